This design comes from an exercise in tuning for a short achievable clock period and few clock cycles on the open sky130 flow, not from production work.
Function was checked by simulation only, so behaviour that the tests miss may differ from the original.
Order is by start time. A run may have started before the one above it ended, and the first run may already hold edits.
Not every run is shown, and edits may drop behaviour that the tests do not exercise.
Power figures rest on the tool's default switching activity, not on a simulated workload.

==> flow/design.v <==
module rvcore_verilog(
   input          clk,
   output [31:0] mem_addr,   
   output [31:0] mem_wdata,  
   output  [3:0] mem_wmask,  
   input  [31:0] mem_rdata,  
   output        mem_rstrb,  
   input         mem_rbusy,  
   input         mem_wbusy,  
   input         reset,       
    input               sobel_busy,
    output  reg         sobel_enable,
    output  reg [31:0]  sobel_in_addr, sobel_out_addr
);
   parameter RESET_ADDR       = 32'h00000000;
   parameter ADDR_WIDTH       = 24;
   wire [4:0] rdId = instr[11:7];
   (* onehot *)
   wire [7:0] funct3Is = 8'b00000001 << instr[14:12];
   wire [31:0] Uimm={    instr[31],   instr[30:12], {12{1'b0}}};
   wire [31:0] Iimm={{21{instr[31]}}, instr[30:20]};
   /*verilator lint_off UNUSED*/  
   wire [31:0] Simm={{21{instr[31]}}, instr[30:25],instr[11:7]};
   wire [31:0] Bimm={{20{instr[31]}}, instr[7],instr[30:25],instr[11:8],1'b0};
   wire [31:0] Jimm={{12{instr[31]}}, instr[19:12],instr[20],instr[30:21],1'b0};
   /*verilator lint_on UNUSED*/
   wire isLoad    =  (instr[6:2] == 5'b00000);  
   wire isALUimm  =  (instr[6:2] == 5'b00100);  
   wire isAUIPC   =  (instr[6:2] == 5'b00101);  
   wire isStore   =  (instr[6:2] == 5'b01000);  
   wire isALUreg  =  (instr[6:2] == 5'b01100);  
   wire isLUI     =  (instr[6:2] == 5'b01101);  
   wire isBranch  =  (instr[6:2] == 5'b11000);  
   wire isJALR    =  (instr[6:2] == 5'b11001);  
   wire isJAL     =  (instr[6:2] == 5'b11011);  
   wire isSYSTEM  =  (instr[6:2] == 5'b11100);  
   wire is_sobel   =  (instr[6:2] == 5'b00010);  
   wire isALU = isALUimm | isALUreg;
   reg [31:0] rs1;
   reg [31:0] rs2;
   reg [31:0] registerFile [31:1];  
   always @(posedge clk) begin
     if (writeBack)
       if (rdId != 0)
         registerFile[rdId] <= writeBackData;
   end
   wire [31:0] aluIn1 = rs1;
   wire [31:0] aluIn2 = isALUreg | isBranch ? rs2 : Iimm;
   wire aluWr;                
   wire [31:0] aluPlus = aluIn1 + aluIn2;
   wire [32:0] aluMinus = {1'b1, ~aluIn2} + {1'b0,aluIn1} + 33'b1;
   wire        LT  = (aluIn1[31] ^ aluIn2[31]) ? aluIn1[31] : aluMinus[32];
   wire        LTU = aluMinus[32];
   wire        EQ  = (aluMinus[31:0] == 0);
   wire [31:0] shifter_in = funct3Is[1] ?
     {aluIn1[ 0], aluIn1[ 1], aluIn1[ 2], aluIn1[ 3], aluIn1[ 4], aluIn1[ 5], 
      aluIn1[ 6], aluIn1[ 7], aluIn1[ 8], aluIn1[ 9], aluIn1[10], aluIn1[11], 
      aluIn1[12], aluIn1[13], aluIn1[14], aluIn1[15], aluIn1[16], aluIn1[17], 
      aluIn1[18], aluIn1[19], aluIn1[20], aluIn1[21], aluIn1[22], aluIn1[23],
      aluIn1[24], aluIn1[25], aluIn1[26], aluIn1[27], aluIn1[28], aluIn1[29], 
      aluIn1[30], aluIn1[31]} : aluIn1;
   /*verilator lint_off WIDTH*/
   wire [31:0] shifter = 
               $signed({instr[30] & aluIn1[31], shifter_in}) >>> aluIn2[4:0];
   /*verilator lint_on WIDTH*/
   wire [31:0] leftshift = {
     shifter[ 0], shifter[ 1], shifter[ 2], shifter[ 3], shifter[ 4], 
     shifter[ 5], shifter[ 6], shifter[ 7], shifter[ 8], shifter[ 9], 
     shifter[10], shifter[11], shifter[12], shifter[13], shifter[14], 
     shifter[15], shifter[16], shifter[17], shifter[18], shifter[19], 
     shifter[20], shifter[21], shifter[22], shifter[23], shifter[24], 
     shifter[25], shifter[26], shifter[27], shifter[28], shifter[29], 
     shifter[30], shifter[31]};
   wire funcM     = instr[25];
   wire isDivide  = isALUreg & funcM & instr[14];  
   wire aluBusy   = |quotient_msk;  
   wire isMULH   = funct3Is[1];
   wire isMULHSU = funct3Is[2];
   wire sign1 = aluIn1[31] &  isMULH;
   wire sign2 = aluIn2[31] & (isMULH | isMULHSU);
   wire signed [32:0] signed1 = {sign1, aluIn1};
   wire signed [32:0] signed2 = {sign2, aluIn2};
   wire signed [63:0] multiply = signed1 * signed2;
   wire [31:0] aluOut_base =
     (funct3Is[0]  ? instr[30] & instr[5] ? aluMinus[31:0] : aluPlus : 32'b0) |
     (funct3Is[1]  ? leftshift                                       : 32'b0) |
     (funct3Is[2]  ? {31'b0, LT}                                     : 32'b0) |
     (funct3Is[3]  ? {31'b0, LTU}                                    : 32'b0) |
     (funct3Is[4]  ? aluIn1 ^ aluIn2                                 : 32'b0) |
     (funct3Is[5]  ? shifter                                         : 32'b0) |
     (funct3Is[6]  ? aluIn1 | aluIn2                                 : 32'b0) |
     (funct3Is[7]  ? aluIn1 & aluIn2                                 : 32'b0) ;
   wire [31:0] aluOut_muldiv =
     (  funct3Is[0]   ?  multiply[31: 0] : 32'b0) |  
     ( |funct3Is[3:1] ?  multiply[63:32] : 32'b0) |  
     (  instr[14]     ?  div_sign ? -divResult : divResult : 32'b0) ; 
   wire [31:0] aluOut = isALUreg & funcM ? aluOut_muldiv : aluOut_base;
   reg [31:0] dividend;
   reg [62:0] divisor;
   reg [31:0] quotient;
   reg [31:0] quotient_msk;
   wire divstep_do = divisor <= {31'b0, dividend};
   wire [31:0] dividendN     = divstep_do ? dividend - divisor[31:0] : dividend;
   wire [31:0] quotientN     = divstep_do ? quotient | quotient_msk  : quotient;
   wire div_sign = ~instr[12] & (instr[13] ? aluIn1[31] : 
                    (aluIn1[31] != aluIn2[31]) & |aluIn2);
   always @(posedge clk) begin
      if (isDivide & aluWr) begin
	 dividend <=   ~instr[12] & aluIn1[31] ? -aluIn1 : aluIn1;
	 divisor  <= {(~instr[12] & aluIn2[31] ? -aluIn2 : aluIn2), 31'b0};
	 quotient <= 0;
	 quotient_msk <= 1 << 31;
      end else begin
	 dividend     <= dividendN;
	 divisor      <= divisor >> 1;
	 quotient     <= quotientN;
	 quotient_msk <= quotient_msk >> 1;
      end
   end
   reg  [31:0] divResult;
   always @(posedge clk) divResult <= instr[13] ? dividendN : quotientN;
    always @(posedge clk)begin
        sobel_enable <= 1'b0;
        if(reset & state[WAIT_ALU_OR_MEM_bit] & is_sobel & !aluBusy &
           !mem_rbusy & !mem_wbusy & !sobel_busy)begin
            sobel_enable <= 1'b1;
            sobel_in_addr <= rs1;
            sobel_out_addr <= rs2; 
        end
    end
   wire predicate =
        funct3Is[0] &  EQ  |  
        funct3Is[1] & !EQ  |  
        funct3Is[4] &  LT  |  
        funct3Is[5] & !LT  |  
        funct3Is[6] &  LTU |  
        funct3Is[7] & !LTU ;  
   reg  [ADDR_WIDTH-1:0] PC;  
   reg  [31:2] instr;         
   wire [ADDR_WIDTH-1:0] PCplus4 = PC + 4;
   wire [ADDR_WIDTH-1:0] PCplusImm = PC + ( instr[3] ? Jimm[ADDR_WIDTH-1:0] :
                                            instr[4] ? Uimm[ADDR_WIDTH-1:0] :
                                                       Bimm[ADDR_WIDTH-1:0] );
   wire [ADDR_WIDTH-1:0] loadstore_addr = rs1[ADDR_WIDTH-1:0] +
                   (instr[5] ? Simm[ADDR_WIDTH-1:0] : Iimm[ADDR_WIDTH-1:0]);
   /*verilator lint_off WIDTH*/
   assign mem_addr = state[WAIT_INSTR_bit] | state[FETCH_INSTR_bit] ?
                     PC : loadstore_addr;
   wire [31:0] writeBackData  =
      (isLUI               ? Uimm      : 32'b0) |   
      (isALU               ? aluOut    : 32'b0) |   
      (isAUIPC             ? PCplusImm : 32'b0) |   
      (isJALR   | isJAL    ? PCplus4   : 32'b0) |   
      (isLoad              ? LOAD_data : 32'b0) ;   
   /*verilator lint_on WIDTH*/
   wire mem_byteAccess     = instr[13:12] == 2'b00;  
   wire mem_halfwordAccess = instr[13:12] == 2'b01;  
   wire LOAD_sign =
        !instr[14] & (mem_byteAccess ? LOAD_byte[7] : LOAD_halfword[15]);
   wire [31:0] LOAD_data =
         mem_byteAccess ? {{24{LOAD_sign}},     LOAD_byte} :
     mem_halfwordAccess ? {{16{LOAD_sign}}, LOAD_halfword} :
                          mem_rdata ;
   wire [15:0] LOAD_halfword =
               loadstore_addr[1] ? mem_rdata[31:16] : mem_rdata[15:0];
   wire  [7:0] LOAD_byte =
               loadstore_addr[0] ? LOAD_halfword[15:8] : LOAD_halfword[7:0];
   assign mem_wdata[ 7: 0] = rs2[7:0];
   assign mem_wdata[15: 8] = loadstore_addr[0] ? rs2[7:0]  : rs2[15: 8];
   assign mem_wdata[23:16] = loadstore_addr[1] ? rs2[7:0]  : rs2[23:16];
   assign mem_wdata[31:24] = loadstore_addr[0] ? rs2[7:0]  :
                             loadstore_addr[1] ? rs2[15:8] : rs2[31:24];
   wire [3:0] STORE_wmask =
              mem_byteAccess      ?
                    (loadstore_addr[1] ?
                          (loadstore_addr[0] ? 4'b1000 : 4'b0100) :
                          (loadstore_addr[0] ? 4'b0010 : 4'b0001)
                    ) :
              mem_halfwordAccess ?
                    (loadstore_addr[1] ? 4'b1100 : 4'b0011) :
              4'b1111;
   localparam FETCH_INSTR_bit     = 0;
   localparam WAIT_INSTR_bit      = 1;
   localparam EXECUTE_bit         = 2;
   localparam WAIT_ALU_OR_MEM_bit = 3;
   localparam NB_STATES           = 4;
   localparam FETCH_INSTR     = 1 << FETCH_INSTR_bit;
   localparam WAIT_INSTR      = 1 << WAIT_INSTR_bit;
   localparam EXECUTE         = 1 << EXECUTE_bit;
   localparam WAIT_ALU_OR_MEM = 1 << WAIT_ALU_OR_MEM_bit;
   (* onehot *)
   reg [NB_STATES-1:0] state;
   wire writeBack = ~(isBranch | isStore ) &
                    (state[EXECUTE_bit] | state[WAIT_ALU_OR_MEM_bit]);
   assign mem_rstrb = state[EXECUTE_bit] & isLoad | state[FETCH_INSTR_bit];
   assign mem_wmask = {4{state[EXECUTE_bit] & isStore}} & STORE_wmask;
   assign aluWr = state[EXECUTE_bit] & isALU;
   wire jumpToPCplusImm = isJAL | (isBranch & predicate);
   wire needToWait = isLoad | isStore | isDivide | is_sobel;    
   wire [ADDR_WIDTH-1:0] PC_new = 
			 isJALR           ? {aluPlus[ADDR_WIDTH-1:1],1'b0} :
                         jumpToPCplusImm  ? PCplusImm :
                         PCplus4;
   always @(posedge clk) begin
      if(!reset) begin
         state      <= WAIT_ALU_OR_MEM;  
         PC         <= RESET_ADDR[ADDR_WIDTH-1:0];
         instr      <= 30'b0;  
      end else
      case(1'b1)
        state[WAIT_INSTR_bit]: begin
           if(!mem_rbusy) begin  
              rs1 <= mem_rdata[19:15] == 5'd0 ? 32'b0 :
                                                registerFile[mem_rdata[19:15]];
              rs2 <= mem_rdata[24:20] == 5'd0 ? 32'b0 :
                                                registerFile[mem_rdata[24:20]];
              instr <= mem_rdata[31:2];  
              state <= EXECUTE;          
           end
        end
        state[EXECUTE_bit]: begin
           PC <= PC_new;
           state <= needToWait ? WAIT_ALU_OR_MEM : FETCH_INSTR;
        end
        state[WAIT_ALU_OR_MEM_bit]: begin
           if(!aluBusy & !mem_rbusy & !mem_wbusy & !(is_sobel & sobel_busy))
             state <= FETCH_INSTR;  
        end
        default: begin  
          state <= WAIT_INSTR;
        end
      endcase
   end
endmodule
==> flow/run.sh <==
#!/bin/bash
# synth_recipe.tcl (not shown) runs the flow's synth.tcl, then flattens the netlist and writes it again
# the make line also repeats each setting of config.mk as NAME=value (left out here)
make -C /OpenROAD-flow-scripts/flow DESIGN_CONFIG=/design/flow/config.mk WORK_HOME=/design/flow/orfs CLKGATE_MAP_FILE= SYNTH_SCRIPT=/design/flow/synth_recipe.tcl finish
==> flow/config.mk <==
export PLATFORM = sky130hd
export DESIGN_NAME = rvcore_verilog
export DESIGN_NICKNAME = rvcore_verilog
export VERILOG_FILES = /design/flow/design.v
export SDC_FILE = /design/flow/constraint.sdc
export NUM_CORES = 4
export LEC_CHECK = 0
export CAP_MARGIN = 20
export CORE_MARGIN = 2
export CORE_UTILIZATION = 30
export SLEW_MARGIN = 20
==> flow/constraint.sdc <==
create_clock -name core_clock -period 15.0 [get_ports {clk}]
set_input_delay 3.0000 -clock core_clock [delete_from_list [all_inputs] [get_ports {clk}]]
set_output_delay 3.0000 -clock core_clock [all_outputs]
set_load 0.01 [all_outputs]
==> results.toml, run 1 <==
[outcome]
status = "no timing/DRC/antenna violations"

[critical_path]
crit_path_max_fanout = 32
crit_slowest_cell = "o21ai_0"
crit_path_end_kind = "flip-flop"
worst_ep_arrival_time_ns = 13.74
required_ns = 15.46
path_class = "flip-flop to flip-flop"
startpoint_type = "flip-flop"
max_stage_delay_ns = 0.85
reg2reg_depth = 36
cp_common_cell = "fa_1"

[cells_and_area]
drive_above_1_share_pct = 12.5
layout_common_cells = "1,319 x inv_1, 1,163 x nand2_1, 1,129 x fa_1, 1,120 x edfxtp_1, 741 x nor2_1"
layout_commonest_cell = "inv_1"
fin_nets = 11900
area_delta_synth_final_pct = 12.0

[routing]
ant_nets = 0
drc = 0
totalWireLength_mm = 463
post_drt_wl_per_cell_um = 30.1
drt_iter0_drc = 10800
dr.pass1.iters = 6
vias = 86500
via_per_inst = 5.61

[worst_hold_path]
hp-class = "flip-flop to flip-flop"
holdPathStages = 2

[synthesis]
netlist-cell-type-count = 100
syn_area_per_cell_um2 = 10.9
syn_inst = 10300
synth_edf_count = 1120
ys_seq_elements = 1369
netlist_area_um2 = 113000
yosysWarnings = 1
synth_ff_type = "edfxtp_1"
seq_area_frac_synth_pct = 34.3
async_flop_share_pct = 0

[pwr]
p_switching_mw = 4.34
seqPwrFrac_pct = 36.7
powerDensity_nw_per_um2 = 96.0
p_leak_nw = 48.4
clkPwrFrac_pct = 31.7
internal_power_mw = 7.77
power_frac_comb_pct = 31.6
p_total_mw = 12.1
swShare_pct = 35.8
max-vdd-ir-drop_uv = 93.2

[timing]
fin_crit_ns = 13.28
worst_slew_pin_slew_ns = 1.32
finalSetupViolCount = 0
max_freq_mhz = 75.3
hold_ws_ns = 0.421
grt_setup_unrepaired = "false"
drv_slew = 0
skew_ns = 0.132
period_share_pct = 88.6
slew_headroom_pct = 11.9
final-hold-violation-count = 0
tns_ns = 0

[global_routing]
grt_pass1_wl_mm = 649
antenna_found_initial = 44
grt_max_degree = 92
grt_use_total_pct = 23.9
grt-ovfl-total = 0
grt_pass1_vias = 85200

[clocking]
clk_path_buf_depth = 4
hold_buffers = 0
cts_max_level = 4
postCtsSetupBuffers = 0
clk_latency_ns = 0.91
clkTransAtPathRegs_ns = 0.06
cts_root_buffer = "clkbuf_16"
cts_tree = "yes"
cts_inserted_buffers = 155
cts.sink_count = 1369
cts_resized = 0

[place]
dp_hpwl_mm = 331
io_buffers = 162
gp_congestion = 1.08

[floorplan]
start_util_pct = 30.2
rows = 224
chipHeight_um = 617
die_area_um2 = 380000
coreArea_um2 = 373000
die-width_um = 617
ioPinCount = 171

[job]
max-cap-violations = 0
stage by stage:
step | util [%] | worst slack (ns) | std cells | cell area [µm²]
after floorplan | - | 3.39 | 10300 | 113000
after global routing | 33.8 | 1.45 | 15400 | 126000
after global placement | 32.4 | 2.23 | 15100 | 121000
after detailed placement | 32.4 | 2.09 | 15100 | 121000
after CTS | 33.8 | 2.03 | 15400 | 126000
final | 33.8 | 1.72 | 15400 | 126000
power by group through the flow:
| stage | clock network, mW | logic, mW | registers (mW) |
|---|---|---|---|
| after floorplan | 0 | 2.16 | 4.50 |
| after global placement | 0 | 3.67 | 4.52 |
| after detailed placement | 0 | 3.68 | 4.52 |
| after CTS | 3.89 | 3.70 | 4.44 |
| after global routing | 4.03 | 4.05 | 4.44 |
| final | 3.84 | 3.83 | 4.44 |
cell type report:
| cell class | instances | area [µm²] |
|---|---|---|
| Multi-Input combinational cell | 6923 | 67000 |
| Timing Repair Buffer | 490 | 4140 |
| Clock inverter | 87 | 903 |
| Clock buffer | 188 | 4090 |
| Sequential cell | 1369 | 38600 |
| Inverter | 1343 | 5040 |
| Antenna cell | 36 | 90.1 |
| Tap cell | 4972 | 6220 |
| Fill cell | 37100 | 247000 |
Yosys cell counts, types with 13 or more instances:
library cell     n  area (µm²)
a211o_1         14         123
a211oi_1        36         270
a21o_1          90         676
a21oi_1        466        2330
a221oi_1       163        1430
a22o_1          38         333
a22oi_1         14         105
a31oi_1         54         338
and2_1          61         382
and3_1          36         225
buf_1          118         443
buf_4           17         128
clkbuf_1       526        1970
clkinv_1        13        48.8
dfxtp_1        249        4980
edfxtp_1      1120       33600
fa_1          1130       22600
ha_1           420        5260
inv_1         1322        4960
mux2_2         156        1760
mux2i_1        266        2660
mux4_2         423        9530
nand2_1       1168        4380
nand2b_1        54         338
nand3_1         70         350
nand4_1         41         257
nor2_1         775        2910
nor2b_1         56         350
nor3_1         144         721
nor4_1          44         275
o211ai_1        37         278
o21a_1          36         270
o21ai_0        387        1940
o21ai_1         14        70.1
o21bai_1        28         210
o221ai_1        69         604
o22ai_1         35         219
o31ai_1         36         270
or2_2           21         131
or3_1           31         194
xnor2_1        209        1830
xor2_1          88         771
path summary, 6_finish.rpt:
check	from	slack [ns]	end
hold / removal	divisor[48]$_DFF_P_	0.42	divisor[47]$_DFF_P_
hold reg to reg	divisor[48]$_DFF_P_	0.42	divisor[47]$_DFF_P_
setup / recovery	instr[5]$_SDFFE_PN0P_	1.72	registerFile[14][5]$_DFFE_PP_
setup reg to reg	instr[5]$_SDFFE_PN0P_	1.72	registerFile[14][5]$_DFFE_PP_
critical path, delay by kind of cell, from the launching register on:
| family | cells | cell delay (ns) |
|---|---|---|
| xor+xnor | 1 | 0.73 |
| buf+inv | 9 | 1.91 |
| fa+ha+maj | 9 | 3.83 |
| flops | 1 | 0.75 |
| compound gates | 12 | 3.51 |
| simple gates | 5 | 2.02 |
cell families (layout without fill, tap and decap cells):
family | after synthesis | after routing | share of synthesized area (%)
AND/OR/NAND/NOR | 2571 | 2571 | 9.86
buffers and inverters | 2017 | 2108 | 6.81
AO/OA/AOI/OAI | 1647 | 1647 | 9.53
adder cells (fa/ha/maj) | 1550 | 1550 | 24.8
flip-flops | 1369 | 1369 | 34.3
multiplexers | 850 | 850 | 12.4
XOR/XNOR | 297 | 297 | 2.31
other | 1 | 44 | 0.00333
layer usage:
layer / track usage [%] / share of wire, % / vias to the layer above
li1: - / - / 35500
met1: 28.7 / 36 / 44200
met2: 37.4 / 45 / 5306
met3: 5.73 / 10 / 1425
met4: 17.7 / 8.8 / 24
met5: 0 / 0.033 / -
sequential cells by signal, summed over array words and instances, names as in the netlist:
name / count
rs2: 32
dividend: 32
rs1: 32
PC: 23
sobel_out_addr: 32
quotient: 32
quotient_msk: 32
registerFile: 992
sobel_enable: 1
divisor: 63
divResult: 32
sobel_in_addr: 32
instr: 30
state: 4
Testbench counts, summed over its fixed seeds: cycles 245,154.
==> run 2: changes to the inputs <==
==> flow/design.v (replaced) <==
module rvcore_verilog(
   input          clk,
   output [31:0] mem_addr,   
   output [31:0] mem_wdata,  
   output  [3:0] mem_wmask,  
   input  [31:0] mem_rdata,  
   output        mem_rstrb,  
   input         mem_rbusy,  
   input         mem_wbusy,  
   input         reset,       
    input               sobel_busy,
    output  reg         sobel_enable,
    output  reg [31:0]  sobel_in_addr, sobel_out_addr
);
   parameter RESET_ADDR       = 32'h00000000;
   parameter ADDR_WIDTH       = 24;
   localparam AW = ADDR_WIDTH;
   wire run = ~mem_rbusy & ~mem_wbusy;
   reg [AW-1:0] fpc;       
   reg          d_valid;   
   reg [AW-1:0] d_pc;      
   reg          e_valid;
   reg  [4:0]   e_rd;
   reg          e_wbE;     
   reg          e_ld, e_st, e_br, e_jal, e_jalr, e_alu, e_md, e_div, e_sob;
   reg  [2:0]   e_f3;
   reg          e_i30, e_i5;
   reg  [31:0]  e_a, e_b;   
   reg  [AW-1:0] e_imm;     
   reg  [AW-1:0] e_tgt;     
   reg  [31:0]  e_fix;      
   reg          e_wt1, e_wt2;  
   reg          m_valid;    
   reg  [4:0]   m_rd;
   reg  [2:0]   m_f3;
   reg  [1:0]   m_lo;
   reg          sob_pend;   
   wire [31:0] resE;
   wire        weE;
   wire [31:0] ld_data;
   wire        weM = m_valid & run & (m_rd != 5'd0);
   wire [32*32-1:0] rfv;
   assign rfv[31:0] = 32'b0;
   genvar gi;
   generate
      for (gi = 1; gi < 32; gi = gi + 1) begin : RF
         reg [31:0] r;
         always @(posedge clk) begin
            if (weE && e_rd == gi)
              r <= resE;
            else if (weM && m_rd == gi)
              r <= ld_data;
         end
         assign rfv[gi*32 +: 32] = r;
      end
   endgenerate
   wire [31:0] di = mem_rdata;
   wire d_isLoad   = (di[6:2] == 5'b00000);
   wire d_isALUimm = (di[6:2] == 5'b00100);
   wire d_isAUIPC  = (di[6:2] == 5'b00101);
   wire d_isStore  = (di[6:2] == 5'b01000);
   wire d_isALUreg = (di[6:2] == 5'b01100);
   wire d_isLUI    = (di[6:2] == 5'b01101);
   wire d_isBranch = (di[6:2] == 5'b11000);
   wire d_isJALR   = (di[6:2] == 5'b11001);
   wire d_isJAL    = (di[6:2] == 5'b11011);
   wire d_isSob    = (di[6:2] == 5'b00010);
   wire [31:0] d_Uimm = {di[31], di[30:12], {12{1'b0}}};
   wire [31:0] d_Iimm = {{21{di[31]}}, di[30:20]};
   wire [31:0] d_Simm = {{21{di[31]}}, di[30:25], di[11:7]};
   wire [31:0] d_Bimm = {{20{di[31]}}, di[7], di[30:25], di[11:8], 1'b0};
   wire [31:0] d_Jimm = {{12{di[31]}}, di[19:12], di[20], di[30:21], 1'b0};
   wire [4:0] d_rs1 = di[19:15];
   wire [4:0] d_rs2 = di[24:20];
   wire [4:0] d_rd  = di[11:7];
   wire d_use1 = ~(d_isLUI | d_isAUIPC | d_isJAL);
   wire d_use2 = d_isALUreg | d_isBranch | d_isStore | d_isSob;
   wire [AW-1:0] d_PCplusImm = d_pc + ( di[3] ? d_Jimm[AW-1:0] :
                                        di[4] ? d_Uimm[AW-1:0] :
                                                d_Bimm[AW-1:0] );
   wire [AW-1:0] d_PCplus4 = d_pc + 4;
   wire [31:0] d_fix =
      (d_isLUI            ? d_Uimm             : 32'b0) |
      (d_isAUIPC          ? {{(32-AW){1'b0}}, d_PCplusImm} : 32'b0) |
      (d_isJAL | d_isJALR ? {{(32-AW){1'b0}}, d_PCplus4}   : 32'b0);
   wire e_done;
   wire e_fwd  = e_done & e_wbE & (e_rd != 5'd0);
   wire e_ldfw = e_valid & e_ld & (e_rd != 5'd0);
   wire m_fwd  = m_valid & (m_rd != 5'd0);
   wire [31:0] rf1 = rfv[d_rs1*32 +: 32];
   wire [31:0] rf2 = rfv[d_rs2*32 +: 32];
   wire [31:0] d_v1 = (e_fwd & e_rd == d_rs1) ? resE :
                      (m_fwd & m_rd == d_rs1) ? ld_data : rf1;
   wire [31:0] d_v2 = (e_fwd & e_rd == d_rs2) ? resE :
                      (m_fwd & m_rd == d_rs2) ? ld_data : rf2;
   wire d_w1 = d_use1 & e_ldfw & (e_rd == d_rs1);
   wire d_w2 = d_use2 & e_ldfw & (e_rd == d_rs2);
   wire [31:0] aluIn1 = e_a;
   wire [31:0] aluIn2 = e_b;
   wire [7:0]  funct3Is = 8'b00000001 << e_f3;
   wire [31:0] aluPlus = aluIn1 + aluIn2;
   wire [32:0] aluMinus = {1'b1, ~aluIn2} + {1'b0,aluIn1} + 33'b1;
   wire        LT  = (aluIn1[31] ^ aluIn2[31]) ? aluIn1[31] : aluMinus[32];
   wire        LTU = aluMinus[32];
   wire        EQ  = (aluIn1 == aluIn2);
   wire [31:0] shifter_in = funct3Is[1] ?
     {aluIn1[ 0], aluIn1[ 1], aluIn1[ 2], aluIn1[ 3], aluIn1[ 4], aluIn1[ 5],
      aluIn1[ 6], aluIn1[ 7], aluIn1[ 8], aluIn1[ 9], aluIn1[10], aluIn1[11],
      aluIn1[12], aluIn1[13], aluIn1[14], aluIn1[15], aluIn1[16], aluIn1[17],
      aluIn1[18], aluIn1[19], aluIn1[20], aluIn1[21], aluIn1[22], aluIn1[23],
      aluIn1[24], aluIn1[25], aluIn1[26], aluIn1[27], aluIn1[28], aluIn1[29],
      aluIn1[30], aluIn1[31]} : aluIn1;
   /*verilator lint_off WIDTH*/
   wire [31:0] shifter =
               $signed({e_i30 & aluIn1[31], shifter_in}) >>> aluIn2[4:0];
   /*verilator lint_on WIDTH*/
   wire [31:0] leftshift = {
     shifter[ 0], shifter[ 1], shifter[ 2], shifter[ 3], shifter[ 4],
     shifter[ 5], shifter[ 6], shifter[ 7], shifter[ 8], shifter[ 9],
     shifter[10], shifter[11], shifter[12], shifter[13], shifter[14],
     shifter[15], shifter[16], shifter[17], shifter[18], shifter[19],
     shifter[20], shifter[21], shifter[22], shifter[23], shifter[24],
     shifter[25], shifter[26], shifter[27], shifter[28], shifter[29],
     shifter[30], shifter[31]};
   wire [31:0] aluOut_base =
     (funct3Is[0]  ? e_i30 & e_i5 ? aluMinus[31:0] : aluPlus : 32'b0) |
     (funct3Is[1]  ? leftshift                               : 32'b0) |
     (funct3Is[2]  ? {31'b0, LT}                             : 32'b0) |
     (funct3Is[3]  ? {31'b0, LTU}                            : 32'b0) |
     (funct3Is[4]  ? aluIn1 ^ aluIn2                         : 32'b0) |
     (funct3Is[5]  ? shifter                                 : 32'b0) |
     (funct3Is[6]  ? aluIn1 | aluIn2                         : 32'b0) |
     (funct3Is[7]  ? aluIn1 & aluIn2                         : 32'b0) ;
   wire predicate =
        funct3Is[0] &  EQ  |  
        funct3Is[1] & !EQ  |  
        funct3Is[4] &  LT  |  
        funct3Is[5] & !LT  |  
        funct3Is[6] &  LTU |  
        funct3Is[7] & !LTU ;  
   wire isMULH   = funct3Is[1];
   wire isMULHSU = funct3Is[2];
   wire sign1 = aluIn1[31] &  isMULH;
   wire sign2 = aluIn2[31] & (isMULH | isMULHSU);
   wire signed [32:0] m_in1  = {sign1, aluIn1};
   wire signed [16:0] m_in2h = {sign2, aluIn2[31:16]};
   wire signed [16:0] m_in2l = {1'b0,  aluIn2[15:0]};
   reg  signed [49:0] p_lo, p_hi;
   reg                mul_ph;     
   always @(posedge clk) begin
      p_lo <= m_in1 * m_in2l;
      p_hi <= m_in1 * m_in2h;
   end
   wire [63:0] p_lo64 = {{14{p_lo[49]}}, p_lo};
   wire [63:0] p_hi64 = {p_hi[47:0], 16'b0};
   wire [63:0] multiply = p_lo64 + p_hi64;
   reg  [1:0]  div_st;    
   reg  [31:0] dv_r, dv_q, dv_d, dv_m;
   wire        dsigned = ~e_f3[0];
   wire [31:0] absN = (dsigned & aluIn1[31]) ? -aluIn1 : aluIn1;
   wire [31:0] absD = (dsigned & aluIn2[31]) ? -aluIn2 : aluIn2;
   wire        div_sign = ~e_f3[0] & (e_f3[1] ? aluIn1[31] :
                          (aluIn1[31] != aluIn2[31]) & |aluIn2);
   wire [31:0] nN0 = absN;
   wire        zN4 = nN0[31:16] == 0; wire [31:0] nN1 = zN4 ? {nN0[15:0],16'b0} : nN0;
   wire        zN3 = nN1[31:24] == 0; wire [31:0] nN2 = zN3 ? {nN1[23:0], 8'b0} : nN1;
   wire        zN2 = nN2[31:28] == 0; wire [31:0] nN3 = zN2 ? {nN2[27:0], 4'b0} : nN2;
   wire        zN1 = nN3[31:30] == 0; wire [31:0] nN4 = zN1 ? {nN3[29:0], 2'b0} : nN3;
   wire        zN0 = ~nN4[31];
   wire [4:0]  clzN = {zN4, zN3, zN2, zN1, zN0};
   wire [31:0] nD0 = absD;
   wire        zD4 = nD0[31:16] == 0; wire [31:0] nD1 = zD4 ? {nD0[15:0],16'b0} : nD0;
   wire        zD3 = nD1[31:24] == 0; wire [31:0] nD2 = zD3 ? {nD1[23:0], 8'b0} : nD1;
   wire        zD2 = nD2[31:28] == 0; wire [31:0] nD3 = zD2 ? {nD2[27:0], 4'b0} : nD2;
   wire        zD1 = nD3[31:30] == 0; wire [31:0] nD4 = zD1 ? {nD3[29:0], 2'b0} : nD3;
   wire        zD0 = ~nD4[31];
   wire [4:0]  clzD = {zD4, zD3, zD2, zD1, zD0};
   wire [4:0]  dshift = clzD - clzN;
   wire        d_zero = (aluIn2 == 32'b0);
   wire        n_lt_d = (absN < absD);
   wire        s1_go  = (dv_m != 0) & (dv_d <= dv_r);
   wire [31:0] s1_r   = s1_go ? dv_r - dv_d : dv_r;
   wire [31:0] s1_q   = s1_go ? dv_q | dv_m : dv_q;
   wire [31:0] s1_d   = dv_d >> 1;
   wire [31:0] s1_m   = dv_m >> 1;
   wire        s2_go  = (s1_m != 0) & (s1_d <= s1_r);
   wire [31:0] s2_r   = s2_go ? s1_r - s1_d : s1_r;
   wire [31:0] s2_q   = s2_go ? s1_q | s1_m : s1_q;
   wire [31:0] s2_d   = s1_d >> 1;
   wire [31:0] s2_m   = s1_m >> 1;
   wire [31:0] divRes  = e_f3[1] ? dv_r : dv_q;
   wire [31:0] divOut  = div_sign ? -divRes : divRes;
   wire [31:0] aluOut_muldiv =
     (  funct3Is[0]   ?  multiply[31: 0] : 32'b0) |  
     ( |funct3Is[3:1] ?  multiply[63:32] : 32'b0) |  
     (  e_f3[2]       ?  divOut          : 32'b0) ;  
   assign resE = e_alu ? (e_md ? aluOut_muldiv : aluOut_base) : e_fix;
   wire e_wait   = e_wt1 | e_wt2;
   wire st_block = e_st & (sob_pend | sobel_enable);
   wire e_busy   = e_div ? (div_st != 2'd2) :
                   e_md  ? ~mul_ph :
                   e_sob ? sob_pend :
                   st_block;
   assign e_done = e_valid & ~e_wait & ~e_busy;
   wire bus_data = e_valid & (e_ld | e_st) & ~e_wait & ~st_block;
   wire e_taken  = e_jal | e_jalr | (e_br & predicate);
   wire redirect = e_done & e_taken;
   wire e_accept = ~e_valid | e_done;
   assign weE = run & e_done & e_wbE & (e_rd != 5'd0);
   wire [AW-1:0] agu = e_a[AW-1:0] + e_imm;
   wire fetch_rq = ~bus_data & (~d_valid | e_accept);
   wire [AW-1:0] faddr = redirect ? (e_jalr ? {agu[AW-1:1], 1'b0} : e_tgt) : fpc;
   assign mem_addr  = {{(32-AW){1'b0}}, bus_data ? agu : faddr};
   assign mem_rstrb = run & (fetch_rq | (bus_data & e_ld));
   wire mem_byteAccess     = e_f3[1:0] == 2'b00;
   wire mem_halfwordAccess = e_f3[1:0] == 2'b01;
   assign mem_wdata[ 7: 0] = e_b[7:0];
   assign mem_wdata[15: 8] = agu[0] ? e_b[7:0]  : e_b[15: 8];
   assign mem_wdata[23:16] = agu[1] ? e_b[7:0]  : e_b[23:16];
   assign mem_wdata[31:24] = agu[0] ? e_b[7:0]  :
                             agu[1] ? e_b[15:8] : e_b[31:24];
   wire [3:0] STORE_wmask =
              mem_byteAccess      ?
                    (agu[1] ?
                          (agu[0] ? 4'b1000 : 4'b0100) :
                          (agu[0] ? 4'b0010 : 4'b0001)
                    ) :
              mem_halfwordAccess ?
                    (agu[1] ? 4'b1100 : 4'b0011) :
              4'b1111;
   assign mem_wmask = {4{run & bus_data & e_st}} & STORE_wmask;
   wire m_byte = m_f3[1:0] == 2'b00;
   wire m_half = m_f3[1:0] == 2'b01;
   wire [15:0] LOAD_halfword = m_lo[1] ? mem_rdata[31:16] : mem_rdata[15:0];
   wire  [7:0] LOAD_byte     = m_lo[0] ? LOAD_halfword[15:8] : LOAD_halfword[7:0];
   wire LOAD_sign = !m_f3[2] & (m_byte ? LOAD_byte[7] : LOAD_halfword[15]);
   assign ld_data = m_byte ? {{24{LOAD_sign}}, LOAD_byte} :
                    m_half ? {{16{LOAD_sign}}, LOAD_halfword} :
                             mem_rdata;
   wire fetch_fire = run & fetch_rq;
   wire d_go = run & d_valid & e_accept & ~redirect;
   always @(posedge clk) begin
      if (!reset) begin
         fpc     <= RESET_ADDR[AW-1:0];
         d_valid <= 1'b0;
         e_valid <= 1'b0;
         e_wt1   <= 1'b0;
         e_wt2   <= 1'b0;
         m_valid <= 1'b0;
         mul_ph  <= 1'b0;
         div_st  <= 2'd0;
      end else if (run) begin
         d_valid <= fetch_rq | (d_valid & ~e_accept);
         if (fetch_rq) begin
            d_pc <= faddr;
            fpc  <= faddr + 4;
         end
         m_valid <= bus_data & e_ld;
         if (bus_data) begin
            m_rd <= e_rd;
            m_f3 <= e_f3;
            m_lo <= agu[1:0];
         end
         mul_ph <= e_valid & e_md & ~e_div & ~e_wait & ~mul_ph;
         if (e_valid & e_div & ~e_wait) begin
            case (div_st)
              2'd0: begin
                 dv_r <= absN;
                 if (d_zero) begin
                    dv_q <= 32'hffffffff;
                    div_st <= 2'd2;
                 end else if (n_lt_d) begin
                    dv_q <= 32'b0;
                    div_st <= 2'd2;
                 end else begin
                    dv_q <= 32'b0;
                    dv_d <= absD << dshift;
                    dv_m <= 32'b1 << dshift;
                    div_st <= 2'd1;
                 end
              end
              2'd1: begin
                 dv_r <= s2_r;
                 dv_q <= s2_q;
                 dv_d <= s2_d;
                 dv_m <= s2_m;
                 if (s2_m == 0) div_st <= 2'd2;
              end
              default: div_st <= 2'd0;
            endcase
         end
         if (d_go) begin
            e_valid <= 1'b1;
            e_rd    <= d_rd;
            e_wbE   <= ~(d_isBranch | d_isStore | d_isLoad);
            e_ld    <= d_isLoad;
            e_st    <= d_isStore;
            e_br    <= d_isBranch;
            e_jal   <= d_isJAL;
            e_jalr  <= d_isJALR;
            e_alu   <= d_isALUimm | d_isALUreg;
            e_md    <= d_isALUreg & di[25];
            e_div   <= d_isALUreg & di[25] & di[14];
            e_sob   <= d_isSob;
            e_f3    <= di[14:12];
            e_i30   <= di[30];
            e_i5    <= di[5];
            e_a     <= d_v1;
            e_b     <= d_isALUimm ? d_Iimm : d_v2;
            e_imm   <= d_isStore ? d_Simm[AW-1:0] : d_Iimm[AW-1:0];
            e_tgt   <= d_PCplusImm;
            e_fix   <= d_fix;
            e_wt1   <= d_w1;
            e_wt2   <= d_w2 & ~d_isALUimm;
         end else begin
            if (e_done) e_valid <= 1'b0;
            if (e_valid & e_wt1 & m_valid) begin
               e_a   <= ld_data;
               e_wt1 <= 1'b0;
            end
            if (e_valid & e_wt2 & m_valid) begin
               e_b   <= ld_data;
               e_wt2 <= 1'b0;
            end
         end
      end
   end
   always @(posedge clk) begin
      sobel_enable <= 1'b0;
      if (!reset) begin
         sob_pend <= 1'b0;
      end else begin
         if (sob_pend & ~sobel_busy & ~sobel_enable) begin
            sobel_enable <= 1'b1;
            sob_pend     <= 1'b0;
         end
         if (run & e_valid & e_sob & ~e_wait & ~sob_pend) begin
            sob_pend       <= 1'b1;
            sobel_in_addr  <= e_a;
            sobel_out_addr <= e_b;
         end
      end
   end
endmodule
==> run 2 against run 1 <==
Still clean on timing, DRC and antenna. Maximum frequency grew 20%. Die area is 21% higher. Clock power is 16% higher. Global-route usage is 0.64 points higher. Via count rose by 32%. Sequential power increased by 9.0%. Register-to-register slack improved by 4.0 ns. Wire length up 25%. Critical path depth down 22. Critical endpoint is now mem_addr[16]. Highest routed layer unchanged.
==> results.toml, run 2 <==
[timing]
fin_crit_ns = 11.05
final-hold-violation-count = 0
max_freq_mhz = 90.5
tns_ns = 0
worst_slew_pin_slew_ns = 1.35
skew_ns = 0.117
slew_headroom_pct = 9.72
timing.final.ws_setup_ns = 3.95
drv_slew = 0
period_share_pct = 73.7
grt_setup_unrepaired = "false"
finalSetupViolCount = 0

[routing]
drt_iter0_drc = 16400
totalWireLength_mm = 579
ant_nets = 0
post_drt_wl_per_cell_um = 29.5
drc = 0
via_per_inst = 5.82
dr.pass1.iters = 7
vias = 114000

[cells_and_area]
fin_cells = 19600
reg_top3 = "RF.r x992, p_lo x50, p_hi x48"
drive_above_1_share_pct = 12.0
area_delta_synth_final_pct = 10.8
largest_register_ffs = 992
layout_common_cells = "1,658 x nand2_1, 1,406 x nor2_1, 1,369 x edfxtp_1, 1,271 x inv_1, 1,031 x fa_1"
design_area_um2 = 151000
layout_commonest_cell = "nand2_1"
top_register = "RF.r"
fin_nets = 15100

[synthesis]
seq_area_frac_synth_pct = 32.0
yosysMostFrequentCell = "nand2_1"
synth_edf_count = 1369
synthDominantCellAreaShare_pct = 30.1
netlist_area_um2 = 137000
synth_top_cell_by_area = "edfxtp_1"
yosysWarnings = 1
ys_seq_elements = 1501
syn_area_per_cell_um2 = 9.87
synth_commonest_cells = "1,658 x nand2_1, 1,440 x nor2_1, 1,369 x edfxtp_1"
syn_inst = 13800
netlist-cell-type-count = 108
yosys-top-cells-area = "edfxtp_1 30%, fa_1 15%, mux4_2 10%"
async_flop_share_pct = 0
synth_ff_type = "edfxtp_1"

[critical_path]
crit_path_max_fanout = 44
path_class = "flip-flop to output port"
required_ns = 12.00
crit_path_end_kind = "output port"
worst_ep_arrival_time_ns = 8.05
worstReg2RegStart = "e_a[9]$_DFFE_PP_"
crit_start = "e_a[24]$_DFFE_PP_"
startpoint_type = "flip-flop"

[floorplan]
coreArea_um2 = 453000
ioPinCount = 171
rows = 247
chipHeight_um = 679
die-width_um = 679
start_util_pct = 30.1
die_area_um2 = 461000

[clocking]
clk_latency_ns = 0.94
cts.sink_count = 1501
cts_resized = 0
clkTransAtPathRegs_ns = 0.07
cts_tree = "yes"
postCtsSetupBuffers = 0
clk_path_buf_depth = 4
hold_buffers = 0
cts_root_buffer = "clkbuf_16"
cts_max_level = 4
cts_inserted_buffers = 176

[pwr]
p_total_mw = 14.4
max-vdd-ir-drop_uv = 150
powerDensity_nw_per_um2 = 95.3
p_leak_nw = 58.0

[worst_hold_path]
hp-class = "flip-flop to flip-flop"
hold_start = "fpc[23]$_SDFFE_PN0P_"

[place]
pre_cts_slack_ns = 5.16
gp_congestion = 1.02
dp_hpwl_mm = 408
io_buffers = 162
placed_cells = 19300
dpl_cell_area_um2 = 146000

[global_routing]
grt_use_total_pct = 24.6
grt_pass1_vias = 111000
grt_pass1_wl_mm = 822
grt-ovfl-total = 0
antenna_found_initial = 42
grt_max_degree = 78

[outcome]
status = "no timing/DRC/antenna violations"

[job]
max-cap-violations = 0
## run 2: cell count changes after synthesis, moves of 104 or more
cell      change
a21oi_1     +545
a221oi_1    -134
clkbuf_1    +358
dfxtp_1     -117
edfxtp_1    +249
ha_1        +104
mux4_2      +189
nand2_1     +490
nor2_1      +665
o21ai_0     +539
## run 2: kinds of logic after synthesis
logic type | count (synthesis) | synth area share [%]
xor gates and xnor gates | 403 | 2.61
and+or+nand+nor | 3892 | 12.0
buffers and inverters | 2428 | 6.79
adders and majority gates | 1557 | 19.9
other | 1 | 0.00275
DFF | 1501 | 32.0
AOI/OAI and AO/OA | 3048 | 13.5
muxes | 1008 | 13.1
## run 2: power by group
part	switching [mW]	internal, mW
clock	1.97	2.49
combinational	3.42	1.71
sequential	0.134	4.71
## run 2: final cells by class
cell class / instances / area, µm²
Multi-Input combinational cell: 9916 / 84700
Timing Repair Buffer: 567 / 4910
Antenna cell: 13 / 32.5
Tap cell: 5976 / 7480
Clock inverter: 91 / 891
Clock buffer: 220 / 4720
Fill cell: 45600 / 302000
Inverter: 1306 / 4900
Sequential cell: 1501 / 43800
## run 2: worst max-delay path: stages (launching register included)
cell             delay [ns]
edfxtp_1               0.32
buf_4                  0.46
clkinv_1               1.03
ha_1                   0.81
or4_1                  0.56
nor4_2                 0.65
nand4_1                0.48
xnor2_1                0.27
a31oi_1                0.33
nand4_1                0.20
o21ai_4                0.26
buf_4                  0.51
mux2i_1                0.52
o21ai_0                0.22
clkdlybuf4s50_1        0.55
## run 2: layer usage
layer | vias to the layer above | routed length (µm) | track usage (%)
met2 | 7737 | 248000 | 36.9
met4 | 38 | 44500 | 15.4
li1 | 47700 | - | -
met5 | - | 257 | 0
met1 | 56700 | 212000 | 31.0
met3 | 1774 | 73300 | 7.06
## run 2: worst paths after layout
kind | endpoint | slack, ns | depth (start not counted)
setup / recovery | mem_addr[16] | 3.95 | 14
hold / removal | fpc[23]$_SDFFE_PN0P_ | 0.48 | 2
setup reg to reg | p_lo[46]$_DFF_P_ | 5.76 | 27
hold reg to reg | fpc[23]$_SDFFE_PN0P_ | 0.48 | 2
## run 2: stage by stage
step / util [%] / hold WS, ns
2_1_floorplan: - / 0.419
4_1_cts: 33.4 / 0.473
6_report: 33.4 / 0.477
3_3_place_gp: 32.1 / 0.460
5_1_grt: 33.4 / 0.492
3_5_place_dp: 32.1 / 0.462
Testbench counts for the RTL of run 2, summed over its fixed seeds: cycles 87,422.
==> run 3: changes to the inputs <==
==> flow/design.v (replaced) <==
module rvcore_verilog(
   input          clk,
   output [31:0] mem_addr,   
   output [31:0] mem_wdata,  
   output  [3:0] mem_wmask,  
   input  [31:0] mem_rdata,  
   output        mem_rstrb,  
   input         mem_rbusy,  
   input         mem_wbusy,  
   input         reset,       
    input               sobel_busy,
    output  reg         sobel_enable,
    output  reg [31:0]  sobel_in_addr, sobel_out_addr
);
   parameter RESET_ADDR       = 32'h00000000;
   parameter ADDR_WIDTH       = 24;
   localparam AW = ADDR_WIDTH;
   wire run = ~mem_rbusy & ~mem_wbusy;
   reg [AW-1:0] fpc;       
   reg          f2_valid;  
   reg [AW-1:0] f2_pc;
   reg [AW-1:0] f2_pnext;
   reg          d_valid;   
   reg [AW-1:0] d_pc;      
   reg [AW-1:0] d_pnext;   
   reg  [31:0]  d_cdata;   
   reg          e_valid;
   reg  [4:0]   e_rd;
   reg          e_wbE;     
   reg          e_ld, e_st, e_br, e_jal, e_jalr, e_alu, e_md, e_div, e_sob;
   reg  [2:0]   e_f3;
   reg          e_i30, e_i5;
   reg  [31:0]  e_a, e_b;   
   reg  [31:0]  e_ca, e_cb;  
   reg [AW-1:0] e_ga;        
   reg          e_ag;        
   reg [AW-1:0] e_addr;      
   reg          e_aok;       
   reg  [31:0]  e_ma, e_mb;  
   reg          e_ms1, e_ms2;  
   reg          e_dsg;       
   reg  [AW-1:0] e_imm;     
   reg  [AW-1:0] e_tgt;     
   reg  [31:0]  e_fix;      
   reg          e_wt1, e_wt2;  
   reg          e_mul;
   reg          e_wdv, e_wd1, e_wd2;  
   reg [AW-1:0] e_pc, e_pc4, e_pc8, e_pnext, e_tgt4;
   reg          e_eqT, e_eqF;   
   reg          jr_mis;         
   reg [AW-1:0] jr_tgt, jr_tgt4;
   reg          m_valid;    
   reg          m_mul;
   reg  [4:0]   m_rd;
   reg  [2:0]   m_f3;
   reg  [1:0]   m_lo;
   reg          sob_pend;   
   wire [31:0] resE;
   wire        weE;
   wire [31:0] ld_data;
   wire [31:0] m_val;
   wire        weD;
   wire [31:0] divOut;
   wire        weM = m_valid & (m_rd != 5'd0);
   wire [32*32-1:0] rfv;
   assign rfv[31:0] = 32'b0;
   genvar gi;
   generate
      for (gi = 1; gi < 32; gi = gi + 1) begin : RF
         reg [31:0] r;
         always @(posedge clk) begin
            if (weE && e_rd == gi)
              r <= resE;
            else if (weM && m_rd == gi)
              r <= m_val;
            else if (weD && div_rd == gi)
              r <= divOut;
         end
         assign rfv[gi*32 +: 32] = r;
      end
   endgenerate
   wire [31:0] di = d_cdata;
   wire d_isLoad   = (di[6:2] == 5'b00000);
   wire d_isALUimm = (di[6:2] == 5'b00100);
   wire d_isAUIPC  = (di[6:2] == 5'b00101);
   wire d_isStore  = (di[6:2] == 5'b01000);
   wire d_isALUreg = (di[6:2] == 5'b01100);
   wire d_isLUI    = (di[6:2] == 5'b01101);
   wire d_isBranch = (di[6:2] == 5'b11000);
   wire d_isJALR   = (di[6:2] == 5'b11001);
   wire d_isJAL    = (di[6:2] == 5'b11011);
   wire d_isSob    = (di[6:2] == 5'b00010);
   wire [31:0] d_Uimm = {di[31], di[30:12], {12{1'b0}}};
   wire [31:0] d_Iimm = {{21{di[31]}}, di[30:20]};
   wire [31:0] d_Simm = {{21{di[31]}}, di[30:25], di[11:7]};
   wire [31:0] d_Bimm = {{20{di[31]}}, di[7], di[30:25], di[11:8], 1'b0};
   wire [31:0] d_Jimm = {{12{di[31]}}, di[19:12], di[20], di[30:21], 1'b0};
   wire [4:0] d_rs1 = di[19:15];
   wire [4:0] d_rs2 = di[24:20];
   wire [4:0] d_rd  = di[11:7];
   wire d_isMul    = d_isALUreg & di[25] & ~di[14];
   wire d_isDiv    = d_isALUreg & di[25] &  di[14];
   wire d_use1 = ~(d_isLUI | d_isAUIPC | d_isJAL);
   wire d_use2 = d_isALUreg | d_isBranch | d_isStore | d_isSob;
   wire [AW-1:0] d_PCplusImm, d_tgt4;
   wire          d_eqT;
   rv_dtgt u_dtgt(.pc(d_pc), .di(di), .pnext(d_pnext),
                  .tgt(d_PCplusImm), .tgt4(d_tgt4), .eq(d_eqT));
   wire [AW-1:0] d_PCplus4 = d_pc + 4;
   wire          d_eqF = (d_pnext == d_PCplus4);
   wire [31:0] d_fix =
      (d_isLUI            ? d_Uimm             : 32'b0) |
      (d_isAUIPC          ? {{(32-AW){1'b0}}, d_PCplusImm} : 32'b0) |
      (d_isJAL | d_isJALR ? {{(32-AW){1'b0}}, d_PCplus4}   : 32'b0);
   wire e_done;
   wire e_fwd  = e_done & e_wbE & (e_rd != 5'd0);
   wire ev;
   wire e_ldfw = ev & (e_ld | e_mul) & (e_rd != 5'd0);
   wire m_fwd  = m_valid & (m_rd != 5'd0);
   wire [31:0] rf1, rf2;
   rv_rfrd u_rf1(.v(rfv), .i(d_rs1), .o(rf1));
   rv_rfrd u_rf2(.v(rfv), .i(d_rs2), .o(rf2));
   wire [31:0] d_v1 = (e_fwd & e_rd == d_rs1) ? resE :
                      (m_fwd & m_rd == d_rs1) ? m_val :
                      (weD & div_rd == d_rs1) ? divOut : rf1;
   wire [31:0] d_v2 = (e_fwd & e_rd == d_rs2) ? resE :
                      (m_fwd & m_rd == d_rs2) ? m_val :
                      (weD & div_rd == d_rs2) ? divOut : rf2;
   wire       e_div_go = e_done & e_div;
   wire       div_hold = div_busy & ~div_fin;
   wire [4:0] hz_rd    = e_div_go ? e_rd : div_rd;
   wire       hz_on    = (e_div_go | div_hold) & (hz_rd != 5'd0);
   wire d_wd1 = hz_on & d_use1 & (d_rs1 == hz_rd);
   wire d_wd2 = hz_on & d_use2 & (d_rs2 == hz_rd);
   wire d_wdw = hz_on & ~(d_isBranch | d_isStore) & (d_rd == hz_rd);
   wire d_w1 = d_use1 & e_ldfw & (e_rd == d_rs1);
   wire [AW-1:0] d_addr;
   wire          d_efw1 = e_fwd & (e_rd == d_rs1);
   wire [AW-1:0] d_base = d_efw1 ? resE[AW-1:0] : rf1[AW-1:0];
   rv_add24 u_dagu(.a(d_base), .b(d_isStore ? d_Simm[AW-1:0] : d_Iimm[AW-1:0]),
                   .s(d_addr));
   wire d_byp1 = ~d_efw1 & ((m_fwd & m_rd == d_rs1) | (weD & div_rd == d_rs1)) |
                 d_w1 | d_wd1;
   wire d_w2 = d_use2 & e_ldfw & (e_rd == d_rs2);
   wire [31:0] aluIn1 = e_a;
   wire [31:0] aluIn2 = e_b;
   wire [7:0]  funct3Is = 8'b00000001 << e_f3;
   wire [31:0] aluOut_base;
   rv_alu u_alu(.a(aluIn1), .b(aluIn2), .f3(e_f3), .i30(e_i30), .i5(e_i5),
                .out(aluOut_base));
   wire predicate;
   rv_bcmp u_bcmp(.a(e_ca), .b(e_cb), .f3(e_f3), .taken(predicate));
   wire sign1 = e_ma[31] & e_ms1;
   wire sign2 = e_mb[31] & e_ms2;
   wire signed [32:0] m_in1 = {sign1, e_ma};
   wire signed  [8:0] m_b0  = {1'b0,  e_mb[ 7: 0]};
   wire signed  [8:0] m_b1  = {1'b0,  e_mb[15: 8]};
   wire signed  [8:0] m_b2  = {1'b0,  e_mb[23:16]};
   wire signed  [8:0] m_b3  = {sign2, e_mb[31:24]};
   wire [41:0] pp0_n, pp1_n, pp2_n, pp3_n;
   rv_mul33x9 u_pp0(.a(m_in1), .b(m_b0), .p(pp0_n));
   rv_mul33x9 u_pp1(.a(m_in1), .b(m_b1), .p(pp1_n));
   rv_mul33x9 u_pp2(.a(m_in1), .b(m_b2), .p(pp2_n));
   rv_mul33x9 u_pp3(.a(m_in1), .b(m_b3), .p(pp3_n));
   reg  [41:0] pp0, pp1, pp2, pp3;
   always @(posedge clk) begin
      if (run) begin
         pp0 <= pp0_n;
         pp1 <= pp1_n;
         pp2 <= pp2_n;
         pp3 <= pp3_n;
      end
   end
   wire [63:0] multiply;
   rv_msum u_msum(.p0(pp0), .p1(pp1), .p2(pp2), .p3(pp3), .s(multiply));
   reg         div_busy;  
   reg  [1:0]  div_st;    
   reg  [4:0]  div_rd;
   reg         div_rem, div_sgn;
   reg  [31:0] dv_r, dv_q, dv_d, dv_m;
   wire [31:0] absN = (e_dsg & aluIn1[31]) ? -aluIn1 : aluIn1;
   wire [31:0] absD = (e_dsg & aluIn2[31]) ? -aluIn2 : aluIn2;
   wire        div_sign = e_dsg & (e_f3[1] ? aluIn1[31] :
                          (aluIn1[31] != aluIn2[31]) & |aluIn2);
   wire [31:0] dsh_n, dmsk_n;
   wire        d_zero, n_lt_d;
   rv_dnorm u_dnorm(.n(dv_r), .d(dv_d), .dsh(dsh_n), .msk(dmsk_n),
                    .dzero(d_zero), .nltd(n_lt_d));
   wire [31:0] s1_r, s1_q, s1_d, s1_m, s2_r, s2_q, s2_d, s2_m;
   rv_dstep u_ds1(.r(dv_r), .q(dv_q), .d(dv_d), .m(dv_m),
                  .r2(s1_r), .q2(s1_q), .d2(s1_d), .m2(s1_m));
   rv_dstep u_ds2(.r(s1_r), .q(s1_q), .d(s1_d), .m(s1_m),
                  .r2(s2_r), .q2(s2_q), .d2(s2_d), .m2(s2_m));
   wire [31:0] divRes  = div_rem ? dv_r : dv_q;
   assign      divOut  = div_sgn ? -divRes : divRes;
   wire        div_fin = div_busy & div_st[1];
   assign      weD     = div_fin & (div_rd != 5'd0);
   wire [31:0] mulOut = (m_f3[1:0] == 2'b00) ? multiply[31:0] : multiply[63:32];
   assign resE = e_alu ? aluOut_base : e_fix;
   assign ev = e_valid & ~jr_mis;
   wire e_wait   = e_wt1 | e_wt2 | e_wdv;
   wire st_block = e_st & (sob_pend | sobel_enable);
   wire e_busy   = e_div ? (div_busy & ~div_fin) :
                   e_sob ? sob_pend :
                   st_block | ((e_ld | e_st) & ~e_aok);
   assign e_done = ev & ~e_wait & ~e_busy;
   wire bus_data = ev & (e_ld | e_st) & ~e_wait & ~st_block & e_aok;
   wire e_taken  = e_jal | (e_br & predicate);
   wire [AW-1:0] agu;
   rv_add24 u_agu(.a(e_ga), .b(e_imm), .s(agu));
   wire [AW-1:0] jalr_tgt = {agu[AW-1:1], 1'b0};
   wire e_bj   = e_br | e_jal;
   wire br_mis_n = e_done & e_bj & (e_taken ? ~e_eqT : ~e_eqF);
   wire jr_mis_n = br_mis_n | e_done & (e_jalr ? (e_pnext != jalr_tgt) : ~e_bj & ~e_eqF);
   wire redir = jr_mis;
   wire [AW-1:0] redir_tgt  = jr_tgt;
   wire [AW-1:0] redir_tgt4 = jr_tgt4;
   wire [AW-1:0] bt_new = e_jalr ? jalr_tgt : e_tgt;
   wire e_accept = ~ev | e_done;
   assign weE = e_done & e_wbE & (e_rd != 5'd0);
   wire [63:0]      ic_v;
   wire [64*16-1:0] ic_tagv;
   wire [64*32-1:0] ic_dv;
   wire [15:0]      bt_v;
   wire [16*18-1:0] bt_tagv;
   wire [16*AW-1:0] bt_tgtv;
   reg           ic_hit_q, bt_hit_q;
   reg  [31:0]   ic_data_q;
   wire          ic_jal_q = (ic_data_q[6:2] == 5'b11011);
   wire          ic_pt_q  = ic_jal_q | ((ic_data_q[6:2] == 5'b11000) & ic_data_q[31]);
   wire [AW-1:0] ic_imm_q = ic_jal_q ?
                  {{(AW-20){ic_data_q[31]}}, ic_data_q[19:12], ic_data_q[20], ic_data_q[30:21], 1'b0} :
                  {{(AW-12){ic_data_q[31]}}, ic_data_q[7], ic_data_q[30:25], ic_data_q[11:8], 1'b0};
   wire [AW-1:0] ic_tgt_q = fpc + ic_imm_q;
   reg  [AW-1:0] bt_tgt_q;
   wire d_free = ~d_valid | e_accept;
   wire fq     = ~f2_valid | d_free;
   wire          r_hitT;
   wire [31:0]   r_dataT;
   rv_iclk2 u_rJ(.a(jr_tgt), .v(ic_v), .tagv(ic_tagv), .dv(ic_dv), .hit(r_hitT), .data(r_dataT));
   wire          redir_hit  = r_hitT;
   wire [31:0]   redir_data = r_dataT;
   wire hit_go    = d_free & (redir ? redir_hit : (~f2_valid & ic_hit_q));
   wire bus_fetch = fq & ~bus_data & ~hit_go;
   wire fetch_go  = hit_go | bus_fetch;
   wire f2_del    = f2_valid & d_free & ~redir;
   wire [AW-1:0] faddr = redir ? redir_tgt : fpc;
   wire [AW-1:0] pnext = redir ? redir_tgt4 : bt_hit_q ? bt_tgt_q :
                         (ic_hit_q & ic_pt_q) ? ic_tgt_q : fpc + 4;
   wire [AW-1:0] pnext_a = bt_hit_q ? bt_tgt_q : (ic_hit_q & ic_pt_q) ? ic_tgt_q : fpc + 4;
   wire          fgo_a   = (d_free & ~f2_valid & ic_hit_q) | (fq & ~bus_data);
   wire [AW-1:0] fpc_c1  = jr_mis ? jr_tgt4 : fgo_a ? pnext_a : fpc;
   wire          ic_hit_1, bt_hit_1;
   wire [31:0]   ic_data_1;
   wire [AW-1:0] bt_tgt_1;
   rv_iclk2 u_iclk1(.a(fpc_c1), .v(ic_v), .tagv(ic_tagv), .dv(ic_dv),
                    .hit(ic_hit_1), .data(ic_data_1));
   rv_btlk u_btlk1(.a(fpc_c1), .v(bt_v), .tagv(bt_tagv), .tgtv(bt_tgtv),
                   .hit(bt_hit_1), .tgt(bt_tgt_1));
   reg  [AW-1:0] pf_addr;   
   reg           pf_pend;   
   reg  [AW-1:0] pf_fa;     
   reg           pf_ok_q;   
   wire [AW-1:0] pf_diff = pf_addr - fpc;
   wire pf_sel  = d_free & ~f2_valid & ic_hit_q & pf_ok_q;
   wire pf_fire = run & ~bus_data & ~redir & pf_sel;
   wire [AW-1:0] alt_addr = pf_sel ? pf_addr : fpc;
   wire [AW-1:0] pf_addr_n = (~bus_data & ~redir & pf_sel) ? pf_addr + 4 :
                             pf_diff[AW-1] ? fpc : pf_addr;
   wire [AW-1:0] pf_addr_r = pf_diff[AW-1] ? fpc : pf_addr;
   wire [AW-1:0] pf_addr_a = (~bus_data & pf_sel) ? pf_addr + 4 : pf_addr_r;
   wire [AW-1:0] pf_diff_1 = (jr_mis ? pf_addr_r : pf_addr_a) - fpc_c1;
   always @(posedge clk) begin
      if (!reset) begin
         ic_hit_q <= 1'b0;
         bt_hit_q <= 1'b0;
         pf_ok_q  <= 1'b1;
      end else begin
         ic_hit_q <= run & ic_hit_1;
         bt_hit_q <= run & bt_hit_1;
         pf_ok_q  <= run & (pf_diff_1 < 24'd192);
      end
      ic_data_q <= ic_data_1;
      bt_tgt_q  <= bt_tgt_1;
   end
   assign mem_addr  = {{(32-AW){1'b0}}, bus_data ? e_addr : jr_mis ? jr_tgt : alt_addr};
   wire   rq_r      = bus_data ? e_ld : fq;
   assign mem_rstrb = (rq_r & ~mem_rbusy) & ~mem_wbusy;
   wire mem_byteAccess     = e_f3[1:0] == 2'b00;
   wire mem_halfwordAccess = e_f3[1:0] == 2'b01;
   assign mem_wdata[ 7: 0] = e_b[7:0];
   assign mem_wdata[15: 8] = e_addr[0] ? e_b[7:0]  : e_b[15: 8];
   assign mem_wdata[23:16] = e_addr[1] ? e_b[7:0]  : e_b[23:16];
   assign mem_wdata[31:24] = e_addr[0] ? e_b[7:0]  :
                             e_addr[1] ? e_b[15:8] : e_b[31:24];
   wire [3:0] STORE_wmask =
              mem_byteAccess      ?
                    (e_addr[1] ?
                          (e_addr[0] ? 4'b1000 : 4'b0100) :
                          (e_addr[0] ? 4'b0010 : 4'b0001)
                    ) :
              mem_halfwordAccess ?
                    (e_addr[1] ? 4'b1100 : 4'b0011) :
              4'b1111;
   assign mem_wmask = ({4{bus_data & e_st}} & STORE_wmask & {4{~mem_rbusy}}) & {4{~mem_wbusy}};
   wire m_byte = m_f3[1:0] == 2'b00;
   wire m_half = m_f3[1:0] == 2'b01;
   wire [15:0] LOAD_halfword = m_lo[1] ? mem_rdata[31:16] : mem_rdata[15:0];
   wire  [7:0] LOAD_byte     = m_lo[0] ? LOAD_halfword[15:8] : LOAD_halfword[7:0];
   wire LOAD_sign = !m_f3[2] & (m_byte ? LOAD_byte[7] : LOAD_halfword[15]);
   assign ld_data = m_byte ? {{24{LOAD_sign}}, LOAD_byte} :
                    m_half ? {{16{LOAD_sign}}, LOAD_halfword} :
                             mem_rdata;
   assign m_val = m_mul ? mulOut : ld_data;
   reg           ic_fill, ic_inv;
   reg  [AW-1:0] ic_fa, ic_ia;
   reg  [31:0]   ic_fd;
   always @(posedge clk) begin
      if (!reset) begin
         ic_fill <= 1'b0;
         ic_inv  <= 1'b0;
      end else begin
         ic_fill <= run & (f2_valid | pf_pend);
         ic_inv  <= run & bus_data & e_st;
      end
      ic_fa <= pf_pend ? pf_fa : f2_pc;
      ic_fd <= mem_rdata;
      ic_ia <= e_addr;
   end
   wire          ic_same = (ic_ia[AW-1:2] == ic_fa[AW-1:2]);
   genvar ci;
   generate
      for (ci = 0; ci < 64; ci = ci + 1) begin : IC
         reg        v;
         reg [15:0] tag;
         reg [31:0] data;
         always @(posedge clk) begin
            if (!reset)
              v <= 1'b0;
            else if (ic_fill && ic_fa[7:2] == ci)
              v <= ~(ic_inv & ic_same);
            else if (ic_inv && ic_ia[7:2] == ci && tag == ic_ia[AW-1:8])
              v <= 1'b0;
            if (ic_fill && ic_fa[7:2] == ci) begin
               tag  <= ic_fa[AW-1:8];
               data <= ic_fd;
            end
         end
         assign ic_v[ci] = v;
         assign ic_tagv[ci*16 +: 16] = tag;
         assign ic_dv[ci*32 +: 32] = data;
      end
   endgenerate
   wire bt_wr  = e_done & (e_taken | e_jalr);
   wire bt_inv = br_mis_n & ~e_taken;
   genvar bi;
   generate
      for (bi = 0; bi < 16; bi = bi + 1) begin : BT
         reg          v;
         reg [17:0]   tag;
         reg [AW-1:0] tgt;
         always @(posedge clk) begin
            if (!reset)
              v <= 1'b0;
            else if (bt_wr && e_pc[5:2] == bi)
              v <= 1'b1;
            else if (bt_inv && e_pc[5:2] == bi)
              v <= 1'b0;
            if (bt_wr && e_pc[5:2] == bi) begin
               tag <= e_pc[AW-1:6];
               tgt <= bt_new;
            end
         end
         assign bt_v[bi] = v;
         assign bt_tagv[bi*18 +: 18] = tag;
         assign bt_tgtv[bi*AW +: AW] = tgt;
      end
   endgenerate
   wire d_go = run & d_valid & e_accept & ~redir;
   always @(posedge clk) begin
      if (!reset) begin
         fpc     <= RESET_ADDR[AW-1:0];
         f2_valid <= 1'b0;
         d_valid <= 1'b0;
         pf_pend <= 1'b0;
         pf_addr <= RESET_ADDR[AW-1:0];
         e_valid <= 1'b0;
         e_wt1   <= 1'b0;
         e_wt2   <= 1'b0;
         m_valid <= 1'b0;
         div_busy <= 1'b0;
         e_wdv   <= 1'b0;
         jr_mis  <= 1'b0;
      end else if (run) begin
         jr_mis  <= jr_mis_n;
         jr_tgt  <= e_jalr ? jalr_tgt : e_taken ? e_tgt : e_pc4;
         jr_tgt4 <= e_jalr ? jalr_tgt + 4 : e_taken ? e_tgt4 : e_pc8;
         pf_pend <= pf_fire;
         pf_fa   <= pf_addr;
         pf_addr <= pf_addr_n;
         if (fetch_go)
            fpc <= pnext;
         f2_valid <= bus_fetch | (f2_valid & ~f2_del & ~redir);
         if (bus_fetch) begin
            f2_pc    <= faddr;
            f2_pnext <= pnext;
         end
         d_valid <= hit_go | f2_del | (d_valid & ~e_accept & ~redir);
         if (f2_del) begin
            d_pc    <= f2_pc;
            d_pnext <= f2_pnext;
            d_cdata <= mem_rdata;
         end else if (hit_go) begin
            d_pc    <= faddr;
            d_pnext <= pnext;
            d_cdata <= redir ? redir_data : ic_data_q;
         end
         m_valid <= (bus_data & e_ld) | (e_done & e_mul);
         m_mul   <= e_mul;
         if (bus_data | e_mul) begin
            m_rd <= e_rd;
            m_f3 <= e_f3;
            m_lo <= e_addr[1:0];
         end
         if (e_div_go) begin
            div_busy <= 1'b1;
            div_rd   <= e_rd;
            div_rem  <= e_f3[1];
            div_sgn  <= div_sign;
            dv_r     <= absN;
            dv_d     <= absD;
            div_st   <= 2'd0;
         end else if (div_busy) begin
            case (div_st)
              2'd0: begin
                 if (d_zero) begin
                    dv_q   <= 32'hffffffff;
                    div_st <= 2'd2;
                 end else if (n_lt_d) begin
                    dv_q   <= 32'b0;
                    div_st <= 2'd2;
                 end else begin
                    dv_q   <= 32'b0;
                    dv_d   <= dsh_n;
                    dv_m   <= dmsk_n;
                    div_st <= 2'd1;
                 end
              end
              2'd1: begin
                 dv_r <= s2_r;
                 dv_q <= s2_q;
                 dv_d <= s2_d;
                 dv_m <= s2_m;
                 if (s2_m == 0) div_st <= 2'd2;
              end
              default: div_busy <= 1'b0;
            endcase
         end
         if (d_go) begin
            e_valid <= 1'b1;
            e_rd    <= d_rd;
            e_wbE   <= ~(d_isBranch | d_isStore | d_isLoad | d_isMul | d_isDiv);
            e_mul   <= d_isMul;
            e_pc    <= d_pc;
            e_pc4   <= d_PCplus4;
            e_pc8   <= d_pc + 8;
            e_pnext <= d_pnext;
            e_tgt4  <= d_tgt4;
            e_eqT   <= d_eqT;
            e_eqF   <= d_eqF;
            e_ld    <= d_isLoad;
            e_st    <= d_isStore;
            e_br    <= d_isBranch;
            e_jal   <= d_isJAL;
            e_jalr  <= d_isJALR;
            e_alu   <= d_isALUimm | d_isALUreg;
            e_md    <= d_isALUreg & di[25];
            e_div   <= d_isALUreg & di[25] & di[14];
            e_sob   <= d_isSob;
            e_f3    <= di[14:12];
            e_i30   <= di[30];
            e_i5    <= di[5];
            e_a     <= d_v1;
            e_b     <= d_isALUimm ? d_Iimm : d_v2;
            e_ag    <= d_isLoad | d_isStore | d_isJALR;
            e_addr  <= d_addr;
            e_aok   <= ~d_byp1;
            e_ms1   <= (di[14:12] == 3'd1);
            e_ms2   <= (di[14:12] == 3'd1) | (di[14:12] == 3'd2);
            e_dsg   <= ~di[12];
            if (d_isMul) begin
               e_ma <= d_v1;
               e_mb <= d_v2;
            end
            if (d_isBranch) begin
               e_ca <= d_v1;
               e_cb <= d_v2;
            end
            if (d_isLoad | d_isStore | d_isJALR)
               e_ga <= d_v1[AW-1:0];
            e_imm   <= d_isStore ? d_Simm[AW-1:0] : d_Iimm[AW-1:0];
            e_tgt   <= d_PCplusImm;
            e_fix   <= d_fix;
            e_wt1   <= d_w1;
            e_wt2   <= d_w2 & ~d_isALUimm;
            e_wdv   <= d_wd1 | d_wd2 | d_wdw;
            e_wd1   <= d_wd1;
            e_wd2   <= d_wd2;
         end else begin
            if (e_done | jr_mis) e_valid <= 1'b0;
            if (ev & (e_ld | e_st) & ~e_wait & ~e_aok) begin
               e_addr <= agu;
               e_aok  <= 1'b1;
            end
            if (e_valid & e_wt1 & m_valid) begin
               e_a   <= m_val;
               if (e_br) e_ca <= m_val;
               if (e_mul) e_ma <= m_val;
               if (e_ag) e_ga <= m_val[AW-1:0];
               e_wt1 <= 1'b0;
            end
            if (e_valid & e_wt2 & m_valid) begin
               e_b   <= m_val;
               if (e_br) e_cb <= m_val;
               if (e_mul) e_mb <= m_val;
               e_wt2 <= 1'b0;
            end
            if (e_valid & e_wdv & div_fin) begin
               if (e_wd1) e_a <= divOut;
               if (e_wd1 & e_br) e_ca <= divOut;
               if (e_wd1 & e_mul) e_ma <= divOut;
               if (e_wd1 & e_ag) e_ga <= divOut[AW-1:0];
               if (e_wd2) e_b <= divOut;
               if (e_wd2 & e_br) e_cb <= divOut;
               if (e_wd2 & e_mul) e_mb <= divOut;
               e_wdv <= 1'b0;
            end
         end
      end
   end
   always @(posedge clk) begin
      sobel_enable <= 1'b0;
      if (!reset) begin
         sob_pend <= 1'b0;
      end else begin
         if (sob_pend & ~sobel_busy & ~sobel_enable) begin
            sobel_enable <= 1'b1;
            sob_pend     <= 1'b0;
         end
         if (run & ev & e_sob & ~e_wait & ~sob_pend) begin
            sob_pend       <= 1'b1;
            sobel_in_addr  <= e_a;
            sobel_out_addr <= e_b;
         end
      end
   end
endmodule
module rv_rfrd(input [32*32-1:0] v, input [4:0] i, output [31:0] o);
   assign o = v[i*32 +: 32];
endmodule
module rv_dtgt(input [23:0] pc, input [31:0] di, input [23:0] pnext,
               output [23:0] tgt, output [23:0] tgt4, output eq);
   wire [31:0] Uimm = {di[31], di[30:12], {12{1'b0}}};
   wire [31:0] Bimm = {{20{di[31]}}, di[7], di[30:25], di[11:8], 1'b0};
   wire [31:0] Jimm = {{12{di[31]}}, di[19:12], di[20], di[30:21], 1'b0};
   wire [23:0] imm  = di[3] ? Jimm[23:0] : di[4] ? Uimm[23:0] : Bimm[23:0];
   assign tgt  = pc + imm;
   assign tgt4 = pc + imm + 24'd4;
   assign eq   = (pnext == tgt);
endmodule
module rv_add24(input [23:0] a, input [23:0] b, output [23:0] s);
   assign s = a + b;
endmodule
module rv_alu(input [31:0] a, input [31:0] b, input [2:0] f3, input i30,
              input i5, output [31:0] out);
   wire [7:0]  funct3Is = 8'b00000001 << f3;
   wire [31:0] aluPlus = a + b;
   wire [32:0] aluMinus = {1'b1, ~b} + {1'b0,a} + 33'b1;
   wire        LT  = (a[31] ^ b[31]) ? a[31] : aluMinus[32];
   wire        LTU = aluMinus[32];
   wire [31:0] shifter_in = funct3Is[1] ?
     {a[ 0], a[ 1], a[ 2], a[ 3], a[ 4], a[ 5], a[ 6], a[ 7],
      a[ 8], a[ 9], a[10], a[11], a[12], a[13], a[14], a[15],
      a[16], a[17], a[18], a[19], a[20], a[21], a[22], a[23],
      a[24], a[25], a[26], a[27], a[28], a[29], a[30], a[31]} : a;
   /*verilator lint_off WIDTH*/
   wire [31:0] shifter = $signed({i30 & a[31], shifter_in}) >>> b[4:0];
   /*verilator lint_on WIDTH*/
   wire [31:0] leftshift = {
     shifter[ 0], shifter[ 1], shifter[ 2], shifter[ 3], shifter[ 4],
     shifter[ 5], shifter[ 6], shifter[ 7], shifter[ 8], shifter[ 9],
     shifter[10], shifter[11], shifter[12], shifter[13], shifter[14],
     shifter[15], shifter[16], shifter[17], shifter[18], shifter[19],
     shifter[20], shifter[21], shifter[22], shifter[23], shifter[24],
     shifter[25], shifter[26], shifter[27], shifter[28], shifter[29],
     shifter[30], shifter[31]};
   assign out =
     (funct3Is[0]  ? i30 & i5 ? aluMinus[31:0] : aluPlus : 32'b0) |
     (funct3Is[1]  ? leftshift                           : 32'b0) |
     (funct3Is[2]  ? {31'b0, LT}                         : 32'b0) |
     (funct3Is[3]  ? {31'b0, LTU}                        : 32'b0) |
     (funct3Is[4]  ? a ^ b                               : 32'b0) |
     (funct3Is[5]  ? shifter                             : 32'b0) |
     (funct3Is[6]  ? a | b                               : 32'b0) |
     (funct3Is[7]  ? a & b                               : 32'b0) ;
endmodule
module rv_bcmp(input [31:0] a, input [31:0] b, input [2:0] f3,
               output taken);
   wire [32:0] d   = {1'b0, a} - {1'b0, b};
   wire        LTU = d[32];
   wire        LT  = (a[31] ^ b[31]) ? a[31] : LTU;
   wire        EQ  = (a == b);
   assign taken = (f3 == 3'd0) ?  EQ  :
                  (f3 == 3'd1) ? ~EQ  :
                  (f3 == 3'd4) ?  LT  :
                  (f3 == 3'd5) ? ~LT  :
                  (f3 == 3'd6) ?  LTU :
                  (f3 == 3'd7) ? ~LTU : 1'b0;
endmodule
module rv_mul33x9(input signed [32:0] a, input signed [8:0] b,
                  output signed [41:0] p);
   assign p = a * b;
endmodule
module rv_msum(input [41:0] p0, input [41:0] p1, input [41:0] p2,
               input [41:0] p3, output [63:0] s);
   wire [63:0] q0 = {{22{p0[41]}}, p0};
   wire [63:0] q1 = {{14{p1[41]}}, p1,  8'b0};
   wire [63:0] q2 = {{ 6{p2[41]}}, p2, 16'b0};
   wire [63:0] q3 = {p3[39:0], 24'b0};
   wire [63:0] cs1s = q0 ^ q1 ^ q2;
   wire [63:0] cs1c = {(q0[62:0] & q1[62:0]) | (q0[62:0] & q2[62:0]) |
                       (q1[62:0] & q2[62:0]), 1'b0};
   wire [63:0] cs2s = cs1s ^ cs1c ^ q3;
   wire [63:0] cs2c = {(cs1s[62:0] & cs1c[62:0]) | (cs1s[62:0] & q3[62:0]) |
                       (cs1c[62:0] & q3[62:0]), 1'b0};
   assign s = cs2s + cs2c;
endmodule
module rv_dnorm(input [31:0] n, input [31:0] d, output [31:0] dsh,
                output [31:0] msk, output dzero, output nltd);
   wire [31:0] nN0 = n;
   wire        zN4 = nN0[31:16] == 0; wire [31:0] nN1 = zN4 ? {nN0[15:0],16'b0} : nN0;
   wire        zN3 = nN1[31:24] == 0; wire [31:0] nN2 = zN3 ? {nN1[23:0], 8'b0} : nN1;
   wire        zN2 = nN2[31:28] == 0; wire [31:0] nN3 = zN2 ? {nN2[27:0], 4'b0} : nN2;
   wire        zN1 = nN3[31:30] == 0; wire [31:0] nN4 = zN1 ? {nN3[29:0], 2'b0} : nN3;
   wire        zN0 = ~nN4[31];
   wire [4:0]  clzN = {zN4, zN3, zN2, zN1, zN0};
   wire [31:0] nD0 = d;
   wire        zD4 = nD0[31:16] == 0; wire [31:0] nD1 = zD4 ? {nD0[15:0],16'b0} : nD0;
   wire        zD3 = nD1[31:24] == 0; wire [31:0] nD2 = zD3 ? {nD1[23:0], 8'b0} : nD1;
   wire        zD2 = nD2[31:28] == 0; wire [31:0] nD3 = zD2 ? {nD2[27:0], 4'b0} : nD2;
   wire        zD1 = nD3[31:30] == 0; wire [31:0] nD4 = zD1 ? {nD3[29:0], 2'b0} : nD3;
   wire        zD0 = ~nD4[31];
   wire [4:0]  clzD = {zD4, zD3, zD2, zD1, zD0};
   wire [4:0]  dshift = clzD - clzN;
   assign dsh   = d << dshift;
   assign msk   = 32'b1 << dshift;
   assign dzero = (d == 32'b0);
   assign nltd  = (n < d);
endmodule
module rv_dstep(input [31:0] r, input [31:0] q, input [31:0] d, input [31:0] m,
                output [31:0] r2, output [31:0] q2, output [31:0] d2,
                output [31:0] m2);
   wire [32:0] df = {1'b0, r} - {1'b0, d};
   wire        go = (m != 0) & ~df[32];
   assign r2 = go ? df[31:0] : r;
   assign q2 = go ? q | m : q;
   assign d2 = d >> 1;
   assign m2 = m >> 1;
endmodule
module rv_btlk(input [23:0] a, input [15:0] v, input [16*18-1:0] tagv,
               input [16*24-1:0] tgtv, output hit, output [23:0] tgt);
   wire [3:0] i = a[5:2];
   assign hit = v[i] & (tagv[i*18 +: 18] == a[23:6]);
   assign tgt = tgtv[i*24 +: 24];
endmodule
module rv_iclk2(input [23:0] a, input [63:0] v, input [64*16-1:0] tagv,
                input [64*32-1:0] dv, output hit, output [31:0] data);
   wire [5:0] i = a[7:2];
   assign hit  = v[i] & (tagv[i*16 +: 16] == a[23:8]);
   assign data = dv[i*32 +: 32];
endmodule
==> flow/flow/run.sh (new file) <==
#!/bin/bash
# Standard synthesis, then the standard layout with three changes in how it
# is made: repair_timing is asked for extra setup slack (flow/margin.txt), so
# that the layout is optimised well below the 15 ns clock period; the port
# buffers are buf_6 cells; and the ports of the busy-to-request paths are
# placed next to each other (flow/io.tcl). The layout steps use 8 threads.
set -uo pipefail
MARGIN=$(cat flow/margin.txt)
bash standard.sh synth > synth.log 2>&1 || exit 1
bash standard.sh SETUP_SLACK_MARGIN=$MARGIN NUM_CORES=8 \
  "BUFFER_PORTS_ARGS=-buffer_cell sky130_fd_sc_hd__buf_6" \
  PRE_IO_PLACEMENT_TCL=$(pwd)/flow/io.tcl finish > layout.log 2>&1 || exit 1
==> flow/flow/io.tcl (new file) <==
# Keep the ports of the paths from the memory's busy inputs to the request
# outputs next to each other, so that their gates sit close to the pins.
set_io_pin_constraint -group -order -pin_names {mem_rbusy mem_wbusy mem_rstrb mem_wmask[0] mem_wmask[1] mem_wmask[2] mem_wmask[3]}
==> flow/flow/margin.txt (new file) <==
8.5
==> flow/standard.sh (new file) <==
#!/bin/bash
# synth_recipe.tcl (not shown) runs the flow's synth.tcl, then flattens the netlist and writes it again
# the make line also repeats each setting of config.mk as NAME=value (left out here)
make -C /OpenROAD-flow-scripts/flow DESIGN_CONFIG=/design/flow/config.mk WORK_HOME=/design/flow/orfs CLKGATE_MAP_FILE= SYNTH_SCRIPT=/design/flow/synth_recipe.tcl "${@:-finish}"
--- a/flow/config.mk
+++ b/flow/config.mk
@@ -9,3 +9,5 @@
 export CORE_MARGIN = 2
 export CORE_UTILIZATION = 30
 export SLEW_MARGIN = 20
+export SYNTH_HIERARCHICAL = 1
+export TNS_END_PERCENT = 10
removed: flow/run.sh
==> run 3 against run 2 <==
Largest cell class unchanged. Combinational power rose to 4.5 times the previous value. Clock skew rose by 0.018 ns. Setup slack improved by 3.9 ns. Still clean.
==> results.toml, run 3 <==
[clocking]
clk_path_buf_depth = 5
cts_tree = "yes"
clkTransAtPathRegs_ns = 0.06
cts.sink_count = 5906
clk_latency_ns = 1.15
cts_max_level = 6
cts_inserted_buffers = 660
cts_root_buffer = "clkbuf_16"

[timing]
grt_setup_unrepaired = "true"
drv_slew = 0
tns_ns = 0
worst_slew_pin_slew_ns = 1.42
final-hold-violation-count = 0
skew_ns = 0.136
period_share_pct = 47.8
fin_crit_ns = 7.17
finalSetupViolCount = 0
max_freq_mhz = 139
slew_headroom_pct = 4.60
hold_ws_ns = 0.475

[critical_path]
worst_ep_arrival_time_ns = 4.17
required_ns = 12.00
crit_path_end_kind = "output port"
path_class = "input port to output port"
reg2reg_depth = 22
r2r_slack_ns = 8.17
crit_path_max_fanout = 3
r2r-end = "e_b[26]$_DFFE_PP_"
worstReg2RegStart = "pp2[17]$_DFFE_PP_"
startpoint_type = "input port"

[pwr]
powerDensity_nw_per_um2 = 138
p_leak_nw = 151
max-vdd-ir-drop_uv = 662
p_total_mw = 58.5

[floorplan]
coreArea_um2 = 1260000
rows = 412
die_area_um2 = 1270000
ioPinCount = 171
chipHeight_mm = 1.13
start_util_pct = 30.0
die-width_mm = 1.13

[routing]
post_drt_wl_per_cell_um = 33.9
vias = 291000
drc = 0
totalWireLength_mm = 1650
via_per_inst = 5.98
drt_iter0_drc = 47800
ant_nets = 0
dr.pass1.iters = 7

[job]
max-cap-violations = 0

[worst_hold_path]
holdPathStages = 2
min_to = "d_pnext[23]$_DFFE_PP_"
hold_start = "f2_pnext[23]$_DFFE_PP_"
hp-class = "flip-flop to flip-flop"

[cells_and_area]
reg_top3 = "IC.data x1920, IC.tag x1024, RF.r x992"
fin_cells = 48600
multi_input_area_um2 = 190000
utilization_pct = 33.8
layout_commonest_cell = "edfxtp_1"
layout_common_cells = "5,633 x edfxtp_1, 4,168 x nand2_1, 2,740 x o21ai_0, 1,941 x mux4_2, 1,580 x mux2i_1"
nFillCells = 123000
area_delta_synth_final_pct = 12.6
drive_above_1_share_pct = 16.9
top_register = "IC.data"
fin_nets = 33100
largest_register_ffs = 1920
seqCellArea_um2 = 175000

[global_routing]
grt_pass1_wl_mm = 2250
grt_use_total_pct = 24.9
antenna_found_initial = 154
grt_max_degree = 157
grt-ovfl-total = 0
grt_pass1_vias = 277000

[place]
placed_cells = 47200
gp_congestion = 1.04
dp_hpwl_mm = 1090
io_buffers = 162

[synthesis]
syn_area_per_cell_um2 = 11.9
syn_inst = 31700
yosysWarnings = 7
netlist_area_um2 = 377000

[outcome]
status = "no timing/DRC/antenna violations"
run 3: area by class of cell:
| cell class | count | area share [%] |
|---|---|---|
| multi-input combinational | 22100 | 44.8 |
| sequential | 5906 | 41.1 |
| tap | 16800 | 4.94 |
| clock buffer | 846 | 4.18 |
| timing repair buffer | 1314 | 2.95 |
| inverter | 1204 | 1.11 |
| clock inverter | 342 | 0.819 |
| antenna | 113 | 0.0666 |
| timing repair inverter | 13 | 0.0250 |
run 3: timing repair:
item	in CTS	in global routing
pin swaps	23	34
gates resized for setup	262	247
cloned	37	7
setup endpoints to repair	373	470
buffers inserted	56	54
hold buffers	0	0
run 3: worst max-delay path, stage by stage:
cell and delay (ns):
buf_6 0.09, or2_4 0.40, buf_12 0.20, a21oi_4 0.16, buf_12 0.18, buf_6 0.11
run 3: per-stage QoR:
stage	setup slack, ns	instance area (µm²)
detailed placement	5.61	399000
CTS	7.88	423000
global route	7.84	425000
floorplan	7.37	378000
global placement	5.24	399000
finish	7.83	425000
run 3: metal layers:
| layer | wire length (µm) | GRT usage, % | vias to the layer above |
|---|---|---|---|
| met5 | 484 | 0 | - |
| met4 | 116000 | 14.1 | 66 |
| li1 | - | - | 117000 |
| met3 | 242000 | 9.57 | 4678 |
| met2 | 693000 | 36.4 | 22200 |
| met1 | 596000 | 31.6 | 147000 |
run 3: worst max-delay path by stage:
stage | start | slack (ns) | endpoint
floorplan | mem_wbusy | 7.37 | e_ag$_DFFE_PP_
global placement | ic_data_q[4]$_DFF_P_ | 5.24 | bt_hit_q$_SDFF_PN0_
detailed placement | ic_data_q[4]$_DFF_P_ | 5.61 | bt_hit_q$_SDFF_PN0_
CTS | mem_rbusy | 7.88 | mem_rstrb
global route | mem_wbusy | 7.84 | mem_rstrb
finish | mem_wbusy | 7.83 | mem_rstrb
run 3: where the power goes:
group	leakage, nW	switching (mW)	internal (mW)
Sequential	53.1	0.362	18.5
Clock	10.3	7.27	9.33
Combinational	87.6	16.1	6.92
Total	151	23.8	34.8
Testbench counts for the RTL of run 3, summed over its fixed seeds: cycles 68,929.

[what the ideal ports hide]
No port has a modelled driver above. Below, the same layouts with a new extraction and two added sets of constraints.
Step 1 sets driving cells, clkbuf_16 on the clock port and buf_2 on the other inputs (assumed; they add their load-dependent delay and slew).
Step 2 times the ports against the registers' clock, not the clock port: input delays grow and output delays shrink by t, the midpoint of the rising clock arrivals with the driver on.
Slacks: ideal ports / drivers / drivers and shift; pairs: ideal ports / drivers.
run	shift t [ns]	setup slack, ns	hold slack, ns	worst register clock-pin slew, ns
run 1	0.930	1.716 / 1.716 / 1.716	0.421 / 0.421 / 0.421	0.08 / 0.08
run 2	0.990	3.950 / 3.839 / 4.829	0.477 / 0.477 / 0.477	0.07 / 0.07
run 3	1.246	7.831 / 7.723 / 7.384	0.475 / 0.475 / 0.475	0.07 / 0.07
After both steps every run listed still meets setup and hold. For run 3, which loses most, drivers alone change the setup slack by -0.108 ns; drivers and shift together by -0.447 ns.
